This is an optimization exercise on Yosys and OpenROAD, whose aim is small area, a short achievable clock period and few clock cycles, not a production implementation. In this exercise RTL edits were held to simulation tests only and were not proved equivalent to the original. The runs stand in the order in which they began. Some may have run side by side, so a run need not build on the results above it, and the first need not be the original design. The series may have gaps, and a smaller design here may also do less where the tests do not look. Power figures rest on the tool's default switching activity, not on a simulated workload.

<file path="flow/run.sh">
#!/bin/bash
# synth_recipe.tcl (not shown) runs the flow's synth.tcl, then flattens the netlist and writes it again
# the make line also repeats each setting of config.mk as NAME=value (left out here)
make -C /OpenROAD-flow-scripts/flow DESIGN_CONFIG=/design/flow/config.mk WORK_HOME=/design/flow/orfs CLKGATE_MAP_FILE= SYNTH_SCRIPT=/design/flow/synth_recipe.tcl finish
</file>
<file path="flow/config.mk">
export PLATFORM = sky130hd
export DESIGN_NAME = JAM
export DESIGN_NICKNAME = JAM
export VERILOG_FILES = /design/flow/design.v
export SDC_FILE = /design/flow/constraint.sdc
export NUM_CORES = 4
export LEC_CHECK = 0
export CAP_MARGIN = 20
export CORE_MARGIN = 2
export CORE_UTILIZATION = 40
export SLEW_MARGIN = 20
</file>
<file path="flow/constraint.sdc">
create_clock -name core_clock -period 4.0 [get_ports {CLK}]
set_input_delay 0.8000 -clock core_clock [delete_from_list [all_inputs] [get_ports {CLK}]]
set_output_delay 0.8000 -clock core_clock [all_outputs]
set_load 0.01 [all_outputs]
</file>
<file path="flow/design.v">
module JAM (
input CLK,
input RST,
output reg [2:0] W,
output reg [2:0] J,
input [6:0] Cost,
output reg [3:0] MatchCount,
output reg [9:0] MinCost,
output reg Valid );
localparam
	FIND_POINT = 0,
	FIND_MIN   = 1,
	SWAP_VAL   = 2,
	ROTATE	   = 3;
localparam
	READ_FIRST_DATA = 0,
	READ_OTHER_DATA = 1,
	SUM_END   		= 2,
	KEEP_VALUE	    = 3;
reg [1:0]cur_state;
reg [1:0]next_state;
integer i;
reg [2:0]array[0:7];
reg [2:0]n_point;
reg [2:0]point;
reg [3:0]min;
reg [2:0]min_addr;
reg [9:0]sum;
reg [3:0]cnt_read;
reg last;
wire end_flag;
assign end_flag = (array[0]==7 && array[1]==6 && array[2]==5 && array[3]==4 && array[4]==3 && array[5]==2 && array[6]==1 && array[7]==0);
always@(posedge CLK) begin
	if(RST)	cur_state <= 2'd0;
	else 	cur_state <= next_state;
end
always@(*) begin
	case(cur_state)
		0:
		begin
			if(end_flag && last)	
				next_state = 0;
			else 						
				next_state = 1;
		end
		1:
		begin
			if(n_point == 7 && cnt_read==8) next_state = 2;
			else 		   				    next_state = 1;
		end
		2 : next_state = 3;
		3 : next_state = 0;
	endcase
end
always@(posedge CLK) begin
	if(RST) begin
		for(i=0; i<=3'd7; i=i+1) array[i] <= i;
		n_point <= 3'd0;
		point <= 3'd0;
		min <= 4'd8;
		min_addr <= 3'd0;
		Valid <= 0;
		last <= 0;
 	end
	else begin
		case(cur_state)
			FIND_POINT:
			begin
				if(end_flag && last)
					Valid <= 1;
				else 
					Valid <= 0;
				if(end_flag)
					last <= 1;
				if(array[7]>array[6]) begin
					point <= 6;
					n_point <= 7;
				end
				else if(array[6]>array[5])begin
					point <= 5;
					n_point <= 6;
				end
				else if(array[5]>array[4])begin
					point <= 4;
					n_point <= 5;
				end
				else if(array[4]>array[3])begin
					point <= 3;
					n_point <= 4;
				end
				else if(array[3]>array[2])begin
					point <= 2;
					n_point <= 3;
				end
				else if(array[2]>array[1])begin
					point <= 1;
					n_point <= 2;
				end
				else if(array[1]>array[0]) begin
					point <= 0;
					n_point <= 1;
				end
				else begin
					point <= 0;
					n_point <= 0;
				end
			end
			FIND_MIN:
			begin
				if(n_point==7)
					n_point <= 7;
				else 
					n_point <= n_point + 1'b1;
				if(array[n_point] > array[point]) begin
					if(min > array[n_point]) begin
						min <= array[n_point];
						min_addr <= n_point;
					end
				end
			end
			SWAP_VAL:
			begin
				n_point <= 0;
				min <= 8;
				if(!last) begin
					array[min_addr] <= array[point];
					array[point] <= array[min_addr];
				end
			end
			ROTATE: 
			begin
				if(!last) case(point)
					0:	
					begin
						array[1] <= array[7];
						array[2] <= array[6];
						array[3] <= array[5];
						array[7] <= array[1];
						array[6] <= array[2];
						array[5] <= array[3];
					end
					1:
					begin
						array[2] <= array[7];
						array[3] <= array[6];
						array[4] <= array[5];
						array[7] <= array[2];
						array[6] <= array[3];
						array[5] <= array[4];
					end
					2:
					begin
						array[3] <= array[7];
						array[4] <= array[6];
						array[7] <= array[3];
						array[6] <= array[4];
					end
					3:
					begin
						array[4] <= array[7];
						array[5] <= array[6];
						array[7] <= array[4];
						array[6] <= array[5];
					end
					4:
					begin
						array[5] <= array[7];
						array[7] <= array[5];
					end
					5:
					begin
						array[6] <= array[7];
						array[7] <= array[6];
					end
				endcase
			end
		endcase
	end
end
always@(posedge CLK) begin
	if(RST) begin
		cnt_read <= 4'd1;
		sum <= 10'd0;
		MatchCount <= 4'd1;
		MinCost <= 10'd1023;
		W <= 3'd0;
		J <= 3'd0;
	end
	else begin
		case(cur_state)
			READ_FIRST_DATA:	
			begin	
				if(cnt_read==1) begin	
					W <= cnt_read;
					J <= array[cnt_read];
					cnt_read <= cnt_read + 1'b1;
				end
				else begin
					W <= 2;
					J <= array[2];
					cnt_read <= 3;
					sum <= Cost;
				end
			end
			READ_OTHER_DATA:	
			begin
				cnt_read <= cnt_read + 1'b1;
				if(cnt_read==2) begin	
					W <= 2;
					J <= array[2];
					sum <= Cost;
				end
				else begin
					sum <= sum + Cost;
					if(cnt_read<8) begin
						W <= cnt_read;
						J <= array[cnt_read];
					end
				end
			end
			SUM_END:
			begin
				W <= 0;
				if(point==0 && !last)
					J <= array[min_addr];
				else
					J <= array[0];
				cnt_read <= 1;
				sum <= sum + Cost;
			end
			KEEP_VALUE:
			begin
				W <= 1;
				if(point==0 && !last)
					J <= array[7];
				else
					J <= array[1];
				cnt_read <= 2;
				sum <= 0;
				if(sum < MinCost) begin
					MinCost <= sum;
					MatchCount <= 1;
				end
				else if(sum == MinCost) begin
					MatchCount <= MatchCount + 1'b1;
				end
			end
		endcase
	end
end
endmodule
</file>
==> results of run 1 <==
-- worst max path at each step --
stage	start	end	slack, ns	cells after the start
2_1_floorplan	flip-flop	min[0]$_SDFFE_PP0P_	1.58	10
3_3_place_gp	Cost[0]	sum[6]$_SDFFE_PP0P_	1.01	10
3_5_place_dp	Cost[0]	sum[8]$_SDFFE_PP0P_	1.0	10
4_1_cts	array[3][0]$_DFFE_PP_	min[2]$_SDFFE_PP0P_	1.10	9
5_1_grt	flip-flop	min[2]$_SDFFE_PP0P_	0.91	10
6_report	array[3][0]$_DFFE_PP_	min[2]$_SDFFE_PP0P_	1.02	9
-- power groups by stage --
stage          clock network (mW)  registers (mW)  logic [mW]
2_1_floorplan                   0           0.991       0.500
3_3_place_gp                    0            1.05       0.620
3_5_place_dp                    0            1.05       0.621
4_1_cts                     0.834            1.03       0.625
5_1_grt                     0.874            1.04       0.698
6_report                    0.814            1.03       0.634
-- tightest hold or removal path, delay by kind of cell (launching register included) --
family	cells	cell delay (ns)
flops	1	0.31
simple gates	1	0.05
compound gates	1	0.05
-- per-stage QoR --
step | cells | utilization, % | worst slack, ns | hold WS [ns] | power, mW
floorplan | 793 | - | 1.58 | 0.438 | 1.49
global placement | 1015 | 43.7 | 1.01 | 0.440 | 1.67
detailed placement | 1015 | 43.7 | 0.998 | 0.448 | 1.67
CTS | 1031 | 45.5 | 1.10 | 0.461 | 2.49
global route | 1031 | 45.5 | 0.911 | 0.505 | 2.62
finish | 1031 | 45.5 | 1.02 | 0.461 | 2.48
-- metal layers --
layer / vias up / part of all wire, % / global-route usage (%) / wire length, um
met2: 320 / 45 / 38.8 / 9620
met3: 75 / 8.4 / 4.80 / 1790
met5: - / 0 / 0 / 0
met1: 2969 / 43 / 32.0 / 9120
li1: 2994 / - / - / -
met4: 0 / 4.2 / 11.8 / 897
-- synthesized netlist by cell type (all sizes together) (20+ instances only) --
master / n
buf: 27
nor3: 20
nand3: 29
nor2: 42
a21oi: 54
ha: 56
o21ai: 53
dfxtp: 60
edfxtp: 24
mux4: 20
mux2i: 22
nand2: 92
inv: 65
-- kinds of logic after synthesis --
family	count (synthesis)	synth area share, %
buffers and inverters	111	7.08
AOI/OAI and AO/OA	231	22.3
and+or+nand+nor	257	20.0
adders and majority gates	57	10.6
muxes	45	10.7
DFF	84	28.3
xor gates and xnor gates	8	1.03
-- layout make-up --
cell class	count	area (um^2)
inverters	68	255
fillers	1657	9050
multi-input cells	598	4400
flip-flops and latches	84	1920
clock inverters	6	43.8
well taps	220	275
clock buffers	10	239
repair buffers	45	405
==> flow_metrics.tcl, run 1 <==
set metrics [dict create \
    status "complete, no violations" \
    cellLeakagePower_nw 2.89 \
    vias 6358 \
    fin_crit_ns 2.98 \
    grt_max_degree 28 \
    arrival_ns 3.21 \
    io_buffers 29 \
    drt_pass1_iterations 5 \
    min_path_cells 2 \
    post-route-period-util_pct 74.4 \
    cpMaxStageDelayCell "edfxtp_1" \
    synth_top_area_cell "dfxtp_1" \
    antenna_found_initial 0 \
    core_mm2 0.0166 \
    ir_drop_uv 220 \
    worstSetupEndpointType "flip-flop" \
    wl_um 21400 \
    grt_remaining_overflow 0 \
    clock_path_buffers 2 \
    grt_pass1_vias 6149 \
    seqPwrFrac_pct 41.7 \
    cp.required_ns 4.23 \
    cts_buffers 9 \
    clkPwrFrac_pct 32.8 \
    ant_nets 0 \
    cts_sinks 84 \
    initial_utilization_pct 41.0 \
    cpPeakStageDelay_ns 0.65 \
    r2r_start "array[3][0]$_DFFE_PP_" \
    min_to "W[1]$_SDFFE_PP0P_" \
    reg2regPathDepth 9 \
    layout-drive-gt1-share_pct 10.4 \
    path_class "flip-flop to flip-flop" \
    rows 47 \
    die_h_um 134 \
    cts_resized 0 \
    maxCapViolations 0 \
    final_common_cell "nand2_1" \
    holdBufCountCts 0 \
    ff2ff_setup_slack_ns 1.02 \
    dpl_cell_area_mm2 0.00725 \
    num_antenna_cells 0 \
    synth_ff_type "dfxtp_1" \
    p_int_mw 1.64 \
    post_cts_buffers 0 \
    finalNetCount 872 \
    reg2reg_to "min[2]$_SDFFE_PP0P_" \
    dieArea_mm2 0.0181 \
    dp_hpwl_um 15700 \
    syn_to_final_growth_pct 10.8 \
    grtUsageTotal_pct 24.5 \
    ys_seq_area_share_pct 28.3 \
    setup_viol 0 \
    max_slew_margin_pct 42.4 \
    wl_per_cell_um 20.8 \
    crit_buf_inv 0 \
    drt_iter0_drc 518 \
    synth_edf_count 24 \
    min_path_type "flip-flop to flip-flop" \
    drc 0 \
    htree_levels 3 \
    synthTopCellsByArea "dfxtp_1, edfxtp_1, ha_1, mux4_2, nand2_1" \
    final_cell_mix "nand2_1, inv_1, dfxtp_1, ha_1, a21oi_1" \
    tightest_slew_ns 0.862 \
    ys_ff_latch 84 \
    tns_ns 0 \
    cts_tree "done" \
    crit_chain "mux4_2 -> mux2_2 -> ha_1 -> nor2b_1 -> o21ai_0 -> nand2b_1 -> nand4_1 -> o2111ai_1 -> o31ai_1" \
    clkSlewWorstSetupHoldPaths_ns 0.07 \
    cts_root_buf "clkbuf_16" \
    drv_slew 0 \
    final-hold-violation-count 0 \
    syn_avg_cell_area_um2 8.58 \
    p_per_area_mw_per_mm2 329 \
    fmax_mhz 336 \
    hold_start "W[1]$_SDFFE_PP0P_" \
    syn-instance-count 793 \
    start_kind "flip-flop" \
    synth_cell_types 81 \
    power_frac_comb_pct 25.5 \
    ys_warn_count 1 \
    io_pins 30 \
    clk_latency_ns 0.35 \
    async_reset_ff_share_pct 0 \
    crit_fanout 10 \
    place_congestion 0.924 \
    final_area_mm2 0.00754 \
    grt_pass1_wl_um 34200 \
    critPathTopFamily "multiplexers" \
    clock_skew_ns 0.00997 \
    die_w_um 134 \
    synth_area_mm2 0.00680 \
    routed_via_density 6.17 \
    synthesis.nets 859 \
    switching_power_mw 0.843 \
    rsz0062_at_grt "no" \
    synth.top_cell.area_share_pct 17.7 \
    swShare_pct 33.9 \
]
Testbench counts, summed over its fixed seeds: cycles 8,712,264.
==> run 2: changes to the inputs <==
==> flow/design.v (replaced) <==
module JAM (
input CLK,
input RST,
output reg [2:0] W,
output reg [2:0] J,
input [6:0] Cost,
output [3:0] MatchCount,
output [9:0] MinCost,
output reg Valid );
localparam K_INIT  = 2'd0,
           K_U     = 2'd1,
           K_RELAX = 2'd2,
           K_TIGHT = 2'd3;
integer q;
function lt9(input [8:0] a, input [8:0] b);
	integer n, m;
	reg t;
	begin
		lt9 = 1'b0;
		for (n = 0; n < 9; n = n + 1) begin
			t = ~a[n] & b[n];
			for (m = n + 1; m < 9; m = m + 1) t = t & ~(a[m] ^ b[m]);
			lt9 = lt9 | t;
		end
	end
endfunction
function [8:0] add9(input [8:0] a, input [8:0] b);
	reg [8:0] g, p, gg, pp, g2, p2;
	integer n, d;
	begin
		g = a & b; p = a ^ b;
		gg = g; pp = p;
		for (d = 1; d < 9; d = d * 2) begin
			g2 = gg; p2 = pp;
			for (n = d; n < 9; n = n + 1) begin
				g2[n] = gg[n] | (pp[n] & gg[n - d]);
				p2[n] = pp[n] & pp[n - d];
			end
			gg = g2; pp = p2;
		end
		add9 = p ^ {gg[7:0], 1'b0};
	end
endfunction
reg s_init, s_wait, s_sel, s_relax, s_aug, s_tight, s_dfs;
reg [2:0] i;           
reg [2:0] r;           
reg [7:0] ac;          
reg       wt;          
reg       fin;         
reg       upd1;        
reg [7:0] dst  [0:7];  
reg [2:0] way  [0:7];  
reg [7:0] nv   [0:7];  
reg [2:0] mrow [0:7];  
reg [7:0] matched;
reg [7:0] vis;         
reg [7:0] dn;          
reg [2:0] js;          
reg [7:0] D;           
reg [8:0] DN;          
reg [8:0] K;           
reg [9:0] total;
reg [8:0] RM;          
reg [2:0] RJ;
reg [7:0] TM;          
reg       a_v, p1_v, p2_v;
reg [1:0] a_k, p1_k, p2_k;
reg [7:0] a_c, p1_c, p2_c;  
reg       a_f, p1_f, p2_f;  
reg       a_l, p1_l, p2_l;  
reg [7:0] NV1;         
reg [8:0] X;
reg [7:0] DD;
reg [2:0] k;
reg [7:0] skip;
reg [3:0] cnt;
assign MinCost = total;
assign MatchCount = cnt;
reg [2:0] acb;
always @(*) begin
	acb = 3'd0;
	for (q = 0; q < 8; q = q + 1) if (ac[q]) acb = acb | q[2:0];
end
wire [7:0] todo = ~vis & ~dn;
wire [7:0] nxo = todo & ~(todo - 8'd1);
reg [2:0] nx;
always @(*) begin
	nx = 3'd0;
	for (q = 0; q < 8; q = q + 1) if (nxo[q]) nx = nx | q[2:0];
end
wire nx_last = (todo & ~nxo) == 8'd0;
reg [7:0] rjo;
always @(*) begin
	for (q = 0; q < 8; q = q + 1) rjo[q] = (RJ == q);
	a_v = 1'b0; a_k = K_INIT; a_c = ac; a_f = ac[0]; a_l = ac[7];
	W = s_tight ? r : i; J = acb;
	if (s_init) a_v = 1'b1;
	if (s_sel) begin
		W = mrow[RJ]; J = RJ;
		a_v = matched[RJ]; a_k = K_U; a_c = rjo;
	end
	if (s_relax) begin
		W = r; J = nx;
		a_v = 1'b1; a_k = K_RELAX; a_c = nxo; a_f = (dn == 8'd0); a_l = nx_last;
	end
	if (s_tight) begin
		a_v = 1'b1; a_k = K_TIGHT;
	end
end
reg [7:0] nva;
always @(*) begin
	nva = 8'd0;
	for (q = 0; q < 8; q = q + 1) if (a_c[q]) nva = nva | nv[q];
end
reg [7:0] dd1;
always @(*) begin
	dd1 = 8'd0;
	for (q = 0; q < 8; q = q + 1) if (p1_c[q]) dd1 = dd1 | dst[q];
end
wire [7:0] nvs = nv[RJ];
wire upd = lt9(X, {1'b0, DD});
wire xlt = lt9(X, RM);
wire xeq = X == RM;
wire dlt = lt9({1'b0, DD}, RM);
wire rkeep = p2_k == K_RELAX && !upd;
wire [8:0] cand = rkeep ? {1'b0, DD} : X;
wire better = p2_f || (rkeep ? dlt : xlt);
wire wr2 = p2_v && (p2_k == K_INIT || (p2_k == K_RELAX && upd));
wire [7:0] trow = dst[k];
wire [7:0] cnd = trow & ~vis & ~skip;
wire [7:0] coh = cnd & ~(cnd - 8'd1);
reg [2:0] cj;
always @(*) begin
	cj = 3'd0;
	for (q = 0; q < 8; q = q + 1) if (coh[q]) cj = cj | q[2:0];
end
reg [7:0] la;
reg [7:0] fr;
always @(*) begin
	for (q = 0; q < 8; q = q + 1) la[q] = 1'b1;
	for (q = 1; q < 8; q = q + 1) begin
		fr = dst[q] & ~vis;
		if (q > k) la = la & {|(fr & 8'b01111111), |(fr & 8'b10111111), |(fr & 8'b11011111), |(fr & 8'b11101111),
		                      |(fr & 8'b11110111), |(fr & 8'b11111011), |(fr & 8'b11111101), |(fr & 8'b11111110)};
	end
end
wire la_ok = |(la & coh);
wire [2:0] km1 = k - 3'd1;
wire [2:0] rm1 = r - 3'd1;
wire [2:0] bsel = way[km1];
reg [7:0] bo, ble;
always @(*) begin
	for (q = 0; q < 8; q = q + 1) begin
		bo[q] = (bsel == q);
		ble[q] = (q <= bsel);
	end
end
wire [2:0] ar = way[js];
reg [2:0] aprev;
always @(*) begin
	aprev = 3'd0;
	for (q = 0; q < 8; q = q + 1) if (matched[q] && mrow[q] == ar) aprev = aprev | q[2:0];
end
always @(posedge CLK) begin
	p1_v <= a_v & ~RST; p1_k <= a_k; p1_c <= a_c; p1_f <= a_f; p1_l <= a_l;
	p2_v <= p1_v & ~RST; p2_k <= p1_k; p2_c <= p1_c; p2_f <= p1_f; p2_l <= p1_l;
	NV1 <= (s_init && i == 3'd0) ? 8'd0 : nva;
	X <= add9({2'b00, Cost}, {1'b0, NV1} + ((p1_k == K_RELAX) ? K : 9'd0));
	DD <= dd1;
	if (p1_v && p1_k == K_U) K <= DN - {2'b00, Cost};
	if (p2_v) begin
		if (p2_k == K_INIT || p2_k == K_RELAX) begin
			if (better) begin RM <= cand; RJ <= p2_c[1] | p2_c[3] | p2_c[5] | p2_c[7] ? {p2_c[4] | p2_c[5] | p2_c[6] | p2_c[7], p2_c[2] | p2_c[3] | p2_c[6] | p2_c[7], 1'b1}
			                                                                          : {p2_c[4] | p2_c[5] | p2_c[6] | p2_c[7], p2_c[2] | p2_c[3] | p2_c[6] | p2_c[7], 1'b0}; end
		end
		if (p2_k == K_TIGHT) begin
			if (p2_f || xlt) begin RM <= X; TM <= p2_c; end
			else if (xeq) TM <= TM | p2_c;
		end
	end
	for (q = 0; q < 8; q = q + 1)
		if (wr2 && p2_c[q]) begin
			dst[q] <= cand[7:0];
			way[q] <= (p2_k == K_INIT) ? i : r;
		end
	if (p2_v && p2_k == K_TIGHT && p2_l) dst[rm1] <= xlt ? p2_c : (xeq ? (TM | p2_c) : TM);
	if (RST) begin
		s_init <= 1'b1; s_wait <= 1'b0; s_sel <= 1'b0; s_relax <= 1'b0;
		s_aug <= 1'b0; s_tight <= 1'b0; s_dfs <= 1'b0;
		i <= 3'd0;
		ac <= 8'd1;
		matched <= 8'd0;
		fin <= 1'b0;
		total <= 10'd0;
		Valid <= 1'b0;
	end
	else begin
		if (s_init) begin
			if (i == 3'd0) for (q = 0; q < 8; q = q + 1) if (ac[q]) nv[q] <= 8'd0;
			vis <= 8'd0;
			ac <= {ac[6:0], ac[7]};
			if (ac[7]) begin s_init <= 1'b0; s_wait <= 1'b1; wt <= 1'b0; end
		end
		if (s_wait) begin
			wt <= 1'b1;
			if (wt) begin
				s_wait <= 1'b0;
				if (fin) begin
					k <= 3'd0;
					vis <= 8'd0;
					skip <= 8'd0;
					cnt <= 4'd0;
					s_dfs <= 1'b1;
				end
				else s_sel <= 1'b1;
			end
		end
		if (s_sel) begin
			js <= RJ;
			D <= RM[7:0];
			DN <= {1'b0, RM[7:0]} - {1'b0, nvs};
			dst[RJ] <= nvs - RM[7:0];
			r <= mrow[RJ];
			vis[RJ] <= 1'b1;
			dn <= 8'd0;
			s_sel <= 1'b0;
			if (matched[RJ]) s_relax <= 1'b1;
			else begin
				total <= total + {2'b00, RM[7:0]};
				upd1 <= 1'b1;
				s_aug <= 1'b1;
			end
		end
		if (s_relax) begin
			dn <= dn | nxo;
			if (nx_last) begin s_relax <= 1'b0; s_wait <= 1'b1; wt <= 1'b0; end
		end
		if (s_aug) begin
			upd1 <= 1'b0;
			if (upd1) for (q = 0; q < 8; q = q + 1) if (vis[q]) nv[q] <= dst[q] + D;
			mrow[js] <= ar;
			matched[js] <= 1'b1;
			if (ar == i) begin
				i <= i + 3'd1;
				ac <= 8'd1;
				r <= 3'd0;
				s_aug <= 1'b0;
				if (i == 3'd7) s_tight <= 1'b1; else s_init <= 1'b1;
			end
			else js <= aprev;
		end
		if (s_tight) begin
			ac <= {ac[6:0], ac[7]};
			if (ac[7]) begin
				r <= r + 3'd1;
				if (r == 3'd7) begin s_tight <= 1'b0; s_wait <= 1'b1; wt <= 1'b0; fin <= 1'b1; end
			end
		end
		if (s_dfs) begin
			if (cnd == 8'd0 || (la_ok && k == 3'd7)) begin
				if (cnd != 8'd0) cnt <= cnt + 4'd1;
				if (k == 3'd0) begin s_dfs <= 1'b0; Valid <= 1'b1; end
				else begin
					k <= km1;
					vis <= vis & ~bo;
					skip <= ble;
				end
			end
			else if (!la_ok) skip <= skip | coh;
			else begin
				way[k] <= cj;
				vis <= vis | coh;
				k <= k + 3'd1;
				skip <= 8'd0;
			end
		end
	end
end
endmodule
==> flow_metrics.tcl, run 2 <==
set metrics [dict create \
    clock_path_buffers 3 \
    wl_per_cell_um 27.1 \
    drt_pass1_iterations 8 \
    critPathTopFamily "compound AO/OA/AOI/OAI gates" \
    grtUsageTotal_pct 28.8 \
    syn_to_final_growth_pct 15.8 \
    initial_utilization_pct 40.3 \
    instances_no_fill 3402 \
    clkSlewWorstSetupHoldPaths_ns 0.06 \
    cts_buffers 43 \
    power_frac_comb_pct 14.1 \
    io_pins 30 \
    syn-instance-count 2445 \
    ys_warn_count 2 \
    grt_remaining_overflow 0 \
    core_mm2 0.0600 \
    crit_chain "inv_1 -> a22oi_1 -> nand3_1 -> a21oi_1 -> nor3_1 -> a211o_1 -> nor4_4 -> buf_4 -> nor3b_4 -> buf_4 -> and4_1 -> buf_4 -> mux2i_1" \
    tns_ns 0 \
    cp.required_ns 4.27 \
    ys_ff_latch 359 \
    status "complete, no violations" \
    async_reset_ff_share_pct 0 \
    drv_slew 0 \
    dieArea_mm2 0.0624 \
    die_w_um 250 \
    place_congestion 1.01 \
    synthTopCellsByArea "edfxtp_1, dfxtp_1, ha_1, mux2i_1, o21ai_0" \
    clock_skew_ns 0.0232 \
    crit_buf_inv 4 \
    final_cell_mix "edfxtp_1, buf_4, nor2_1, nand2_1, mux2i_1" \
    finalNetCount 2754 \
    layout-drive-gt1-share_pct 13.6 \
    arrival_ns 4.17 \
    synth_edf_count 261 \
    ant_nets 0 \
    swShare_pct 27.3 \
    synth_most_common_cell "edfxtp_1" \
    synth_ff_type "edfxtp_1" \
    synth_top_area_cell "edfxtp_1" \
    cts_tree "done" \
    dpl.cell_count 3304 \
    cpMaxStageDelayCell "edfxtp_1" \
    cts_sinks 359 \
    post-route-period-util_pct 97.4 \
    dp_hpwl_um 72000 \
    tightest_slew_ns 1.31 \
    cts_root_buf "clkbuf_16" \
    final-hold-violation-count 0 \
    p_per_area_mw_per_mm2 346 \
    crit_fanout 9 \
    final_common_cell "edfxtp_1" \
    synthesis.nets 2614 \
    routed_via_density 6.20 \
    seqPwrFrac_pct 44.0 \
    ys_seq_area_share_pct 40.5 \
    largestRegisters "dst: 64 flops, nv: 64 flops" \
    fin_crit_ns 3.90 \
    fin_ws_ns 0.103 \
    setup_viol 0 \
    drt_iter0_drc 2212 \
    p_int_mw 7.04 \
    ir_drop_uv 323 \
    htree_levels 2 \
    wl_um 92300 \
    synth_cell_types 89 \
    cpPeakStageDelay_ns 0.71 \
    cp_common_cell "buf_4" \
    place_ws_ns -0.101 \
    rows 90 \
    synth_area_mm2 0.0242 \
    syn_avg_cell_area_um2 9.89 \
    fmax_mhz 257 \
    maxCapViolations 0 \
    clkPwrFrac_pct 41.8 \
    vias 21090 \
    worstSetupEndpointType "flip-flop" \
    antenna_found_initial 1 \
    synthTopCellsByCount "edfxtp_1, nor2_1, nand2_1" \
    io_buffers 29 \
    start_kind "flip-flop" \
    clk_latency_ns 0.58 \
    max_slew_margin_pct 12.5 \
    grt_pass1_wl_um 134000 \
    cellLeakagePower_nw 11.1 \
    path_class "flip-flop to flip-flop" \
    drc 0 \
    synth.top_cell.area_share_pct 32.4 \
    min_path_type "flip-flop to flip-flop" \
    grt_max_degree 73 \
    grt_pass1_vias 20136 \
    die_h_um 250 \
    switching_power_mw 2.65 \
]
run 2: cell types whose count changed after synthesis, sizes merged, moves of 68 or more:
cell    before  now
edfxtp      24  261
mux2i       22  153
nor2        42  171
o21ai       53  153
nand3       29  125
ha          56  146
a21oi       54  139
a22oi        3   80
clkbuf      16   88
xnor2        3   71
run 2: power groups by stage:
stage,sequential [mW],clock (mW),combinational (mW)
global route,4.27,4.23,1.45
finish,4.27,4.05,1.37
floorplan,4.26,0,0.816
CTS,4.26,4.09,1.29
detailed placement,4.34,0,1.28
global placement,4.34,0,1.27
run 2: cells by family (layout without fill, tap and decap cells):
| family | after synthesis | after routing | share of synthesized area [%] |
|---|---|---|---|
| adders and majority gates | 162 | 162 | 8.80 |
| AOI/OAI and AO/OA | 641 | 641 | 17.7 |
| other | 0 | 1 | 0 |
| and+or+nand+nor | 709 | 709 | 14.8 |
| buffers and inverters | 256 | 430 | 4.20 |
| xor gates and xnor gates | 125 | 125 | 4.53 |
| muxes | 193 | 193 | 9.41 |
| DFF | 359 | 359 | 40.5 |
run 2: through the flow:
stage	power (mW)	hold slack [ns]	instance area, um^2	utilization (%)
6_report	9.69	0.330	28000	46.7
4_1_cts	9.64	0.334	27700	46.2
2_1_floorplan	5.08	0.310	24200	-
3_3_place_gp	5.61	0.321	26300	43.8
5_1_grt	9.96	0.341	28000	46.7
3_5_place_dp	5.62	0.319	26300	43.8
run 2: worst paths after layout:
check	startpoint	end	slack, ns	cells after the start
worst max-delay path	vis[6]$_DFFE_PN_	way[1][1]$_DFFE_PP_	0.10	13
worst min-delay path	p1_f$_DFF_P_	p2_f$_DFF_P_	0.33	0
worst max register to register	vis[6]$_DFFE_PN_	way[1][1]$_DFFE_PP_	0.10	13
worst min register to register	p1_f$_DFF_P_	p2_f$_DFF_P_	0.33	0
run 2: what timing repair did:
| item | 4_1_cts | 5_1_grt |
|---|---|---|
| hold buffers | 0 | 0 |
| pin swaps | 0 | 10 |
| endpoints found under the hold margin | 0 | 0 |
| gates cloned | 0 | 0 |
| setup endpoints to repair | 18 | 98 |
| buffers inserted | 2 | 16 |
| gates resized for setup | 5 | 28 |
run 2: area by class of cell:
type | count | area (um^2)
clock inverter | 18 | 174
tap | 782 | 978
timing repair buffer | 224 | 1790
multi-input combinational | 1830 | 13500
antenna | 1 | 2.50
clock buffer | 61 | 1270
inverter | 127 | 479
sequential | 359 | 9800
fill | 5648 | 32000
run 2: per-layer routing:
layer | share of wire, % | routed length, um | up-vias | track usage [%]
met4 | 5.7 | 5260 | 0 | 14.0
li1 | - | - | 9428 | -
met3 | 8.6 | 7950 | 256 | 4.79
met1 | 41 | 37800 | 10293 | 38.1
met2 | 45 | 41300 | 1113 | 45.7
met5 | 0 | 0 | - | 0
Testbench counts for the RTL of run 2, summed over its fixed seeds: cycles 6,257.
==> run 3: changes to the inputs <==
--- a/flow/config.mk
+++ b/flow/config.mk
@@ -8,4 +8,5 @@
 export CAP_MARGIN = 20
 export CORE_MARGIN = 2
 export CORE_UTILIZATION = 40
+export SETUP_SLACK_MARGIN = 0.8
 export SLEW_MARGIN = 20
==> flow_metrics.tcl, run 3 <==
set metrics [dict create \
    status "complete, no violations" \
    cellLeakagePower_nw 11.7 \
    holdWs_ns 0.330 \
    synth_cell_types 89 \
    post-route-period-util_pct 95.1 \
    min_path_type "flip-flop to flip-flop" \
    ys_ff_latch 359 \
    maxCapViolations 0 \
    cts_sinks 359 \
    cts_root_buf "clkbuf_16" \
    synth_top_area_cell "edfxtp_1" \
    instances_no_fill 3460 \
    grt_remaining_overflow 0 \
    final_common_cell "edfxtp_1" \
    drv_slew 0 \
    syn_avg_cell_area_um2 9.89 \
    fmax_mhz 263 \
    setup_viol 0 \
    htree_levels 2 \
    cts_tree "done" \
    io_buffers 29 \
    grtUsageTotal_pct 28.8 \
    rsz0062_at_grt "yes" \
    grt_max_degree 68 \
    wl_um 92600 \
    initial_utilization_pct 40.3 \
    io_pins 30 \
    finalNetCount 2810 \
    final_cell_mix "edfxtp_1, buf_4, nor2_1, mux2i_1, nand2_1" \
    cts_buffers 44 \
    synthTopCellsByCount "edfxtp_1, nor2_1, nand2_1" \
    ir_drop_uv 354 \
    start_kind "flip-flop" \
    drc 0 \
    final-hold-violation-count 0 \
    ys_seq_area_share_pct 40.5 \
    p_per_area_mw_per_mm2 343 \
    dieArea_mm2 0.0624 \
    total_power_mw 10.2 \
    grt_pass1_wl_um 135000 \
    crit_fanout 8 \
    layout-drive-gt1-share_pct 22.3 \
    cp.required_ns 4.32 \
    antenna_found_initial 3 \
    clk_latency_ns 0.61 \
    synth.top_cell.area_share_pct 32.4 \
    tightest_slew_ns 1.24 \
    dp_hpwl_um 69100 \
    clock_path_buffers 3 \
    core_mm2 0.0600 \
    worstSetupEndpointType "flip-flop" \
    fin_crit_ns 3.80 \
    fin_ws_ns 0.197 \
    place_congestion 1.01 \
    clock_skew_ns 0.0288 \
    largestRegisters "dst: 64 flops, nv: 64 flops" \
    die_w_um 250 \
    synthTopCellsByArea "edfxtp_1, dfxtp_1, ha_1, mux2i_1, o21ai_0" \
    rows 90 \
    drt_iter0_drc 2536 \
    die_h_um 250 \
    clkSlewWorstSetupHoldPaths_ns 0.06 \
    ant_nets 0 \
    wl_per_cell_um 26.8 \
    syn-instance-count 2445 \
    synth_ff_type "edfxtp_1" \
    synth_area_mm2 0.0242 \
    place_ws_ns -0.124 \
    syn_to_final_growth_pct 23.4 \
    vias 21465 \
    max_slew_margin_pct 17.0 \
    tns_ns 0 \
    path_class "flip-flop to flip-flop" \
    drt_pass1_iterations 8 \
    synth_edf_count 261 \
    synth_most_common_cell "edfxtp_1" \
    fin_util_pct 49.7 \
    synthesis.nets 2614 \
    dpl_cell_area_mm2 0.0263 \
    grt_pass1_vias 20788 \
    holdBufCountCts 0 \
    async_reset_ff_share_pct 0 \
    arrival_ns 4.12 \
    ys_warn_count 2 \
    routed_via_density 6.20 \
    final_area_mm2 0.0298 \
    dpl.cell_count 3277 \
]
run 3: cell counts after synthesis:
No cell type changed its count.
run 3: layer usage:
layer / part of all wire [%] / up-vias / global-route usage, %
met5: 0.025 / - / 0
met4: 5.9 / 4 / 13.9
met3: 9.1 / 287 / 5.76
met2: 45 / 1106 / 45.7
met1: 40 / 10504 / 37.5
li1: - / 9564 / -
run 3: kinds of logic after synthesis:
| family | synth area share (%) |
|---|---|
| xor gates and xnor gates | 4.53 |
| adders and majority gates | 8.80 |
| buffers and inverters | 4.20 |
| DFF | 40.5 |
| AOI/OAI and AO/OA | 17.7 |
| and+or+nand+nor | 14.8 |
| muxes | 9.41 |
run 3: timing repair:
item,4_1_cts,5_1_grt
buffers inserted,56,39
gates cloned,5,0
resized for setup,198,136
pin swaps,59,84
setup endpoints to repair,192,215
run 3: layout make-up:
| type | count | area [um^2] |
|---|---|---|
| diodes | 1 | 2.50 |
| clock buffers | 66 | 1340 |
| clock inverters | 16 | 223 |
| fillers | 5418 | 30200 |
| inverters | 127 | 503 |
| multi-input cells | 1832 | 14600 |
| flip-flops and latches | 359 | 9820 |
| well taps | 782 | 978 |
| repair buffers | 277 | 2360 |
run 3: where the power goes:
| part | switching (mW) | internal, mW |
|---|---|---|
| registers | 0.149 | 4.12 |
| logic | 0.953 | 0.698 |
| clock network | 1.72 | 2.60 |
run 3: path summary, 6_finish.rpt:
check                                startpoint             endpoint  slack, ns  cells after the start
worst max-delay path            RJ[1]$_DFFE_PP_  dst[4][6]$_DFFE_PP_       0.20                     18
worst min-delay path               p1_l$_DFF_P_         p2_l$_DFF_P_       0.33                      0
worst max register to register  RJ[1]$_DFFE_PP_  dst[4][6]$_DFFE_PP_       0.20                     18
worst min register to register     p1_l$_DFF_P_         p2_l$_DFF_P_       0.33                      0
run 3: critical path: stages, from the launching register on:
cell      delay (ns)
edfxtp_1        0.48
clkinv_4        0.09
ha_4            0.18
ha_4            0.17
a222oi_1        0.39
o21a_1          0.21
a21oi_2         0.05
o21a_1          0.21
inv_1           0.07
ha_2            0.19
inv_2           0.05
fa_2            0.34
a21o_1          0.17
a21oi_2         0.15
o21bai_1        0.11
a21oi_2         0.27
xnor2_4         0.19
nor2_1          0.12
a21oi_1         0.06
==> run 4: changes to the inputs <==
==> flow/design.v (replaced) <==
module JAM (
input CLK,
input RST,
output reg [2:0] W,
output reg [2:0] J,
input [6:0] Cost,
output [3:0] MatchCount,
output [9:0] MinCost,
output reg Valid );
localparam K_INIT  = 2'd0,
           K_U     = 2'd1,
           K_RELAX = 2'd2,
           K_TIGHT = 2'd3;
integer q;
function lt9(input [8:0] a, input [8:0] b);
	integer n, m;
	reg t;
	begin
		lt9 = 1'b0;
		for (n = 0; n < 9; n = n + 1) begin
			t = ~a[n] & b[n];
			for (m = n + 1; m < 9; m = m + 1) t = t & ~(a[m] ^ b[m]);
			lt9 = lt9 | t;
		end
	end
endfunction
function [8:0] add9(input [8:0] a, input [8:0] b);
	reg [8:0] g, p, gg, pp, g2, p2;
	integer n, d;
	begin
		g = a & b; p = a ^ b;
		gg = g; pp = p;
		for (d = 1; d < 9; d = d * 2) begin
			g2 = gg; p2 = pp;
			for (n = d; n < 9; n = n + 1) begin
				g2[n] = gg[n] | (pp[n] & gg[n - d]);
				p2[n] = pp[n] & pp[n - d];
			end
			gg = g2; pp = p2;
		end
		add9 = p ^ {gg[7:0], 1'b0};
	end
endfunction
function [8:0] add9c(input [8:0] a, input [8:0] b, input ci);
	reg [8:0] g, p, gg, pp, g2, p2;
	integer n, d;
	begin
		g = a & b; p = a ^ b;
		gg = g; gg[0] = g[0] | (p[0] & ci);
		pp = p;
		for (d = 1; d < 9; d = d * 2) begin
			g2 = gg; p2 = pp;
			for (n = d; n < 9; n = n + 1) begin
				g2[n] = gg[n] | (pp[n] & gg[n - d]);
				p2[n] = pp[n] & pp[n - d];
			end
			gg = g2; pp = p2;
		end
		add9c = p ^ {gg[7:0], ci};
	end
endfunction
function [7:0] low8(input [7:0] a);
	integer n;
	reg seen;
	begin
		seen = 1'b0;
		for (n = 0; n < 8; n = n + 1) begin
			low8[n] = a[n] & ~seen;
			seen = seen | a[n];
		end
	end
endfunction
function [2:0] enc8(input [7:0] a);
	enc8 = {a[4] | a[5] | a[6] | a[7], a[2] | a[3] | a[6] | a[7], a[1] | a[3] | a[5] | a[7]};
endfunction
reg s_init, s_wait, s_sel, s_relax, s_aug, s_tight, s_dfs;
reg [2:0] i;           
reg [2:0] r;           
reg [7:0] ac;          
reg       wt;          
reg       fin;         
reg       upd1;        
reg [7:0] dst  [0:7];  
reg [2:0] way  [0:7];  
reg [7:0] nv   [0:7];  
reg [2:0] mrow [0:7];  
reg [7:0] matched;
reg [7:0] vis;         
reg [7:0] cur;         
reg [7:0] rest;        
reg       rfirst;
reg [2:0] js;          
reg [7:0] D;           
reg [8:0] DN;          
reg [8:0] K;           
reg [9:0] total;
reg [8:0] RM;          
reg [2:0] RJ;
reg [7:0] TM;          
reg       a_v, p1_v, p2_v;
reg [1:0] a_k, p1_k, p2_k;
reg [7:0] a_c, p1_c, p2_c;  
reg       a_f, p1_f, p2_f;  
reg       a_l, p1_l, p2_l;  
reg [7:0] NV1;         
reg [7:0] NV2;
reg [7:0] RNV;         
reg [8:0] X;
reg [7:0] DD;
reg       UPD;         
reg [2:0] k;
reg [7:0] crow;        
reg [7:0] skip;
reg [3:0] cnt;
assign MinCost = total;
assign MatchCount = cnt;
wire [2:0] acb = enc8(ac);
wire [2:0] curb = enc8(cur);
reg [7:0] rjo;
always @(*) for (q = 0; q < 8; q = q + 1) rjo[q] = (RJ == q);
always @(*) begin
	a_v = 1'b0; a_k = K_INIT; a_c = ac; a_f = ac[0]; a_l = ac[7];
	W = s_tight ? r : i; J = acb;
	if (s_init) a_v = 1'b1;
	if (s_sel) begin
		W = mrow[RJ]; J = RJ;
		a_v = matched[RJ]; a_k = K_U; a_c = rjo;
	end
	if (s_relax) begin
		W = r; J = curb;
		a_v = 1'b1; a_k = K_RELAX; a_c = cur; a_f = rfirst; a_l = (rest == 8'd0);
	end
	if (s_tight) begin
		a_v = 1'b1; a_k = K_TIGHT;
	end
end
reg [7:0] nva;
always @(*) begin
	nva = 8'd0;
	for (q = 0; q < 8; q = q + 1) if (a_c[q]) nva = nva | nv[q];
end
reg [7:0] dd1;
always @(*) begin
	dd1 = 8'd0;
	for (q = 0; q < 8; q = q + 1) if (p1_c[q]) dd1 = dd1 | dst[q];
end
wire [7:0] nvs = RNV;
wire [8:0] o1 = {2'b00, Cost};
wire [8:0] o2 = {1'b0, NV1};
wire [8:0] o3 = (p1_k == K_RELAX) ? K : 9'd0;
wire [8:0] cs_s = o1 ^ o2 ^ o3;
wire [8:0] cs_c = {(o1[7:0] & o2[7:0]) | (o1[7:0] & o3[7:0]) | (o2[7:0] & o3[7:0]), 1'b0};
wire [8:0] x1 = add9(cs_s, cs_c);
wire xlt = lt9(X, RM);
wire xeq = X == RM;
wire dlt = lt9({1'b0, DD}, RM);
wire rkeep = p2_k == K_RELAX && !UPD;
wire [8:0] cand = rkeep ? {1'b0, DD} : X;
wire better = p2_f || (rkeep ? dlt : xlt);
wire wr2 = p2_v && (p2_k == K_INIT || (p2_k == K_RELAX && UPD));
wire [7:0] cnd = crow & ~vis & ~skip;
wire [7:0] coh = low8(cnd);
reg [7:0] koh, kge;
always @(*) for (q = 0; q < 8; q = q + 1) begin koh[q] = (k == q); kge[q] = (q >= k); end
reg dead;
always @(*) begin
	dead = 1'b0;
	for (q = 0; q < 8; q = q + 1) if (kge[q] && (dst[q] & ~vis) == 8'd0) dead = 1'b1;
end
wire [2:0] km1 = k - 3'd1;
wire [2:0] kp1 = k + 3'd1;
wire [2:0] rm1 = r - 3'd1;
wire [2:0] bsel = way[km1];
reg [7:0] bo, ble;
always @(*) begin
	for (q = 0; q < 8; q = q + 1) begin
		bo[q] = (bsel == q);
		ble[q] = (q <= bsel);
	end
end
wire [2:0] ar = way[js];
reg [2:0] aprev;
always @(*) begin
	aprev = 3'd0;
	for (q = 0; q < 8; q = q + 1) if (matched[q] && mrow[q] == ar) aprev = aprev | q[2:0];
end
wire [7:0] unv = ~(vis | rjo);
wire [8:0] dns = add9c({1'b0, RM[7:0]}, {1'b1, ~nvs}, 1'b1);
wire [8:0] snd = add9c({1'b0, nvs}, {1'b1, ~RM[7:0]}, 1'b1);
wire [7:0] unv1 = low8(unv);
wire [7:0] rest1 = low8(rest);
always @(posedge CLK) begin
	p1_v <= a_v & ~RST; p1_k <= a_k; p1_c <= a_c; p1_f <= a_f; p1_l <= a_l;
	p2_v <= p1_v & ~RST; p2_k <= p1_k; p2_c <= p1_c; p2_f <= p1_f; p2_l <= p1_l;
	NV1 <= (s_init && i == 3'd0) ? 8'd0 : nva;
	X <= x1;
	NV2 <= NV1;
	DD <= dd1;
	UPD <= lt9(x1, {1'b0, dd1});
	if (p1_v && p1_k == K_U) K <= add9c(DN, {2'b11, ~Cost}, 1'b1);
	if (p2_v) begin
		if (p2_k == K_INIT || p2_k == K_RELAX) begin
			if (better) begin RM <= cand; RJ <= enc8(p2_c); RNV <= NV2; end
		end
		if (p2_k == K_TIGHT) begin
			if (p2_f || xlt) begin RM <= X; TM <= p2_c; end
			else if (xeq) TM <= TM | p2_c;
		end
	end
	for (q = 0; q < 8; q = q + 1)
		if (wr2 && p2_c[q]) begin
			dst[q] <= X[7:0];
			way[q] <= (p2_k == K_INIT) ? i : r;
		end
	if (p2_v && p2_k == K_TIGHT && p2_l) dst[rm1] <= xlt ? p2_c : (xeq ? (TM | p2_c) : TM);
	if (RST) begin
		s_init <= 1'b1; s_wait <= 1'b0; s_sel <= 1'b0; s_relax <= 1'b0;
		s_aug <= 1'b0; s_tight <= 1'b0; s_dfs <= 1'b0;
		i <= 3'd0;
		ac <= 8'd1;
		matched <= 8'd0;
		fin <= 1'b0;
		total <= 10'd0;
		Valid <= 1'b0;
	end
	else begin
		if (s_init) begin
			if (i == 3'd0) for (q = 0; q < 8; q = q + 1) if (ac[q]) nv[q] <= 8'd0;
			vis <= 8'd0;
			ac <= {ac[6:0], ac[7]};
			if (ac[7]) begin s_init <= 1'b0; s_wait <= 1'b1; wt <= 1'b0; end
		end
		if (s_wait) begin
			wt <= 1'b1;
			if (wt) begin
				s_wait <= 1'b0;
				if (fin) begin
					k <= 3'd0;
					crow <= dst[0];
					vis <= 8'd0;
					skip <= 8'd0;
					cnt <= 4'd0;
					s_dfs <= 1'b1;
				end
				else s_sel <= 1'b1;
			end
		end
		if (s_sel) begin
			js <= RJ;
			D <= RM[7:0];
			DN <= dns;
			dst[RJ] <= snd[7:0];
			r <= mrow[RJ];
			vis[RJ] <= 1'b1;
			cur <= unv1;
			rest <= unv & ~unv1;
			rfirst <= 1'b1;
			s_sel <= 1'b0;
			if (matched[RJ]) s_relax <= 1'b1;
			else begin
				total <= total + {2'b00, RM[7:0]};
				upd1 <= 1'b1;
				s_aug <= 1'b1;
			end
		end
		if (s_relax) begin
			rfirst <= 1'b0;
			cur <= rest1;
			rest <= rest & ~rest1;
			if (rest == 8'd0) begin s_relax <= 1'b0; s_wait <= 1'b1; wt <= 1'b0; end
		end
		if (s_aug) begin
			upd1 <= 1'b0;
			if (upd1) for (q = 0; q < 8; q = q + 1) if (vis[q]) nv[q] <= add9({1'b0, dst[q]}, {1'b0, D});
			mrow[js] <= ar;
			matched[js] <= 1'b1;
			if (ar == i) begin
				i <= i + 3'd1;
				ac <= 8'd1;
				r <= 3'd0;
				s_aug <= 1'b0;
				if (i == 3'd7) s_tight <= 1'b1; else s_init <= 1'b1;
			end
			else js <= aprev;
		end
		if (s_tight) begin
			ac <= {ac[6:0], ac[7]};
			if (ac[7]) begin
				r <= r + 3'd1;
				if (r == 3'd7) begin s_tight <= 1'b0; s_wait <= 1'b1; wt <= 1'b0; fin <= 1'b1; end
			end
		end
		if (s_dfs) begin
			if (dead || cnd == 8'd0 || k == 3'd7) begin
				if (!dead && cnd != 8'd0) cnt <= cnt + 4'd1;
				if (k == 3'd0) begin s_dfs <= 1'b0; Valid <= 1'b1; end
				else begin
					k <= km1;
					crow <= dst[km1];
					vis <= vis & ~bo;
					skip <= ble;
				end
			end
			else begin
				way[k] <= enc8(coh);
				vis <= vis | coh;
				k <= kp1;
				crow <= dst[kp1];
				skip <= 8'd0;
			end
		end
	end
end
endmodule
--- a/flow/config.mk
+++ b/flow/config.mk
@@ -8,5 +8,4 @@
 export CAP_MARGIN = 20
 export CORE_MARGIN = 2
 export CORE_UTILIZATION = 40
-export SETUP_SLACK_MARGIN = 0.8
 export SLEW_MARGIN = 20
==> flow_metrics.tcl, run 4 <==
set metrics [dict create \
    cts_resized 0 \
    htree_levels 2 \
    async_reset_ff_share_pct 0 \
    ys_ff_latch 389 \
    endpoint "W[2]" \
    syn-instance-count 2237 \
    cts_sinks 389 \
    cts_root_buf "clkbuf_16" \
    holdBufCountCts 0 \
    ir_drop_uv 392 \
    worstSetupEndpointType "output pin" \
    clock_path_buffers 3 \
    synthTopCellsByArea "edfxtp_1, dfxtp_1, ha_1, mux4_2, nand2_1" \
    largestRegisters "dst: 64 flops, nv: 64 flops" \
    drv_slew 0 \
    fmax_mhz 274 \
    cts_tree "done" \
    post-route-period-util_pct 91.4 \
    grt_remaining_overflow 0 \
    fin_crit_ns 3.66 \
    synth_area_mm2 0.0238 \
    ys_seq_area_share_pct 44.7 \
    final_cell_mix "edfxtp_1, nand2_1, ha_1, inv_1, o21ai_0" \
    syn_avg_cell_area_um2 10.6 \
    ant_nets 0 \
    die_h_um 248 \
    setup_viol 0 \
    ff2ff_setup_slack_ns 0.45 \
    drt_iter0_drc 2677 \
    vias 19343 \
    synth_top_area_cell "edfxtp_1" \
    initial_utilization_pct 40.4 \
    antenna_found_initial 4 \
    drc 0 \
    dieArea_mm2 0.0614 \
    clkSlewWorstSetupHoldPaths_ns 0.06 \
    synth_ff_type "edfxtp_1" \
    maxCapViolations 0 \
    synth_edf_count 285 \
    finalNetCount 2459 \
    syn_to_final_growth_pct 12.0 \
    post_cts_buffers 0 \
    wl_um 83100 \
    p_per_area_mw_per_mm2 365 \
    arrival_ns 2.86 \
    rsz0062_at_grt "no" \
    grt_max_degree 71 \
    reg2regPathDepth 14 \
    grtUsageTotal_pct 27.1 \
    clock_skew_ns 0.0134 \
    routed_via_density 6.24 \
    total_power_mw 9.73 \
    r2r_start "p1_k[1]$_SDFF_PP1_" \
    crit_fanout 6 \
    fin_ws_ns 0.344 \
    instances_no_fill 3099 \
    place_congestion 1.03 \
    ys_warn_count 2 \
    dpl.cell_count 3015 \
    final-hold-violation-count 0 \
    clk_latency_ns 0.60 \
    io_buffers 29 \
    synthTopCellsByCount "edfxtp_1, nand2_1, ha_1" \
    path_class "flip-flop to output pin" \
    tightest_slew_ns 1.19 \
    min_path_type "flip-flop to flip-flop" \
    final_common_cell "edfxtp_1" \
    start_kind "flip-flop" \
    place_ws_ns -0.00309 \
    synth_cell_types 84 \
    synth.top_cell.area_share_pct 36.0 \
    cellLeakagePower_nw 10.5 \
    fin_util_pct 45.2 \
    cp.required_ns 3.20 \
    reg2reg_to "UPD$_DFF_P_" \
    core_mm2 0.0589 \
    cts_buffers 45 \
    tns_ns 0 \
    max_slew_margin_pct 20.1 \
    num_antenna_cells 0 \
    status "complete, no violations" \
    io_pins 30 \
    dp_hpwl_um 61800 \
    synth_most_common_cell "edfxtp_1" \
    die_w_um 248 \
    layout-drive-gt1-share_pct 11.1 \
    drt_pass1_iterations 12 \
    synthesis.nets 2407 \
    grt_pass1_vias 18509 \
    wl_per_cell_um 26.8 \
    rows 89 \
    grt_pass1_wl_um 123000 \
]
[run 4: layer usage]
metal | track usage (%) | up-vias | share of wire [%]
met5 | 0 | - | 0
met4 | 10.7 | 0 | 4.3
met3 | 5.61 | 200 | 10
met2 | 40.7 | 1121 | 43
met1 | 38.1 | 9450 | 42
li1 | - | 8572 | -
[run 4: metrics by stage]
stage | hold slack (ns) | cell area, um^2
final | 0.330 | 26600
after global routing | 0.346 | 26600
after CTS | 0.330 | 26600
after detailed placement | 0.315 | 25200
after global placement | 0.315 | 25200
after floorplan | 0.310 | 23800
[run 4: worst min path at each step]
stage,startpoint,to,depth (start not counted),slack [ns]
finish,p1_l$_DFF_P_,p2_l$_DFF_P_,0,0.33
global route,p1_l$_DFF_P_,p2_l$_DFF_P_,0,0.35
CTS,p1_l$_DFF_P_,p2_l$_DFF_P_,0,0.33
detailed placement,p1_l$_DFF_P_,p2_l$_DFF_P_,0,0.31
global placement,p1_l$_DFF_P_,p2_l$_DFF_P_,0,0.32
floorplan,p1_f$_DFF_P_,p2_f$_DFF_P_,0,0.31
[run 4: layout make-up]
cell class	instances	area (um^2)
inverters	141	534
well taps	773	967
flip-flops and latches	389	10600
repair buffers	100	816
multi-input cells	1612	12200
fillers	5427	32300
clock buffers	55	1190
clock inverters	29	249
[run 4: cells by family after synthesis]
group / synth area share (%)
AO/OA/AOI/OAI: 16.9
XOR/XNOR: 4.20
adder cells (fa/ha/maj): 9.10
buffers and inverters: 3.89
flip-flops: 44.7
multiplexers: 8.68
AND/OR/NAND/NOR: 12.5
[run 4: report_power, final]
| group | total (mW) | switching [mW] | leakage, nW | internal (mW) |
|---|---|---|---|---|
| Clock | 4.12 | 1.83 | 0.709 | 2.29 |
| Sequential | 4.62 | 0.165 | 3.53 | 4.45 |
| Combinational | 0.996 | 0.599 | 6.28 | 0.397 |
[run 4: worst max-delay path, cell delays in order (launching register included)]
cell	delay [ns]
dfxtp_1	0.58
mux4_2	0.58
mux2i_1	0.40
o221ai_1	0.19
clkdlybuf4s50_1	0.51
Testbench counts for the RTL of run 4, summed over its fixed seeds: cycles 6,321.
==> run 5: changes to the inputs <==
--- a/flow/design.v
+++ b/flow/design.v
@@ -105,6 +105,9 @@
 reg [7:0] NV1;         
 reg [7:0] NV2;
 reg [7:0] RNV;         
+reg [2:0] RW;          
+reg [2:0] MR2;         
+reg [8:0] KX;          
 reg [8:0] X;
 reg [7:0] DD;
 reg       UPD;         
@@ -123,7 +126,7 @@
 	W = s_tight ? r : i; J = acb;
 	if (s_init) a_v = 1'b1;
 	if (s_sel) begin
-		W = mrow[RJ]; J = RJ;
+		W = RW; J = RJ;
 		a_v = matched[RJ]; a_k = K_U; a_c = rjo;
 	end
 	if (s_relax) begin
@@ -145,12 +148,18 @@
 	for (q = 0; q < 8; q = q + 1) if (p1_c[q]) dd1 = dd1 | dst[q];
 end
 wire [7:0] nvs = RNV;
+reg [2:0] mr1;
+always @(*) begin
+	mr1 = 3'd0;
+	for (q = 0; q < 8; q = q + 1) if (p1_c[q]) mr1 = mr1 | mrow[q];
+end
 wire [8:0] o1 = {2'b00, Cost};
 wire [8:0] o2 = {1'b0, NV1};
-wire [8:0] o3 = (p1_k == K_RELAX) ? K : 9'd0;
+wire [8:0] o3 = KX;
 wire [8:0] cs_s = o1 ^ o2 ^ o3;
 wire [8:0] cs_c = {(o1[7:0] & o2[7:0]) | (o1[7:0] & o3[7:0]) | (o2[7:0] & o3[7:0]), 1'b0};
 wire [8:0] x1 = add9(cs_s, cs_c);
+wire [8:0] kn = add9c(DN, {2'b11, ~Cost}, 1'b1);
 wire xlt = lt9(X, RM);
 wire xeq = X == RM;
 wire dlt = lt9({1'b0, DD}, RM);
@@ -195,12 +204,14 @@
 	NV1 <= (s_init && i == 3'd0) ? 8'd0 : nva;
 	X <= x1;
 	NV2 <= NV1;
+	MR2 <= mr1;
 	DD <= dd1;
 	UPD <= lt9(x1, {1'b0, dd1});
-	if (p1_v && p1_k == K_U) K <= add9c(DN, {2'b11, ~Cost}, 1'b1);
+	if (p1_v && p1_k == K_U) K <= kn;
+	KX <= (a_k == K_RELAX) ? ((p1_v && p1_k == K_U) ? kn : K) : 9'd0;
 	if (p2_v) begin
 		if (p2_k == K_INIT || p2_k == K_RELAX) begin
-			if (better) begin RM <= cand; RJ <= enc8(p2_c); RNV <= NV2; end
+			if (better) begin RM <= cand; RJ <= enc8(p2_c); RNV <= NV2; RW <= MR2; end
 		end
 		if (p2_k == K_TIGHT) begin
 			if (p2_f || xlt) begin RM <= X; TM <= p2_c; end
@@ -250,7 +261,7 @@
 			D <= RM[7:0];
 			DN <= dns;
 			dst[RJ] <= snd[7:0];
-			r <= mrow[RJ];
+			r <= RW;
 			vis[RJ] <= 1'b1;
 			cur <= unv1;
 			rest <= unv & ~unv1;
==> flow_metrics.tcl, run 5 <==
set metrics [dict create \
    clkSlewWorstSetupHoldPaths_ns 0.06 \
    routed_via_density 6.20 \
    core_mm2 0.0592 \
    final_common_cell "edfxtp_1" \
    synth_edf_count 279 \
    synth_area_mm2 0.0240 \
    synth_cell_types 80 \
    io_pins 30 \
    cp.required_ns 3.20 \
    finalNetCount 2525 \
    cts_tree "done" \
    holdBufCountCts 0 \
    async_reset_ff_share_pct 0 \
    die_h_um 249 \
    num_antenna_cells 0 \
    status "complete, no violations" \
    maxCapViolations 0 \
    ir_drop_uv 293 \
    drc 0 \
    dieArea_mm2 0.0620 \
    rows 89 \
    grtUsageTotal_pct 26.6 \
    rsz0062_at_grt "no" \
    drt_pass1_iterations 6 \
    final_cell_mix "edfxtp_1, o21ai_0, nor2_1, nand2_1, ha_1" \
    min_path_cells 0 \
    grt_remaining_overflow 0 \
    synth_most_common_cell "edfxtp_1" \
    antenna_found_initial 2 \
    ys_ff_latch 401 \
    cellLeakagePower_nw 10.9 \
    worstSetupEndpointType "output pin" \
    final-hold-violation-count 0 \
    post_cts_buffers 0 \
    arrival_ns 2.94 \
    io_buffers 29 \
    drv_slew 0 \
    fin_crit_ns 3.74 \
    synthTopCellsByArea "edfxtp_1, dfxtp_1, ha_1, mux4_2, o21ai_0" \
    drt_iter0_drc 2472 \
    post-route-period-util_pct 93.5 \
    wl_per_cell_um 26.7 \
    cp-startpoint "s_sel$_SDFF_PP0_" \
    syn-instance-count 2293 \
    synthesis.nets 2463 \
    layout-drive-gt1-share_pct 10.5 \
    fmax_mhz 267 \
    vias 19646 \
    cts_root_buf "clkbuf_16" \
    cts_resized 0 \
    dpl_cell_area_mm2 0.0256 \
    place_congestion 0.982 \
    r2r_start "vis[1]$_DFFE_PN_" \
    ys_warn_count 2 \
    clk_latency_ns 0.62 \
    ant_nets 0 \
    dp_hpwl_um 62500 \
    clock_skew_ns 0.0337 \
    path_class "flip-flop to output pin" \
    min_path_type "flip-flop to flip-flop" \
    die_w_um 249 \
    clock_path_buffers 3 \
    start_kind "flip-flop" \
    max_slew_margin_pct 27.1 \
    syn_avg_cell_area_um2 10.5 \
    grt_max_degree 77 \
    p_per_area_mw_per_mm2 383 \
    ys_seq_area_share_pct 45.0 \
    synthTopCellsByCount "edfxtp_1, o21ai_0, nor2_1" \
    grt_pass1_vias 18873 \
    crit_fanout 16 \
    synth_ff_type "edfxtp_1" \
    synth_top_area_cell "edfxtp_1" \
    tns_ns 0 \
    tightest_slew_ns 1.09 \
    cts_sinks 401 \
    grt_pass1_wl_um 124000 \
    setup_viol 0 \
    synth.top_cell.area_share_pct 34.9 \
    largestRegisters "dst: 64 flops, nv: 64 flops" \
    final_area_mm2 0.0272 \
    hold_start "p1_l$_DFF_P_" \
    cts_buffers 47 \
    wl_um 84500 \
    htree_levels 2 \
    syn_to_final_growth_pct 13.3 \
    reg2regPathDepth 7 \
    initial_utilization_pct 40.6 \
]
-- run 5: cell types whose count changed after synthesis, moves of 12 or more --
cell / change
a211o_1: +64
nor2_1: +56
nor2b_1: +12
o21ai_0: +60
clkbuf_1: +27
a21oi_1: -22
a21o_1: +18
o221ai_1: -54
inv_1: -16
o21bai_1: -17
dfxtp_1: +18
nand2_1: -69
-- run 5: layout make-up --
class / instances / area (um^2)
tap: 773 / 967
clock inverter: 34 / 417
sequential: 401 / 10800
clock buffer: 54 / 1220
timing repair buffer: 119 / 973
fill: 5481 / 32000
multi-input combinational: 1667 / 12400
inverter: 119 / 449
-- run 5: logic make-up (layout without fill, tap and decap cells) --
family / after synthesis / in the layout / synth area share, %
simple gates: 612 / 612 / 12.2
fa+ha+maj: 161 / 161 / 9.01
mux: 120 / 120 / 7.62
xor+xnor: 117 / 117 / 4.27
flops: 401 / 401 / 45.0
buf+inv: 225 / 326 / 3.57
compound gates: 657 / 657 / 18.3
-- run 5: stage by stage --
step	setup slack [ns]	instances	power (mW)	hold slack, ns	utilization [%]
4_1_cts	0.268	3167	10.5	0.335	45.9
3_3_place_gp	0.135	3079	5.86	0.316	43.2
2_1_floorplan	0.394	2293	5.44	0.310	-
6_report	0.261	3167	10.4	0.336	45.9
5_1_grt	0.126	3167	10.7	0.340	45.9
3_5_place_dp	0.140	3079	5.88	0.322	43.2
-- run 5: routing by layer --
metal,track usage [%],vias to the layer above,part of all wire (%),wire length [um]
li1,-,8805,-,-
met1,36.5,9532,41,34800
met2,42.4,1114,45,38100
met3,4.58,195,9.8,8300
met4,9.86,0,3.9,3330
met5,0,-,0,0
-- run 5: path summary, 6_finish.rpt --
path,end,slack [ns]
worst min-delay path,p2_l$_DFF_P_,0.34
worst max-delay path,W[0],0.26
worst max register to register,way[7][2]$_DFFE_PP_,0.55
worst min register to register,p2_l$_DFF_P_,0.34
-- run 5: where the power goes --
part	total, mW	switching (mW)	internal, mW
Clock	4.61	1.88	2.73
Combinational	1.09	0.662	0.431
Sequential	4.73	0.152	4.58
-- run 5: critical path, stage by stage, from the launching register on --
cell,delay [ns]
dfxtp_1,0.75
clkinv_1,0.52
a21o_1,0.31
nand2_1,0.07
o21ai_0,0.15
clkdlybuf4s50_1,0.54
Testbench counts for the RTL of run 5, summed over its fixed seeds: cycles 6,321.
==> run 6: changes to the inputs <==
--- a/flow/config.mk
+++ b/flow/config.mk
@@ -7,5 +7,5 @@
 export LEC_CHECK = 0
 export CAP_MARGIN = 20
 export CORE_MARGIN = 2
-export CORE_UTILIZATION = 40
+export CORE_UTILIZATION = 65
 export SLEW_MARGIN = 20
==> flow_metrics.tcl, run 6 <==
set metrics [dict create \
    status "complete, no violations" \
    drt_iter0_drc 2963 \
    arrival_ns 3.79 \
    cts_tree "done" \
    synth_area_mm2 0.0240 \
    ys_ff_latch 401 \
    post_cts_buffers 0 \
    syn_to_final_growth_pct 10.5 \
    dieArea_mm2 0.0385 \
    syn-instance-count 2293 \
    vias 20276 \
    synth_most_common_cell "edfxtp_1" \
    synth_edf_count 279 \
    grt_remaining_overflow 0 \
    clock_skew_ns 0.0173 \
    async_reset_ff_share_pct 0 \
    maxCapViolations 0 \
    dpl.cell_count 2764 \
    synthAdderAreaFrac_pct 9.01 \
    synthMuxAreaShare_pct 7.62 \
    synthSimpleGateAreaFrac_pct 12.2 \
    ant_nets 0 \
    crit_fanout 10 \
    synth_compound_area_share_pct 18.3 \
    cts_sinks 401 \
    dp_hpwl_um 58800 \
    synthTopCellsByArea "edfxtp_1, dfxtp_1, ha_1, mux4_2, o21ai_0" \
    grt_pass1_vias 19078 \
    min_path_type "flip-flop to flip-flop" \
    die_h_um 196 \
    synth_ff_type "edfxtp_1" \
    drv_slew 0 \
    min_path_cells 0 \
    largestRegisters "dst: 64 flops, nv: 64 flops" \
    synth_top_area_cell "edfxtp_1" \
    htree_levels 2 \
    syn_avg_cell_area_um2 10.5 \
    instances_no_fill 2847 \
    cts_root_buf "clkbuf_16" \
    cp.required_ns 4.28 \
    finalNetCount 2511 \
    synth_top_family_by_area "compound AO/OA/AOI/OAI gates" \
    die_w_um 196 \
    synthesis.nets 2463 \
    p_per_area_mw_per_mm2 372 \
    ir_drop_uv 511 \
    synthTopCellsByCount "edfxtp_1, o21ai_0, nor2_1" \
    synthXorXnorAreaFrac_pct 4.27 \
    ys_warn_count 2 \
    synth.top_cell.area_share_pct 34.9 \
    final-hold-violation-count 0 \
    nFillCells 2547 \
    io_pins 30 \
    start_kind "flip-flop" \
    rows 70 \
    routed_via_density 7.12 \
    max_slew_margin_pct 29.4 \
    tns_ns 0 \
    wl_per_cell_um 28.0 \
    setup_viol 0 \
    clock_path_buffers 3 \
    tightest_slew_ns 1.06 \
    clk_latency_ns 0.59 \
    final_cell_mix "edfxtp_1, o21ai_0, nor2_1, nand2_1, ha_1" \
    synth_cell_types 80 \
    grtUsageTotal_pct 41.6 \
    drc 0 \
    fmax_mhz 285 \
    reg2regPathDepth 8 \
    clkSlewWorstSetupHoldPaths_ns 0.06 \
    post-route-period-util_pct 87.7 \
    ys_seq_area_share_pct 45.0 \
    antenna_found_initial 0 \
    worstSetupEndpointType "flip-flop" \
    core_mm2 0.0365 \
    grt_max_degree 78 \
    rsz0062_at_grt "no" \
    grt_pass1_wl_um 119000 \
    cts_buffers 43 \
    initial_utilization_pct 65.8 \
    fin_crit_ns 3.51 \
    cellLeakagePower_nw 10.7 \
    io_buffers 29 \
    layout-drive-gt1-share_pct 9.85 \
    holdBufCountCts 0 \
    place_congestion 1.03 \
    drt_pass1_iterations 9 \
    path_class "flip-flop to flip-flop" \
    cts_resized 0 \
    wl_um 79800 \
    final_common_cell "edfxtp_1" \
]
## run 6: cell counts after synthesis
Identical to the previous run, type by type.
## run 6: final timing paths
check / from / end / slack [ns]
min: p1_f$_DFF_P_ / p2_f$_DFF_P_ / 0.34
max reg2reg: vis[4]$_DFFE_PN_ / way[6][1]$_DFFE_PP_ / 0.49
min reg2reg: p1_f$_DFF_P_ / p2_f$_DFF_P_ / 0.34
max: vis[4]$_DFFE_PN_ / way[6][1]$_DFFE_PP_ / 0.49
## run 6: worst max-delay path: stages (launching register included)
cell,delay (ns)
edfxtp_1,0.62
or3b_1,0.50
nand2b_1,0.14
nor3_1,0.09
a211o_1,0.38
nor4_4,0.63
and3_1,0.31
nand3_1,0.28
nand2_1,0.24
## run 6: per-layer routing
layer	GRT usage, %	vias up	wire, um
met5	0	-	0
met3	11.1	242	10500
li1	-	8760	-
met1	57.8	9816	30700
met2	61.5	1458	34400
met4	18.9	0	4130
## run 6: kinds of logic after synthesis
kind of cell,after synthesis
and+or+nand+nor,612
AOI/OAI and AO/OA,657
xor gates and xnor gates,117
muxes,120
DFF,401
adders and majority gates,161
buffers and inverters,225
## run 6: where the power goes
group	internal, mW	switching, mW	total, mW
combinational	0.421	0.648	1.07
sequential	4.58	0.153	4.73
clock	2.34	1.73	4.06
## run 6: area by class of cell
type / count / area, um^2 / area share (%)
diodes: 3 / 7.51 / 0.0283
clock inverters: 21 / 184 / 0.693
flip-flops and latches: 401 / 10800 / 40.8
well taps: 468 / 586 / 2.21
repair buffers: 109 / 886 / 3.34
inverters: 119 / 449 / 1.69
multi-input cells: 1667 / 12400 / 46.6
clock buffers: 59 / 1250 / 4.71
## run 6: through the flow
stage                     utilization [%]  hold slack (ns)  instance area [um^2]  setup slack [ns]  power (mW)
after floorplan                         -            0.310                 24000             0.394        5.44
after global placement               68.7            0.321                 25100             0.159        5.81
after detailed placement             68.8            0.319                 25100            0.0526        5.84
after CTS                            72.7            0.340                 26500             0.590        9.83
after global routing                 72.7            0.345                 26500             0.357        10.1
final                                72.7            0.342                 26600             0.490        9.87
==> run 7: changes to the inputs <==
--- a/flow/design.v
+++ b/flow/design.v
@@ -121,21 +121,12 @@
 wire [2:0] curb = enc8(cur);
 reg [7:0] rjo;
 always @(*) for (q = 0; q < 8; q = q + 1) rjo[q] = (RJ == q);
+reg       A_v;
+reg [1:0] A_k;
+reg [7:0] A_c;
+reg       A_f, A_l;
 always @(*) begin
-	a_v = 1'b0; a_k = K_INIT; a_c = ac; a_f = ac[0]; a_l = ac[7];
-	W = s_tight ? r : i; J = acb;
-	if (s_init) a_v = 1'b1;
-	if (s_sel) begin
-		W = RW; J = RJ;
-		a_v = matched[RJ]; a_k = K_U; a_c = rjo;
-	end
-	if (s_relax) begin
-		W = r; J = curb;
-		a_v = 1'b1; a_k = K_RELAX; a_c = cur; a_f = rfirst; a_l = (rest == 8'd0);
-	end
-	if (s_tight) begin
-		a_v = 1'b1; a_k = K_TIGHT;
-	end
+	a_v = A_v; a_k = A_k; a_c = A_c; a_f = A_f; a_l = A_l;
 end
 reg [7:0] nva;
 always @(*) begin
@@ -194,6 +185,12 @@
 	for (q = 0; q < 8; q = q + 1) if (matched[q] && mrow[q] == ar) aprev = aprev | q[2:0];
 end
 wire [7:0] unv = ~(vis | rjo);
+wire bp = p2_v && (p2_k == K_INIT || p2_k == K_RELAX) && better;
+wire [2:0] RJn = bp ? enc8(p2_c) : RJ;
+wire [2:0] RWn = bp ? MR2 : RW;
+reg [7:0] rjno;
+always @(*) for (q = 0; q < 8; q = q + 1) rjno[q] = (RJn == q);
+wire [7:0] acr = {ac[6:0], ac[7]};
 wire [8:0] dns = add9c({1'b0, RM[7:0]}, {1'b1, ~nvs}, 1'b1);
 wire [8:0] snd = add9c({1'b0, nvs}, {1'b1, ~RM[7:0]}, 1'b1);
 wire [7:0] unv1 = low8(unv);
@@ -208,7 +205,7 @@
 	DD <= dd1;
 	UPD <= lt9(x1, {1'b0, dd1});
 	if (p1_v && p1_k == K_U) K <= kn;
-	KX <= (a_k == K_RELAX) ? ((p1_v && p1_k == K_U) ? kn : K) : 9'd0;
+	KX <= (A_k == K_RELAX) ? ((p1_v && p1_k == K_U) ? kn : K) : 9'd0;
 	if (p2_v) begin
 		if (p2_k == K_INIT || p2_k == K_RELAX) begin
 			if (better) begin RM <= cand; RJ <= enc8(p2_c); RNV <= NV2; RW <= MR2; end
@@ -224,7 +221,10 @@
 			way[q] <= (p2_k == K_INIT) ? i : r;
 		end
 	if (p2_v && p2_k == K_TIGHT && p2_l) dst[rm1] <= xlt ? p2_c : (xeq ? (TM | p2_c) : TM);
+	A_v <= 1'b0;
 	if (RST) begin
+		A_v <= 1'b1; A_k <= K_INIT; A_c <= 8'd1; A_f <= 1'b1; A_l <= 1'b0;
+		W <= 3'd0; J <= 3'd0;
 		s_init <= 1'b1; s_wait <= 1'b0; s_sel <= 1'b0; s_relax <= 1'b0;
 		s_aug <= 1'b0; s_tight <= 1'b0; s_dfs <= 1'b0;
 		i <= 3'd0;
@@ -238,8 +238,12 @@
 		if (s_init) begin
 			if (i == 3'd0) for (q = 0; q < 8; q = q + 1) if (ac[q]) nv[q] <= 8'd0;
 			vis <= 8'd0;
-			ac <= {ac[6:0], ac[7]};
+			ac <= acr;
 			if (ac[7]) begin s_init <= 1'b0; s_wait <= 1'b1; wt <= 1'b0; end
+			else begin
+				A_v <= 1'b1; A_k <= K_INIT; A_c <= acr; A_f <= 1'b0; A_l <= acr[7];
+				W <= i; J <= enc8(acr);
+			end
 		end
 		if (s_wait) begin
 			wt <= 1'b1;
@@ -253,7 +257,11 @@
 					cnt <= 4'd0;
 					s_dfs <= 1'b1;
 				end
-				else s_sel <= 1'b1;
+				else begin
+					s_sel <= 1'b1;
+					A_v <= |(matched & rjno); A_k <= K_U; A_c <= rjno; A_f <= 1'b0; A_l <= 1'b0;
+					W <= RWn; J <= RJn;
+				end
 			end
 		end
 		if (s_sel) begin
@@ -267,7 +275,11 @@
 			rest <= unv & ~unv1;
 			rfirst <= 1'b1;
 			s_sel <= 1'b0;
-			if (matched[RJ]) s_relax <= 1'b1;
+			if (matched[RJ]) begin
+				s_relax <= 1'b1;
+				A_v <= 1'b1; A_k <= K_RELAX; A_c <= unv1; A_f <= 1'b1; A_l <= (unv & ~unv1) == 8'd0;
+				W <= RW; J <= enc8(unv1);
+			end
 			else begin
 				total <= total + {2'b00, RM[7:0]};
 				upd1 <= 1'b1;
@@ -279,6 +291,10 @@
 			cur <= rest1;
 			rest <= rest & ~rest1;
 			if (rest == 8'd0) begin s_relax <= 1'b0; s_wait <= 1'b1; wt <= 1'b0; end
+			else begin
+				A_v <= 1'b1; A_k <= K_RELAX; A_c <= rest1; A_f <= 1'b0; A_l <= (rest & ~rest1) == 8'd0;
+				W <= r; J <= enc8(rest1);
+			end
 		end
 		if (s_aug) begin
 			upd1 <= 1'b0;
@@ -290,15 +306,20 @@
 				ac <= 8'd1;
 				r <= 3'd0;
 				s_aug <= 1'b0;
-				if (i == 3'd7) s_tight <= 1'b1; else s_init <= 1'b1;
+				A_v <= 1'b1; A_c <= 8'd1; A_f <= 1'b1; A_l <= 1'b0;
+				J <= 3'd0;
+				if (i == 3'd7) begin s_tight <= 1'b1; A_k <= K_TIGHT; W <= 3'd0; end
+				else begin s_init <= 1'b1; A_k <= K_INIT; W <= i + 3'd1; end
 			end
 			else js <= aprev;
 		end
 		if (s_tight) begin
-			ac <= {ac[6:0], ac[7]};
-			if (ac[7]) begin
-				r <= r + 3'd1;
-				if (r == 3'd7) begin s_tight <= 1'b0; s_wait <= 1'b1; wt <= 1'b0; fin <= 1'b1; end
+			ac <= acr;
+			if (ac[7]) r <= r + 3'd1;
+			if (ac[7] && r == 3'd7) begin s_tight <= 1'b0; s_wait <= 1'b1; wt <= 1'b0; fin <= 1'b1; end
+			else begin
+				A_v <= 1'b1; A_k <= K_TIGHT; A_c <= acr; A_f <= acr[0]; A_l <= acr[7];
+				W <= ac[7] ? r + 3'd1 : r; J <= enc8(acr);
 			end
 		end
 		if (s_dfs) begin
--- a/flow/config.mk
+++ b/flow/config.mk
@@ -7,5 +7,5 @@
 export LEC_CHECK = 0
 export CAP_MARGIN = 20
 export CORE_MARGIN = 2
-export CORE_UTILIZATION = 65
+export CORE_UTILIZATION = 40
 export SLEW_MARGIN = 20
==> flow_metrics.tcl, run 7 <==
set metrics [dict create \
    synthMuxAreaShare_pct 7.66 \
    routed_via_density 6.30 \
    clock_path_buffers 3 \
    ys_ff_latch 411 \
    power_frac_comb_pct 10.3 \
    ff2ff_setup_slack_ns 0.23 \
    synth_top_family_by_area "compound AO/OA/AOI/OAI gates" \
    synthSimpleGateAreaFrac_pct 12.5 \
    maxCapViolations 0 \
    place_congestion 1.00 \
    dpl_cell_area_mm2 0.0264 \
    met1_usage_pct 36.7 \
    rsz0062_at_grt "no" \
    synth_most_common_cell "edfxtp_1" \
    p_int_mw 8.08 \
    wl_um 91900 \
    cts_tree "done" \
    cts_root_buf "clkbuf_16" \
    synth_top_area_cell "edfxtp_1" \
    layout-drive-gt1-share_pct 9.59 \
    syn-instance-count 2463 \
    synth_ff_type "edfxtp_1" \
    cpPeakStageDelay_ns 0.65 \
    dp_hpwl_um 68000 \
    fin_crit_ns 3.77 \
    tightest_slew_ns 1.14 \
    clkPwrFrac_pct 45.3 \
    post-route-period-util_pct 94.3 \
    cp.required_ns 4.31 \
    fmax_mhz 265 \
    min_path_type "flip-flop to flip-flop" \
    cellLeakagePower_nw 10.9 \
    cts_buffers 47 \
    holdWs_ns 0.326 \
    async_reset_ff_share_pct 0 \
    reg2reg_to "dst[3][1]$_DFFE_PP_" \
    synthAdderAreaFrac_pct 8.74 \
    synth_cell_types 90 \
    syn_to_final_growth_pct 12.8 \
    io_pins 30 \
    dieArea_mm2 0.0645 \
    crit_buf_inv 2 \
    rows 91 \
    r2r_start "X[3]$_DFF_P_" \
    finalNetCount 2665 \
    synth_edf_count 270 \
    io_buffers 29 \
    cts_sinks 411 \
    final_area_mm2 0.0282 \
    clock_skew_ns 0.0458 \
    critPathTopFamily "compound AO/OA/AOI/OAI gates" \
    synth_compound_area_share_pct 19.0 \
    drt_pass1_iterations 7 \
    clk_latency_ns 0.63 \
    drt_iter0_drc 2878 \
    crit_chain "inv_1 -> ha_1 -> a211oi_1 -> o221ai_1 -> a21o_1 -> a21o_1 -> a21oi_2 -> o21ai_1 -> a22oi_1 -> buf_4 -> o221ai_1" \
    synthesis.nets 2633 \
    die_w_um 254 \
    synthTopCellsByCount "edfxtp_1, nand2_1, o21ai_0" \
    die_h_um 254 \
    final_cell_mix "edfxtp_1, nand2_1, o21ai_0, inv_1, a22oi_1" \
    cpMaxStageDelayCell "dfxtp_1" \
    synth.top_cell.area_share_pct 32.4 \
    start_kind "flip-flop" \
    synth_area_mm2 0.0250 \
    switching_power_mw 2.82 \
    p_per_area_mw_per_mm2 387 \
    drc 0 \
    ant_nets 0 \
    grt_remaining_overflow 0 \
    cp-startpoint "X[3]$_DFF_P_" \
    core_mm2 0.0617 \
    met3_usage_pct 5.78 \
    holdBufCountCts 0 \
    ys_warn_count 2 \
    cts_resized 0 \
    htree_levels 2 \
    post_cts_buffers 0 \
    grtUsageTotal_pct 28.3 \
    initial_utilization_pct 40.5 \
    drv_slew 0 \
    fin_util_pct 45.7 \
    swShare_pct 25.9 \
    crit_cells 11 \
    status "complete, no violations" \
    final-hold-violation-count 0 \
    synthXorXnorAreaFrac_pct 3.98 \
    largestRegisters "dst: 64 flops, nv: 64 flops" \
    ir_drop_uv 275 \
    path_class "flip-flop to flip-flop" \
    arrival_ns 4.08 \
    wl_per_cell_um 27.3 \
    crit_fanout 9 \
    synthTopCellsByArea "edfxtp_1, dfxtp_1, ha_1, a22oi_1, mux4_2" \
    num_antenna_cells 0 \
    grt_pass1_vias 20372 \
    grt-busiest-layer "met2" \
    grt_max_degree 115 \
    endpoint "dst[3][1]$_DFFE_PP_" \
    final_common_cell "edfxtp_1" \
    reg2regPathDepth 11 \
    nFillCells 5807 \
    syn_avg_cell_area_um2 10.1 \
    vias 21226 \
    use_met2_pct 45.2 \
    setup_viol 0 \
    max_slew_margin_pct 23.1 \
    worstSetupEndpointType "flip-flop" \
    clkSlewWorstSetupHoldPaths_ns 0.06 \
    grt_pass1_wl_um 135000 \
    antenna_found_initial 0 \
    seqPwrFrac_pct 44.5 \
    ys_seq_area_share_pct 43.7 \
]
==> run 7: cell count changes in the layout (fill, tap and decap cells not counted), moves of 30 or more <==
| cell | change |
|---|---|
| inv_1 | +42 |
| a21oi_1 | +32 |
| nand2_1 | +41 |
| a211o_1 | -66 |
| o21bai_1 | +30 |
| nor2_1 | -32 |
| a21o_1 | -31 |
| a22oi_1 | +60 |
==> run 7: worst min-delay path by stage <==
stage / endpoint / depth (start not counted) / from / slack [ns]
detailed placement: p2_f$_DFF_P_ / 0 / p1_f$_DFF_P_ / 0.31
global placement: p2_f$_DFF_P_ / 0 / p1_f$_DFF_P_ / 0.31
CTS: p2_l$_DFF_P_ / 0 / p1_l$_DFF_P_ / 0.33
finish: p2_l$_DFF_P_ / 0 / p1_l$_DFF_P_ / 0.33
floorplan: p2_f$_DFF_P_ / 0 / p1_f$_DFF_P_ / 0.31
global route: p2_l$_DFF_P_ / 0 / p1_l$_DFF_P_ / 0.35
==> run 7: metal layers <==
| metal | part of all wire [%] | vias to the layer above | wire, um |
|---|---|---|---|
| li1 | - | 9339 | - |
| met3 | 9.6 | 273 | 8860 |
| met4 | 5.3 | 0 | 4880 |
| met5 | 0 | - | 0 |
| met1 | 40 | 10406 | 36600 |
| met2 | 45 | 1208 | 41600 |
==> run 7: worst reg2reg max path: stages, from the launching register on <==
cell and delay, ns:
dfxtp_1 0.65, inv_1 0.16, ha_1 0.36, a211oi_1 0.24, o221ai_1 0.21, a21o_1 0.22
a21o_1 0.21, a21oi_2 0.42, o21ai_1 0.38, a22oi_1 0.27, buf_4 0.21, o221ai_1 0.15
==> run 7: logic make-up (layout without fill, tap and decap cells) <==
group	after synthesis	in the layout
simple gates	651	651
fa+ha+maj	163	163
compound gates	719	719
xor+xnor	112	112
flops	411	411
mux	129	129
buf+inv	278	349
==> run 7: final cells by class <==
class	instances	area, um^2	area share (%)
inverter	157	592	2.10
clock buffer	54	1280	4.53
tap	837	1050	3.71
sequential	411	10900	38.8
multi-input combinational	1774	13000	46.1
clock inverter	34	498	1.77
timing repair buffer	104	861	3.05
==> run 7: power groups by stage <==
| stage | Sequential, mW | Clock [mW] | Combinational [mW] |
|---|---|---|---|
| after global routing | 4.86 | 5.15 | 1.20 |
| after global placement | 4.93 | 0 | 1.07 |
| after floorplan | 4.83 | 0 | 0.769 |
| after CTS | 4.84 | 4.99 | 1.10 |
| after detailed placement | 4.93 | 0 | 1.09 |
| final | 4.85 | 4.93 | 1.12 |
==> run 7: per-stage QoR <==
step	setup slack, ns	total power, mW	TNS (ns)	std cells
2_1_floorplan	0.484	5.60	0	2463
5_1_grt	0.191	11.2	0	3371
4_1_cts	0.404	10.9	0	3371
3_5_place_dp	-0.0486	6.02	-0.0486	3283
6_report	0.229	10.9	0	3371
3_3_place_gp	-0.0258	6.00	-0.0258	3283
Testbench counts for the RTL of run 7, summed over its fixed seeds: cycles 6,321.
==> run 8: changes to the inputs <==
--- a/flow/config.mk
+++ b/flow/config.mk
@@ -7,5 +7,5 @@
 export LEC_CHECK = 0
 export CAP_MARGIN = 20
 export CORE_MARGIN = 2
-export CORE_UTILIZATION = 40
+export CORE_UTILIZATION = 65
 export SLEW_MARGIN = 20
==> flow_metrics.tcl, run 8 <==
set metrics [dict create \
    status "complete, no violations" \
    instances_no_fill 3049 \
    synth.top_cell.area_share_pct 32.4 \
    synth_compound_area_share_pct 19.0 \
    max_slew_margin_pct 21.4 \
    maxCapViolations 0 \
    routed_via_density 7.18 \
    synth_ff_type "edfxtp_1" \
    layout-drive-gt1-share_pct 9.22 \
    clock_path_buffers 3 \
    synth_most_common_cell "edfxtp_1" \
    grt_max_degree 66 \
    ant_nets 0 \
    critPathTopFamily "compound AO/OA/AOI/OAI gates" \
    core_mm2 0.0378 \
    final_cell_mix "edfxtp_1, nand2_1, o21ai_0, inv_1, a22oi_1" \
    tns_ns 0 \
    cellLeakagePower_nw 10.8 \
    worstSetupEndpointType "flip-flop" \
    post-route-period-util_pct 95.1 \
    crit_fanout 9 \
    place_ws_ns -0.169 \
    synthXorXnorAreaFrac_pct 3.98 \
    clk_latency_ns 0.59 \
    die_w_um 200 \
    num_antenna_cells 0 \
    grt_remaining_overflow 0 \
    dpl_cell_area_mm2 0.0261 \
    switching_power_mw 2.63 \
    power_frac_comb_pct 11.3 \
    arrival_ns 4.10 \
    holdWs_ns 0.326 \
    ir_drop_uv 371 \
    path_class "flip-flop to flip-flop" \
    clkSlewWorstSetupHoldPaths_ns 0.07 \
    wl_um 88900 \
    drv_slew 0 \
    die_h_um 200 \
    ys_ff_latch 411 \
    grtUsageTotal_pct 43.9 \
    final-hold-violation-count 0 \
    min_path_type "flip-flop to flip-flop" \
    synthAdderAreaFrac_pct 8.74 \
    final_area_mm2 0.0275 \
    tightest_slew_ns 1.15 \
    fin_crit_ns 3.81 \
    vias 21893 \
    grt_pass1_vias 20801 \
    cpMaxStageDelayCell "dfxtp_1" \
    syn-instance-count 2463 \
    synthesis.nets 2633 \
    start_kind "flip-flop" \
    clock_skew_ns 0.0211 \
    cts_buffers 45 \
    synthTopCellsByArea "edfxtp_1, dfxtp_1, ha_1, a22oi_1, mux4_2" \
    cts_sinks 411 \
    drt_iter0_drc 3316 \
    io_pins 30 \
    crit_buf_inv 2 \
    initial_utilization_pct 66.2 \
    synth_top_family_by_area "compound AO/OA/AOI/OAI gates" \
    total_power_mw 10.0 \
    finalNetCount 2673 \
    grt_pass1_wl_um 132000 \
    synth_cell_types 90 \
    synth_top_area_cell "edfxtp_1" \
    p_int_mw 7.37 \
    cts_tree "done" \
    ys_seq_area_share_pct 43.7 \
    fmax_mhz 263 \
    synth_area_mm2 0.0250 \
    dp_hpwl_um 66000 \
    rsz0062_at_grt "no" \
    ys_warn_count 2 \
    setup_viol 0 \
    fin_util_pct 72.8 \
    rows 71 \
    largestRegisters "dst: 64 flops, nv: 64 flops" \
    synthSimpleGateAreaFrac_pct 12.5 \
    dieArea_mm2 0.0400 \
    htree_levels 2 \
    swShare_pct 26.3 \
    synthTopCellsByCount "edfxtp_1, nand2_1, o21ai_0" \
    drc 0 \
    async_reset_ff_share_pct 0 \
    cpPeakStageDelay_ns 0.63 \
    drt_pass1_iterations 9 \
    antenna_found_initial 0 \
    dpl.cell_count 2967 \
    final_common_cell "edfxtp_1" \
    clkPwrFrac_pct 40.1 \
    fin_ws_ns 0.194 \
    cp_common_cell "a21o_1" \
    cts_root_buf "clkbuf_16" \
    syn_avg_cell_area_um2 10.1 \
    syn_to_final_growth_pct 9.88 \
    crit_chain "inv_1 -> ha_1 -> a211oi_1 -> o221ai_1 -> a21o_1 -> a21o_1 -> a21oi_2 -> o21ai_1 -> a22oi_1 -> buf_4 -> o21ai_0" \
    p_per_area_mw_per_mm2 364 \
    cp.required_ns 4.30 \
    synthMuxAreaShare_pct 7.66 \
    wl_per_cell_um 29.2 \
    place_congestion 1.07 \
    synth_edf_count 270 \
    io_buffers 29 \
    seqPwrFrac_pct 48.6 \
]
[run 8: path summary, 6_finish.rpt]
path                 from             endpoint  slack, ns  depth (start not counted)
min reg2reg  p1_f$_DFF_P_         p2_f$_DFF_P_       0.33                          0
max          X[3]$_DFF_P_  dst[5][3]$_DFFE_PP_       0.19                         11
max reg2reg  X[3]$_DFF_P_  dst[5][3]$_DFFE_PP_       0.19                         11
min          p1_f$_DFF_P_         p2_f$_DFF_P_       0.33                          0
[run 8: routing by layer]
| layer | track usage [%] | part of all wire [%] | up-vias |
|---|---|---|---|
| met3 | 10.1 | 12 | 396 |
| met5 | 1.67 | 0.075 | - |
| met1 | 57.3 | 36 | 10440 |
| met4 | 29.6 | 8.2 | 2 |
| met2 | 65.4 | 43 | 1704 |
| li1 | - | - | 9351 |
[run 8: what timing repair did]
action                                 CTS  global route
buffers inserted                         0             0
hold buffers                             0             0
resized for setup                        0             1
endpoints found under the hold margin    0             0
setup endpoints to repair                0            48
[run 8: cells by family after synthesis]
group	Yosys count
AOI/OAI and AO/OA	719
and+or+nand+nor	651
DFF	411
buffers and inverters	278
adders and majority gates	163
muxes	129
xor gates and xnor gates	112
[run 8: cell type report]
class | instances | area [um^2]
fill | 2704 | 10300
timing repair buffer | 114 | 936
clock inverter | 18 | 121
tap | 511 | 639
sequential | 411 | 10900
multi-input combinational | 1774 | 13000
clock buffer | 64 | 1260
inverter | 157 | 592
[run 8: power by group through the flow]
stage | Combinational (mW) | Sequential, mW | Clock (mW)
3_5_place_dp | 1.08 | 4.94 | 0
3_3_place_gp | 1.05 | 4.93 | 0
6_report | 1.13 | 4.86 | 4.01
5_1_grt | 1.20 | 4.86 | 4.15
4_1_cts | 1.09 | 4.85 | 4.00
2_1_floorplan | 0.769 | 4.83 | 0
==> run 9: changes to the inputs <==
--- a/flow/design.v
+++ b/flow/design.v
@@ -109,9 +109,13 @@
 reg [2:0] MR2;         
 reg [8:0] KX;          
 reg [8:0] X;
+reg       p3_l;        
+reg [2:0] TR;          
+reg       wt2;
 reg [7:0] DD;
 reg       UPD;         
-reg [2:0] k;
+reg [7:0] koh;         
+reg [7:0] top;         
 reg [7:0] crow;        
 reg [7:0] skip;
 reg [3:0] cnt;
@@ -121,12 +125,21 @@
 wire [2:0] curb = enc8(cur);
 reg [7:0] rjo;
 always @(*) for (q = 0; q < 8; q = q + 1) rjo[q] = (RJ == q);
-reg       A_v;
-reg [1:0] A_k;
-reg [7:0] A_c;
-reg       A_f, A_l;
 always @(*) begin
-	a_v = A_v; a_k = A_k; a_c = A_c; a_f = A_f; a_l = A_l;
+	a_v = 1'b0; a_k = K_INIT; a_c = ac; a_f = ac[0]; a_l = ac[7];
+	W = s_tight ? r : i; J = acb;
+	if (s_init) a_v = 1'b1;
+	if (s_sel) begin
+		W = RW; J = RJ;
+		a_v = matched[RJ]; a_k = K_U; a_c = rjo;
+	end
+	if (s_relax) begin
+		W = r; J = curb;
+		a_v = 1'b1; a_k = K_RELAX; a_c = cur; a_f = rfirst; a_l = (rest == 8'd0);
+	end
+	if (s_tight) begin
+		a_v = 1'b1; a_k = K_TIGHT;
+	end
 end
 reg [7:0] nva;
 always @(*) begin
@@ -160,24 +173,37 @@
 wire wr2 = p2_v && (p2_k == K_INIT || (p2_k == K_RELAX && UPD));
 wire [7:0] cnd = crow & ~vis & ~skip;
 wire [7:0] coh = low8(cnd);
-reg [7:0] koh, kge;
-always @(*) for (q = 0; q < 8; q = q + 1) begin koh[q] = (k == q); kge[q] = (q >= k); end
-reg dead;
+reg [7:0] kgt;
 always @(*) begin
-	dead = 1'b0;
-	for (q = 0; q < 8; q = q + 1) if (kge[q] && (dst[q] & ~vis) == 8'd0) dead = 1'b1;
+	kgt[0] = 1'b0;
+	for (q = 1; q < 8; q = q + 1) kgt[q] = kgt[q - 1] | koh[q - 1];
 end
-wire [2:0] km1 = k - 3'd1;
-wire [2:0] kp1 = k + 3'd1;
-wire [2:0] rm1 = r - 3'd1;
-wire [2:0] bsel = way[km1];
-reg [7:0] bo, ble;
+reg dead;              
+reg deadn;
 always @(*) begin
+	deadn = 1'b0;
+	for (q = 0; q < 8; q = q + 1) if (kgt[q] && (dst[q] & ~vis & ~coh) == 8'd0) deadn = 1'b1;
+end
+wire [7:0] km1 = {1'b0, koh[7:1]};
+wire [7:0] kp1 = {koh[6:0], 1'b0};
+wire [7:0] km2 = {2'b00, koh[7:2]};
+reg [7:0] rowm1, rowp1;
+reg [2:0] wayk2;
+always @(*) begin
+	rowm1 = 8'd0; rowp1 = 8'd0; wayk2 = 3'd0;
 	for (q = 0; q < 8; q = q + 1) begin
-		bo[q] = (bsel == q);
-		ble[q] = (q <= bsel);
+		if (km1[q]) rowm1 = rowm1 | dst[q];
+		if (kp1[q]) rowp1 = rowp1 | dst[q];
+		if (km2[q]) wayk2 = wayk2 | way[q];
 	end
 end
+wire [2:0] rm1 = r - 3'd1;
+reg [7:0] ble, topn;
+always @(*) begin
+	ble[7] = top[7];
+	for (q = 6; q >= 0; q = q - 1) ble[q] = ble[q + 1] | top[q];
+	for (q = 0; q < 8; q = q + 1) topn[q] = (wayk2 == q);
+end
 wire [2:0] ar = way[js];
 reg [2:0] aprev;
 always @(*) begin
@@ -185,12 +211,6 @@
 	for (q = 0; q < 8; q = q + 1) if (matched[q] && mrow[q] == ar) aprev = aprev | q[2:0];
 end
 wire [7:0] unv = ~(vis | rjo);
-wire bp = p2_v && (p2_k == K_INIT || p2_k == K_RELAX) && better;
-wire [2:0] RJn = bp ? enc8(p2_c) : RJ;
-wire [2:0] RWn = bp ? MR2 : RW;
-reg [7:0] rjno;
-always @(*) for (q = 0; q < 8; q = q + 1) rjno[q] = (RJn == q);
-wire [7:0] acr = {ac[6:0], ac[7]};
 wire [8:0] dns = add9c({1'b0, RM[7:0]}, {1'b1, ~nvs}, 1'b1);
 wire [8:0] snd = add9c({1'b0, nvs}, {1'b1, ~RM[7:0]}, 1'b1);
 wire [7:0] unv1 = low8(unv);
@@ -205,7 +225,7 @@
 	DD <= dd1;
 	UPD <= lt9(x1, {1'b0, dd1});
 	if (p1_v && p1_k == K_U) K <= kn;
-	KX <= (A_k == K_RELAX) ? ((p1_v && p1_k == K_U) ? kn : K) : 9'd0;
+	KX <= (a_k == K_RELAX) ? ((p1_v && p1_k == K_U) ? kn : K) : 9'd0;
 	if (p2_v) begin
 		if (p2_k == K_INIT || p2_k == K_RELAX) begin
 			if (better) begin RM <= cand; RJ <= enc8(p2_c); RNV <= NV2; RW <= MR2; end
@@ -220,17 +240,17 @@
 			dst[q] <= X[7:0];
 			way[q] <= (p2_k == K_INIT) ? i : r;
 		end
-	if (p2_v && p2_k == K_TIGHT && p2_l) dst[rm1] <= xlt ? p2_c : (xeq ? (TM | p2_c) : TM);
-	A_v <= 1'b0;
+	p3_l <= p2_v && p2_k == K_TIGHT && p2_l && !RST;
+	TR <= rm1;
+	if (p3_l) dst[TR] <= TM;
 	if (RST) begin
-		A_v <= 1'b1; A_k <= K_INIT; A_c <= 8'd1; A_f <= 1'b1; A_l <= 1'b0;
-		W <= 3'd0; J <= 3'd0;
 		s_init <= 1'b1; s_wait <= 1'b0; s_sel <= 1'b0; s_relax <= 1'b0;
 		s_aug <= 1'b0; s_tight <= 1'b0; s_dfs <= 1'b0;
 		i <= 3'd0;
 		ac <= 8'd1;
 		matched <= 8'd0;
 		fin <= 1'b0;
+		wt2 <= 1'b0;
 		total <= 10'd0;
 		Valid <= 1'b0;
 	end
@@ -238,30 +258,24 @@
 		if (s_init) begin
 			if (i == 3'd0) for (q = 0; q < 8; q = q + 1) if (ac[q]) nv[q] <= 8'd0;
 			vis <= 8'd0;
-			ac <= acr;
+			ac <= {ac[6:0], ac[7]};
 			if (ac[7]) begin s_init <= 1'b0; s_wait <= 1'b1; wt <= 1'b0; end
-			else begin
-				A_v <= 1'b1; A_k <= K_INIT; A_c <= acr; A_f <= 1'b0; A_l <= acr[7];
-				W <= i; J <= enc8(acr);
-			end
 		end
 		if (s_wait) begin
 			wt <= 1'b1;
-			if (wt) begin
+			if (wt && fin && !wt2) wt2 <= 1'b1;
+			else if (wt) begin
 				s_wait <= 1'b0;
 				if (fin) begin
-					k <= 3'd0;
+					koh <= 8'd1;
+					dead <= 1'b0;
 					crow <= dst[0];
 					vis <= 8'd0;
 					skip <= 8'd0;
 					cnt <= 4'd0;
 					s_dfs <= 1'b1;
 				end
-				else begin
-					s_sel <= 1'b1;
-					A_v <= |(matched & rjno); A_k <= K_U; A_c <= rjno; A_f <= 1'b0; A_l <= 1'b0;
-					W <= RWn; J <= RJn;
-				end
+				else s_sel <= 1'b1;
 			end
 		end
 		if (s_sel) begin
@@ -275,11 +289,7 @@
 			rest <= unv & ~unv1;
 			rfirst <= 1'b1;
 			s_sel <= 1'b0;
-			if (matched[RJ]) begin
-				s_relax <= 1'b1;
-				A_v <= 1'b1; A_k <= K_RELAX; A_c <= unv1; A_f <= 1'b1; A_l <= (unv & ~unv1) == 8'd0;
-				W <= RW; J <= enc8(unv1);
-			end
+			if (matched[RJ]) s_relax <= 1'b1;
 			else begin
 				total <= total + {2'b00, RM[7:0]};
 				upd1 <= 1'b1;
@@ -291,14 +301,10 @@
 			cur <= rest1;
 			rest <= rest & ~rest1;
 			if (rest == 8'd0) begin s_relax <= 1'b0; s_wait <= 1'b1; wt <= 1'b0; end
-			else begin
-				A_v <= 1'b1; A_k <= K_RELAX; A_c <= rest1; A_f <= 1'b0; A_l <= (rest & ~rest1) == 8'd0;
-				W <= r; J <= enc8(rest1);
-			end
 		end
 		if (s_aug) begin
 			upd1 <= 1'b0;
-			if (upd1) for (q = 0; q < 8; q = q + 1) if (vis[q]) nv[q] <= add9({1'b0, dst[q]}, {1'b0, D});
+			if (upd1) for (q = 0; q < 8; q = q + 1) if (vis[q]) nv[q] <= dst[q] + D;
 			mrow[js] <= ar;
 			matched[js] <= 1'b1;
 			if (ar == i) begin
@@ -306,38 +312,37 @@
 				ac <= 8'd1;
 				r <= 3'd0;
 				s_aug <= 1'b0;
-				A_v <= 1'b1; A_c <= 8'd1; A_f <= 1'b1; A_l <= 1'b0;
-				J <= 3'd0;
-				if (i == 3'd7) begin s_tight <= 1'b1; A_k <= K_TIGHT; W <= 3'd0; end
-				else begin s_init <= 1'b1; A_k <= K_INIT; W <= i + 3'd1; end
+				if (i == 3'd7) s_tight <= 1'b1; else s_init <= 1'b1;
 			end
 			else js <= aprev;
 		end
 		if (s_tight) begin
-			ac <= acr;
-			if (ac[7]) r <= r + 3'd1;
-			if (ac[7] && r == 3'd7) begin s_tight <= 1'b0; s_wait <= 1'b1; wt <= 1'b0; fin <= 1'b1; end
-			else begin
-				A_v <= 1'b1; A_k <= K_TIGHT; A_c <= acr; A_f <= acr[0]; A_l <= acr[7];
-				W <= ac[7] ? r + 3'd1 : r; J <= enc8(acr);
+			ac <= {ac[6:0], ac[7]};
+			if (ac[7]) begin
+				r <= r + 3'd1;
+				if (r == 3'd7) begin s_tight <= 1'b0; s_wait <= 1'b1; wt <= 1'b0; fin <= 1'b1; end
 			end
 		end
+		if (s_dfs) for (q = 0; q < 8; q = q + 1) if (koh[q]) way[q] <= enc8(coh);
 		if (s_dfs) begin
-			if (dead || cnd == 8'd0 || k == 3'd7) begin
+			dead <= 1'b0;
+			if (dead || cnd == 8'd0 || koh[7]) begin
 				if (!dead && cnd != 8'd0) cnt <= cnt + 4'd1;
-				if (k == 3'd0) begin s_dfs <= 1'b0; Valid <= 1'b1; end
+				if (koh[0]) begin s_dfs <= 1'b0; Valid <= 1'b1; end
 				else begin
-					k <= km1;
-					crow <= dst[km1];
-					vis <= vis & ~bo;
+					koh <= km1;
+					crow <= rowm1;
+					vis <= vis & ~top;
 					skip <= ble;
+					top <= topn;
 				end
 			end
 			else begin
-				way[k] <= enc8(coh);
 				vis <= vis | coh;
-				k <= kp1;
-				crow <= dst[kp1];
+				koh <= kp1;
+				top <= coh;
+				dead <= deadn;
+				crow <= rowp1;
 				skip <= 8'd0;
 			end
 		end
==> flow_metrics.tcl, run 9 <==
set metrics [dict create \
    synth_top_family_by_area "compound AO/OA/AOI/OAI gates" \
    min_path_type "flip-flop to flip-flop" \
    clkPwrFrac_pct 43.4 \
    syn_avg_cell_area_um2 9.83 \
    clk_latency_ns 0.60 \
    io_buffers 29 \
    synthTopCellsByArea "edfxtp_1, dfxtp_1, ha_1, o21ai_0, nand2_1" \
    fin_crit_ns 3.77 \
    synth.top_cell.area_share_pct 33.5 \
    synth_compound_area_share_pct 21.5 \
    final_area_mm2 0.0266 \
    instances_no_fill 2969 \
    fin_ws_ns 0.225 \
    cts_root_buf "clkbuf_16" \
    ff2ff_setup_slack_ns 0.35 \
    ir_drop_uv 435 \
    htree_levels 2 \
    min_to "p2_l$_DFF_P_" \
    min_path_cells 0 \
    arrival_ns 4.27 \
    ys_seq_area_share_pct 45.8 \
    vias 21089 \
    switching_power_mw 2.59 \
    synth_cell_types 81 \
    finalNetCount 2629 \
    grtUsageTotal_pct 42.6 \
    clock_path_buffers 3 \
    dieArea_mm2 0.0386 \
    ys_ff_latch 417 \
    start_kind "input pin" \
    fmax_mhz 265 \
    rows 70 \
    initial_utilization_pct 66.0 \
    p_per_area_mw_per_mm2 390 \
    core_mm2 0.0365 \
    cellLeakagePower_nw 10.4 \
    routed_via_density 7.10 \
    grt_pass1_vias 20210 \
    grt_max_degree 105 \
    post-route-period-util_pct 94.4 \
    power_frac_comb_pct 9.3 \
    synthXorXnorAreaFrac_pct 3.42 \
    dp_hpwl_um 59000 \
    final-hold-violation-count 0 \
    final_common_cell "edfxtp_1" \
    async_reset_ff_share_pct 0 \
    synth_area_mm2 0.0241 \
    swShare_pct 25.0 \
    dpl_cell_area_mm2 0.0250 \
    rsz0062_at_grt "no" \
    r2r_start "js[1]$_DFFE_PN_" \
    clkSlewWorstSetupHoldPaths_ns 0.06 \
    cts_buffers 44 \
    ant_nets 0 \
    synthSimpleGateAreaFrac_pct 13.1 \
    drc 0 \
    drv_slew 0 \
    wl_um 81900 \
    drt_iter0_drc 3266 \
    setup_viol 0 \
    wl_per_cell_um 27.6 \
    reg2regPathDepth 10 \
    cts_sinks 417 \
    crit_fanout 2 \
    cp.required_ns 4.49 \
    synthMuxAreaShare_pct 3.23 \
    max_slew_margin_pct 32.4 \
    layout-drive-gt1-share_pct 7.08 \
    die_w_um 197 \
    path_class "input pin to flip-flop" \
    grt_pass1_wl_um 123000 \
    synthesis.nets 2616 \
    hold_start "p1_l$_DFF_P_" \
    grt_remaining_overflow 0 \
    synth_ff_type "edfxtp_1" \
    syn-instance-count 2452 \
    num_antenna_cells 0 \
    io_pins 30 \
    reg2reg_to "js[2]$_DFFE_PN_" \
    seqPwrFrac_pct 47.3 \
    synthTopCellsByCount "edfxtp_1, nand2_1, o21ai_0" \
    worstSetupEndpointType "flip-flop" \
    clock_skew_ns 0.0254 \
    cts_tree "done" \
    p_int_mw 7.76 \
    cp-startpoint "Cost[0]" \
    place_congestion 1.03 \
    total_power_mw 10.4 \
    tightest_slew_ns 1.01 \
    antenna_found_initial 3 \
    synth_top_area_cell "edfxtp_1" \
    largestRegisters "dst: 64 flops, nv: 64 flops" \
    synthAdderAreaFrac_pct 8.67 \
    synth_most_common_cell "edfxtp_1" \
    holdWs_ns 0.332 \
    syn_to_final_growth_pct 10.2 \
    synth_edf_count 269 \
    ys_warn_count 3 \
    place_ws_ns -0.344 \
    maxCapViolations 0 \
    dpl.cell_count 2887 \
    drt_pass1_iterations 7 \
    final_cell_mix "edfxtp_1, nand2_1, o21ai_0, nor2_1, inv_1" \
    die_h_um 197 \
    status "complete, no violations" \
]
run 9: changes by cell type in the layout (fill, tap and decap cells not counted), moves of 14 or more:
cell / delta
a22oi_1: -45
nand2_1: +44
o221ai_1: -23
mux4_2: -42
mux2i_1: -36
nand3_1: -25
nor2b_1: -18
a222oi_1: +28
a21oi_1: +34
nor2_1: +21
mux2_2: +14
a31oi_1: -17
o21ai_0: +24
buf_4: -31
run 9: how the worst max path moves through the flow:
stage / end / cells after the start / slack, ns
6_report: UPD$_DFF_P_ / 18 / 0.23
3_3_place_gp: UPD$_DFF_P_ / 18 / -0.15
3_5_place_dp: UPD$_DFF_P_ / 18 / -0.34
4_1_cts: W[0] / 5 / 0.17
5_1_grt: UPD$_DFF_P_ / 18 / 0.009
2_1_floorplan: dst[1][0]$_DFFE_PP_ / 7 / 0.46
run 9: power by group through the flow:
stage | sequential (mW) | clock (mW) | combinational [mW]
finish | 4.90 | 4.49 | 0.958
global route | 4.91 | 4.64 | 1.03
CTS | 4.89 | 4.49 | 0.924
detailed placement | 4.98 | 0 | 0.911
global placement | 4.97 | 0 | 0.880
floorplan | 4.90 | 0 | 0.642
run 9: final cells by class:
cell class | count | area [um^2]
fill | 2656 | 9970
sequential | 417 | 11000
clock inverter | 24 | 339
clock buffer | 58 | 1250
multi-input combinational | 1759 | 12000
tap | 468 | 586
inverter | 160 | 608
timing repair buffer | 83 | 703
run 9: timing repair:
item                       in CTS  in global routing
resized for setup               0                  3
setup buffers                   0                  0
hold buffers                    0                  0
setup endpoints to repair       0                  2
run 9: logic make-up (layout without fill, tap and decap cells):
group           Yosys count  count (layout)
compound gates          774             774
xor+xnor                 94              94
fa+ha+maj               155             155
buf+inv                 276             325
flops                   417             417
mux                      65              65
simple gates            671             671
run 9: stage by stage:
step | setup TNS [ns] | util, %
5_1_grt | 0 | 72.7
3_3_place_gp | -0.150 | 68.3
4_1_cts | 0 | 72.7
3_5_place_dp | -0.344 | 68.3
2_1_floorplan | 0 | -
6_report | 0 | 72.7
run 9: metal layers:
layer	track usage [%]	part of all wire, %	vias up
met3	9.36	13	374
met5	0.383	0	-
met2	64.7	43	1587
met1	56.7	37	9908
li1	-	-	9220
met4	24.7	6.8	0
run 9: worst max-delay path, stage by stage:
cell and delay, ns:
clkdlybuf4s50_1 0.50, inv_1 0.07, fa_1 0.42, inv_1 0.08, ha_1 0.17, inv_1 0.07, fa_1 0.46, inv_1 0.07
a21oi_1 0.07, o21bai_1 0.21, a21oi_1 0.10, o21bai_1 0.18, xnor2_1 0.12, ha_1 0.23, a2111oi_1 0.35, o21ai_0 0.19
o21ai_0 0.12, nor2_1 0.05
Testbench counts for the RTL of run 9, summed over its fixed seeds: cycles 6,345.
==> run 10: changes to the inputs <==
--- a/flow/config.mk
+++ b/flow/config.mk
@@ -7,5 +7,5 @@
 export LEC_CHECK = 0
 export CAP_MARGIN = 20
 export CORE_MARGIN = 2
-export CORE_UTILIZATION = 65
+export CORE_UTILIZATION = 40
 export SLEW_MARGIN = 20
==> flow_metrics.tcl, run 10 <==
set metrics [dict create \
    status "complete, no violations" \
    finalNetCount 2651 \
    fmax_mhz 271 \
    io_pins 30 \
    vias 20618 \
    async_reset_ff_share_pct 0 \
    place_congestion 0.961 \
    routed_via_density 6.24 \
    start_kind "flip-flop" \
    crit_fanout 13 \
    drv_slew 0 \
    core_mm2 0.0592 \
    arrival_ns 2.89 \
    drt_pass1_iterations 10 \
    synthXorXnorAreaFrac_pct 3.42 \
    drt_iter0_drc 2856 \
    syn_to_final_growth_pct 12.9 \
    cts_resized 0 \
    dp_hpwl_um 62800 \
    synth_cell_types 81 \
    cts_sinks 417 \
    grt_max_degree 94 \
    nFillCells 5550 \
    ant_nets 0 \
    grt_pass1_wl_um 126000 \
    cts_root_buf "clkbuf_16" \
    total_power_mw 10.6 \
    ys_seq_area_share_pct 45.8 \
    post-route-period-util_pct 92.3 \
    cts_buffers 48 \
    reg2reg_to "js[2]$_DFFE_PN_" \
    rsz0062_at_grt "no" \
    cellLeakagePower_nw 10.5 \
    ys_warn_count 3 \
    final_common_cell "edfxtp_1" \
    grt_pass1_vias 19540 \
    min_path_cells 0 \
    setup_viol 0 \
    synthTopCellsByArea "edfxtp_1, dfxtp_1, ha_1, o21ai_0, nand2_1" \
    reg2regPathDepth 9 \
    synthSimpleGateAreaFrac_pct 13.1 \
    synth_top_family_by_area "compound AO/OA/AOI/OAI gates" \
    min_to "p2_f$_DFF_P_" \
    drc 0 \
    cts_tree "done" \
    synthTopCellsByCount "edfxtp_1, nand2_1, o21ai_0" \
    place_ws_ns -0.176 \
    die_w_um 249 \
    path_class "flip-flop to output pin" \
    tns_ns 0 \
    post_cts_buffers 0 \
    clkSlewWorstSetupHoldPaths_ns 0.06 \
    clock_skew_ns 0.0259 \
    synth_top_area_cell "edfxtp_1" \
    synthesis.nets 2616 \
    syn-instance-count 2452 \
    syn_avg_cell_area_um2 9.83 \
    clk_latency_ns 0.61 \
    synthMuxAreaShare_pct 3.23 \
    maxCapViolations 0 \
    die_h_um 249 \
    ys_ff_latch 417 \
    synth_area_mm2 0.0241 \
    synth_edf_count 269 \
    fin_ws_ns 0.310 \
    final_cell_mix "edfxtp_1, nand2_1, o21ai_0, nor2_1, inv_1" \
    cp.required_ns 3.20 \
    layout-drive-gt1-share_pct 7.87 \
    rows 89 \
    ff2ff_setup_slack_ns 0.37 \
    wl_um 84800 \
    antenna_found_initial 3 \
    hold_start "p1_f$_DFF_P_" \
    wl_per_cell_um 25.7 \
    grt_remaining_overflow 0 \
    initial_utilization_pct 40.7 \
    htree_levels 2 \
    p_per_area_mw_per_mm2 391 \
    worstSetupEndpointType "output pin" \
    tightest_slew_ns 1.06 \
    clock_path_buffers 3 \
    grtUsageTotal_pct 26.7 \
    dieArea_mm2 0.0622 \
    synthAdderAreaFrac_pct 8.67 \
    ir_drop_uv 387 \
    synth_most_common_cell "edfxtp_1" \
    fin_crit_ns 3.69 \
    min_path_type "flip-flop to flip-flop" \
    largestRegisters "dst: 64 flops, nv: 64 flops" \
    holdBufCountCts 0 \
    synth_compound_area_share_pct 21.5 \
    final-hold-violation-count 0 \
    io_buffers 29 \
    max_slew_margin_pct 28.6 \
    r2r_start "js[0]$_DFFE_PN_" \
    synth.top_cell.area_share_pct 33.5 \
    synth_ff_type "edfxtp_1" \
]
[run 10: logic make-up (layout without fill, tap and decap cells)]
family	after synthesis	in the layout
adders and majority gates	155	155
buffers and inverters	276	351
and+or+nand+nor	671	671
xor gates and xnor gates	94	94
DFF	417	417
muxes	65	65
AOI/OAI and AO/OA	774	774
other	0	2
[run 10: area by class of cell]
type	instances	area, um^2	share of cell area, %
sequential	417	11000	40.6
timing repair buffer	101	838	3.08
tap	773	967	3.56
multi-input combinational	1759	12000	44.2
inverter	160	604	2.22
clock inverter	35	440	1.62
antenna	2	5.00	0.0184
clock buffer	55	1270	4.67
[run 10: worst max path at each step]
| stage | from | end | slack, ns |
|---|---|---|---|
| finish | RJ[2]$_DFFE_PP_ | J[2] | 0.31 |
| detailed placement | Cost[1] | UPD$_DFF_P_ | -0.18 |
| CTS | RJ[2]$_DFFE_PP_ | J[2] | 0.35 |
| floorplan | RST | dst[1][0]$_DFFE_PP_ | 0.46 |
| global route | Cost[1] | UPD$_DFF_P_ | 0.09 |
| global placement | Cost[0] | UPD$_DFF_P_ | -0.19 |
[run 10: critical path: stages, from the launching register on]
cell and delay, ns:
edfxtp_1 0.76, inv_1 0.25, nand2_1 0.20, o21ai_0 0.14, o21ai_0 0.32, clkdlybuf4s50_1 0.61
[run 10: where the power goes]
part	total [mW]	switching (mW)	internal, mW	leakage (nW)
clock network	4.77	1.95	2.82	0.805
registers	4.90	0.161	4.74	3.74
logic	0.972	0.604	0.368	5.98
[run 10: through the flow]
stage	hold slack, ns	instances	util (%)	area (um^2)
after floorplan	0.310	2452	-	24100
after global placement	0.317	3210	43.0	25500
after detailed placement	0.312	3210	43.0	25500
after CTS	0.328	3300	45.9	27200
after global routing	0.334	3300	45.9	27200
final	0.329	3302	45.9	27200
[run 10: metal layers]
metal	global-route usage [%]	share of wire, %
met2	41.0	44
met3	5.09	9.3
met1	36.8	42
met5	0	0
met4	11.4	4.7
==> run 11: changes to the inputs <==
--- a/flow/design.v
+++ b/flow/design.v
@@ -113,7 +113,7 @@
 reg [2:0] TR;          
 reg       wt2;
 reg [7:0] DD;
-reg       UPD;         
+wire      UPD = lt9(X, {1'b0, DD});
 reg [7:0] koh;         
 reg [7:0] top;         
 reg [7:0] crow;        
@@ -125,21 +125,12 @@
 wire [2:0] curb = enc8(cur);
 reg [7:0] rjo;
 always @(*) for (q = 0; q < 8; q = q + 1) rjo[q] = (RJ == q);
+reg       A_v;
+reg [1:0] A_k;
+reg [7:0] A_c;
+reg       A_f, A_l;
 always @(*) begin
-	a_v = 1'b0; a_k = K_INIT; a_c = ac; a_f = ac[0]; a_l = ac[7];
-	W = s_tight ? r : i; J = acb;
-	if (s_init) a_v = 1'b1;
-	if (s_sel) begin
-		W = RW; J = RJ;
-		a_v = matched[RJ]; a_k = K_U; a_c = rjo;
-	end
-	if (s_relax) begin
-		W = r; J = curb;
-		a_v = 1'b1; a_k = K_RELAX; a_c = cur; a_f = rfirst; a_l = (rest == 8'd0);
-	end
-	if (s_tight) begin
-		a_v = 1'b1; a_k = K_TIGHT;
-	end
+	a_v = A_v; a_k = A_k; a_c = A_c; a_f = A_f; a_l = A_l;
 end
 reg [7:0] nva;
 always @(*) begin
@@ -211,6 +202,12 @@
 	for (q = 0; q < 8; q = q + 1) if (matched[q] && mrow[q] == ar) aprev = aprev | q[2:0];
 end
 wire [7:0] unv = ~(vis | rjo);
+wire bp = p2_v && (p2_k == K_INIT || p2_k == K_RELAX) && better;
+wire [2:0] RJn = bp ? enc8(p2_c) : RJ;
+wire [2:0] RWn = bp ? MR2 : RW;
+reg [7:0] rjno;
+always @(*) for (q = 0; q < 8; q = q + 1) rjno[q] = (RJn == q);
+wire [7:0] acr = {ac[6:0], ac[7]};
 wire [8:0] dns = add9c({1'b0, RM[7:0]}, {1'b1, ~nvs}, 1'b1);
 wire [8:0] snd = add9c({1'b0, nvs}, {1'b1, ~RM[7:0]}, 1'b1);
 wire [7:0] unv1 = low8(unv);
@@ -223,9 +220,8 @@
 	NV2 <= NV1;
 	MR2 <= mr1;
 	DD <= dd1;
-	UPD <= lt9(x1, {1'b0, dd1});
 	if (p1_v && p1_k == K_U) K <= kn;
-	KX <= (a_k == K_RELAX) ? ((p1_v && p1_k == K_U) ? kn : K) : 9'd0;
+	KX <= (A_k == K_RELAX) ? ((p1_v && p1_k == K_U) ? kn : K) : 9'd0;
 	if (p2_v) begin
 		if (p2_k == K_INIT || p2_k == K_RELAX) begin
 			if (better) begin RM <= cand; RJ <= enc8(p2_c); RNV <= NV2; RW <= MR2; end
@@ -243,7 +239,10 @@
 	p3_l <= p2_v && p2_k == K_TIGHT && p2_l && !RST;
 	TR <= rm1;
 	if (p3_l) dst[TR] <= TM;
+	A_v <= 1'b0;
 	if (RST) begin
+		A_v <= 1'b1; A_k <= K_INIT; A_c <= 8'd1; A_f <= 1'b1; A_l <= 1'b0;
+		W <= 3'd0; J <= 3'd0;
 		s_init <= 1'b1; s_wait <= 1'b0; s_sel <= 1'b0; s_relax <= 1'b0;
 		s_aug <= 1'b0; s_tight <= 1'b0; s_dfs <= 1'b0;
 		i <= 3'd0;
@@ -258,8 +257,12 @@
 		if (s_init) begin
 			if (i == 3'd0) for (q = 0; q < 8; q = q + 1) if (ac[q]) nv[q] <= 8'd0;
 			vis <= 8'd0;
-			ac <= {ac[6:0], ac[7]};
+			ac <= acr;
 			if (ac[7]) begin s_init <= 1'b0; s_wait <= 1'b1; wt <= 1'b0; end
+			else begin
+				A_v <= 1'b1; A_k <= K_INIT; A_c <= acr; A_f <= 1'b0; A_l <= acr[7];
+				W <= i; J <= enc8(acr);
+			end
 		end
 		if (s_wait) begin
 			wt <= 1'b1;
@@ -275,7 +278,11 @@
 					cnt <= 4'd0;
 					s_dfs <= 1'b1;
 				end
-				else s_sel <= 1'b1;
+				else begin
+					s_sel <= 1'b1;
+					A_v <= |(matched & rjno); A_k <= K_U; A_c <= rjno; A_f <= 1'b0; A_l <= 1'b0;
+					W <= RWn; J <= RJn;
+				end
 			end
 		end
 		if (s_sel) begin
@@ -289,7 +296,11 @@
 			rest <= unv & ~unv1;
 			rfirst <= 1'b1;
 			s_sel <= 1'b0;
-			if (matched[RJ]) s_relax <= 1'b1;
+			if (matched[RJ]) begin
+				s_relax <= 1'b1;
+				A_v <= 1'b1; A_k <= K_RELAX; A_c <= unv1; A_f <= 1'b1; A_l <= (unv & ~unv1) == 8'd0;
+				W <= RW; J <= enc8(unv1);
+			end
 			else begin
 				total <= total + {2'b00, RM[7:0]};
 				upd1 <= 1'b1;
@@ -301,6 +312,10 @@
 			cur <= rest1;
 			rest <= rest & ~rest1;
 			if (rest == 8'd0) begin s_relax <= 1'b0; s_wait <= 1'b1; wt <= 1'b0; end
+			else begin
+				A_v <= 1'b1; A_k <= K_RELAX; A_c <= rest1; A_f <= 1'b0; A_l <= (rest & ~rest1) == 8'd0;
+				W <= r; J <= enc8(rest1);
+			end
 		end
 		if (s_aug) begin
 			upd1 <= 1'b0;
@@ -312,15 +327,20 @@
 				ac <= 8'd1;
 				r <= 3'd0;
 				s_aug <= 1'b0;
-				if (i == 3'd7) s_tight <= 1'b1; else s_init <= 1'b1;
+				A_v <= 1'b1; A_c <= 8'd1; A_f <= 1'b1; A_l <= 1'b0;
+				J <= 3'd0;
+				if (i == 3'd7) begin s_tight <= 1'b1; A_k <= K_TIGHT; W <= 3'd0; end
+				else begin s_init <= 1'b1; A_k <= K_INIT; W <= i + 3'd1; end
 			end
 			else js <= aprev;
 		end
 		if (s_tight) begin
-			ac <= {ac[6:0], ac[7]};
-			if (ac[7]) begin
-				r <= r + 3'd1;
-				if (r == 3'd7) begin s_tight <= 1'b0; s_wait <= 1'b1; wt <= 1'b0; fin <= 1'b1; end
+			ac <= acr;
+			if (ac[7]) r <= r + 3'd1;
+			if (ac[7] && r == 3'd7) begin s_tight <= 1'b0; s_wait <= 1'b1; wt <= 1'b0; fin <= 1'b1; end
+			else begin
+				A_v <= 1'b1; A_k <= K_TIGHT; A_c <= acr; A_f <= acr[0]; A_l <= acr[7];
+				W <= ac[7] ? r + 3'd1 : r; J <= enc8(acr);
 			end
 		end
 		if (s_dfs) for (q = 0; q < 8; q = q + 1) if (koh[q]) way[q] <= enc8(coh);
==> flow_metrics.tcl, run 11 <==
set metrics [dict create \
    dp_hpwl_um 68000 \
    wl_per_cell_um 25.8 \
    htree_levels 2 \
    die_w_um 254 \
    synth_ff_type "edfxtp_1" \
    post-route-period-util_pct 85.3 \
    rsz0062_at_grt "no" \
    syn_to_final_growth_pct 12.1 \
    grt_remaining_overflow 0 \
    start_kind "flip-flop" \
    post_cts_buffers 0 \
    antenna_found_initial 1 \
    min_path_type "flip-flop to flip-flop" \
    synthTopCellsByArea "edfxtp_1, dfxtp_1, ha_1, o21ai_0, nand2_1" \
    fin_crit_ns 3.41 \
    use_met2_pct 44.1 \
    drc 0 \
    synthesis.nets 2806 \
    synthMuxAreaShare_pct 3.14 \
    drt_iter0_drc 2491 \
    drt_pass1_iterations 8 \
    routed_via_density 6.14 \
    holdBufCountCts 0 \
    setup_viol 0 \
    path_class "flip-flop to flip-flop" \
    grtUsageTotal_pct 28.2 \
    synth_top_area_cell "edfxtp_1" \
    syn_avg_cell_area_um2 9.43 \
    cts_buffers 49 \
    crit_chain "inv_1 -> ha_1 -> a211oi_1 -> o211ai_1 -> o21ai_1 -> mux2i_1 -> buf_4 -> o21bai_2 -> o21ai_1 -> nand2_1 -> o21ai_0" \
    cp_common_cell "o21ai_1" \
    finalNetCount 2819 \
    ant_nets 0 \
    io_pins 30 \
    synthSimpleGateAreaFrac_pct 14.7 \
    wl_um 91000 \
    synth_top_family_by_area "compound AO/OA/AOI/OAI gates" \
    rows 91 \
    cpPeakStageDelay_ns 0.56 \
    grt_pass1_wl_um 135000 \
    hold_start "p1_f$_DFF_P_" \
    drv_slew 0 \
    io_buffers 29 \
    clock_skew_ns 0.0236 \
    layout-drive-gt1-share_pct 7.72 \
    die_h_um 254 \
    max_slew_margin_pct 34.0 \
    async_reset_ff_share_pct 0 \
    r2r_start "X[4]$_DFF_P_" \
    core_mm2 0.0616 \
    tns_ns 0 \
    cp.required_ns 4.33 \
    synthXorXnorAreaFrac_pct 3.97 \
    cts_tree "done" \
    final_common_cell "nand2_1" \
    dpl.cell_count 3440 \
    synth_edf_count 260 \
    clock_path_buffers 3 \
    clkSlewWorstSetupHoldPaths_ns 0.06 \
    vias 21702 \
    synth_compound_area_share_pct 20.5 \
    cts_root_buf "clkbuf_16" \
    met3_usage_pct 4.67 \
    cts_sinks 426 \
    largestRegisters "dst: 64 flops, nv: 64 flops" \
    syn-instance-count 2641 \
    maxCapViolations 0 \
    grt-busiest-layer "met2" \
    synthAdderAreaFrac_pct 8.48 \
    synth_area_mm2 0.0249 \
    cellLeakagePower_nw 10.7 \
    fmax_mhz 293 \
    crit_fanout 19 \
    crit_buf_inv 2 \
    status "complete, no violations" \
    ys_seq_area_share_pct 44.7 \
    ys_ff_latch 426 \
    ys_warn_count 3 \
    synth_most_common_cell "nand2_1" \
    grt_pass1_vias 20560 \
    critPathTopFamily "compound AO/OA/AOI/OAI gates" \
    synthTopCellsByCount "nand2_1, edfxtp_1, o21ai_0" \
    cts_resized 0 \
    final-hold-violation-count 0 \
    grt_max_degree 101 \
    worstSetupEndpointType "flip-flop" \
    met1_usage_pct 38.4 \
    p_per_area_mw_per_mm2 389 \
    cpMaxStageDelayCell "o21bai_2" \
    final_cell_mix "nand2_1, edfxtp_1, o21ai_0, a21oi_1, nor2_1" \
    cp-startpoint "X[4]$_DFF_P_" \
    tightest_slew_ns 0.986 \
    ir_drop_uv 323 \
    initial_utilization_pct 40.4 \
    place_congestion 1.01 \
    synth.top_cell.area_share_pct 31.4 \
    dieArea_mm2 0.0643 \
    instances_no_fill 3533 \
    synth_cell_types 86 \
    arrival_ns 3.75 \
    clk_latency_ns 0.62 \
]
run 11: final cells by class:
cell class	instances	area [um^2]
clock buffer	62	1370
tap	837	1050
multi-input combinational	1931	12700
timing repair buffer	98	816
fill	5894	33700
sequential	426	11100
antenna	1	2.50
inverter	148	558
clock inverter	30	344
run 11: worst reg2reg max path: stages (launching register included):
cell and delay, ns:
dfxtp_1 0.46, inv_1 0.16, ha_1 0.35, a211oi_1 0.27
o211ai_1 0.13, o21ai_1 0.28, mux2i_1 0.17, buf_4 0.17
o21bai_2 0.56, o21ai_1 0.36, nand2_1 0.14, o21ai_0 0.09
run 11: where the power goes:
part | switching (mW) | total, mW | internal (mW) | leakage (nW)
logic | 0.635 | 1.01 | 0.376 | 6.03
registers | 0.186 | 5.02 | 4.83 | 3.82
clock network | 2.00 | 4.83 | 2.83 | 0.846
total | 2.82 | 10.9 | 8.04 | 10.7
run 11: stage by stage:
step	cell area [um^2]	setup slack, ns	total power, mW	hold WS, ns	util [%]
2_1_floorplan	24900	0.677	5.69	0.310	-
3_3_place_gp	26200	0.600	6.08	0.315	42.6
3_5_place_dp	26200	0.632	6.09	0.325	42.6
4_1_cts	27900	0.646	10.9	0.343	45.3
5_1_grt	27900	0.332	11.2	0.353	45.3
6_report	27900	0.588	10.9	0.345	45.3
run 11: logic make-up (layout without fill, tap and decap cells):
| family | after synthesis | count (layout) |
|---|---|---|
| compound gates | 801 | 801 |
| simple gates | 788 | 788 |
| flops | 426 | 426 |
| buf+inv | 284 | 338 |
| fa+ha+maj | 157 | 157 |
| xor+xnor | 113 | 113 |
| mux | 72 | 72 |
| other cells | 0 | 1 |
run 11: metal layers:
metal  wire length, um  vias up
met5                17        -
met1             39100    10492
met2             40400     1174
met4              4260        2
li1                  -     9776
met3              7250      258
run 11: path summary, 6_finish.rpt:
check / to / slack [ns] / cells after the start
setup / recovery: RM[4]$_DFFE_PP_ / 0.59 / 11
hold reg to reg: p2_f$_DFF_P_ / 0.34 / 0
hold / removal: p2_f$_DFF_P_ / 0.34 / 0
setup reg to reg: RM[4]$_DFFE_PP_ / 0.59 / 11
Testbench counts for the RTL of run 11, summed over its fixed seeds: cycles 6,345.
==> run 12: changes to the inputs <==
--- a/flow/config.mk
+++ b/flow/config.mk
@@ -7,5 +7,5 @@
 export LEC_CHECK = 0
 export CAP_MARGIN = 20
 export CORE_MARGIN = 2
-export CORE_UTILIZATION = 40
+export CORE_UTILIZATION = 60
 export SLEW_MARGIN = 20
==> flow_metrics.tcl, run 12 <==
set metrics [dict create \
    io_buffers 29 \
    synthesis.nets 2806 \
    layout-drive-gt1-share_pct 6.88 \
    p_int_mw 7.67 \
    final_cell_mix "nand2_1, edfxtp_1, o21ai_0, a21oi_1, nor2_1" \
    largestRegisters "dst: 64 flops, nv: 64 flops" \
    fin_crit_ns 3.68 \
    place_congestion 1.02 \
    final_area_mm2 0.0272 \
    die_h_um 208 \
    p_per_area_mw_per_mm2 379 \
    synth.top_cell.area_share_pct 31.4 \
    drt_iter0_drc 2914 \
    syn-instance-count 2641 \
    synth_ff_type "edfxtp_1" \
    dp_hpwl_um 63300 \
    swShare_pct 25.8 \
    syn_to_final_growth_pct 9.41 \
    htree_levels 2 \
    post-route-period-util_pct 92.0 \
    synth_top_area_cell "edfxtp_1" \
    fmax_mhz 272 \
    cts_tree "done" \
    fin_ws_ns 0.321 \
    synthTopCellsByCount "nand2_1, edfxtp_1, o21ai_0" \
    routed_via_density 6.76 \
    grt_pass1_wl_um 127000 \
    cp.required_ns 4.33 \
    total_power_mw 10.3 \
    io_pins 30 \
    crit_fanout 19 \
    cts_root_buf "clkbuf_16" \
    grt_max_degree 101 \
    setup_viol 0 \
    clock_skew_ns 0.0170 \
    grtUsageTotal_pct 38.8 \
    synthTopCellsByArea "edfxtp_1, dfxtp_1, ha_1, o21ai_0, nand2_1" \
    seqPwrFrac_pct 48.7 \
    ys_warn_count 3 \
    fin_util_pct 66.6 \
    ir_drop_uv 432 \
    dpl_cell_area_mm2 0.0257 \
    place_ws_ns 0.484 \
    rsz0062_at_grt "no" \
    grt_pass1_vias 20661 \
    status "complete, no violations" \
    power_frac_comb_pct 9.4 \
    synth_most_common_cell "nand2_1" \
    clock_path_buffers 3 \
    wl_per_cell_um 26.6 \
    drt_pass1_iterations 8 \
    final-hold-violation-count 0 \
    clk_latency_ns 0.60 \
    antenna_found_initial 1 \
    ant_nets 0 \
    cellLeakagePower_nw 10.5 \
    grt_remaining_overflow 0 \
    tightest_slew_ns 1.06 \
    ys_ff_latch 426 \
    drc 0 \
    tns_ns 0 \
    synth_edf_count 260 \
    cts_resized 0 \
    arrival_ns 4.01 \
    path_class "flip-flop to flip-flop" \
    die_w_um 208 \
    min_path_type "flip-flop to flip-flop" \
    clkPwrFrac_pct 41.9 \
    vias 21688 \
    drv_slew 0 \
    ys_seq_area_share_pct 44.7 \
    wl_um 85400 \
    maxCapViolations 0 \
    synth_area_mm2 0.0249 \
    synth_cell_types 86 \
    clkSlewWorstSetupHoldPaths_ns 0.06 \
    rows 74 \
    max_slew_margin_pct 27.6 \
    start_kind "flip-flop" \
    post_cts_buffers 0 \
    holdBufCountCts 0 \
    async_reset_ff_share_pct 0 \
    initial_utilization_pct 60.8 \
    dieArea_mm2 0.0431 \
    worstSetupEndpointType "flip-flop" \
    cts_buffers 46 \
    syn_avg_cell_area_um2 9.43 \
    finalNetCount 2802 \
    switching_power_mw 2.67 \
    cts_sinks 426 \
    core_mm2 0.0409 \
    final_common_cell "nand2_1" \
]
[run 12: cell counts after synthesis]
Identical to the previous run, type by type.
[run 12: worst max-delay path: stages (launching register included)]
cell and delay (ns):
dfxtp_1 0.43, inv_1 0.15, ha_1 0.34, a211oi_1 0.32, o211ai_1 0.17, o21ai_1 0.45, mux2i_1 0.49, o21bai_2 0.32
o21ai_1 0.55, a22oi_1 0.17
[run 12: power groups by stage]
stage / Combinational, mW / Clock, mW / Sequential (mW)
2_1_floorplan: 0.685 / 0 / 5.00
3_3_place_gp: 0.917 / 0 / 5.11
3_5_place_dp: 0.941 / 0 / 5.11
4_1_cts: 0.946 / 4.34 / 5.02
5_1_grt: 1.05 / 4.49 / 5.04
6_report: 0.970 / 4.33 / 5.03
[run 12: final timing paths]
check                           cells after the start  slack, ns         endpoint          from
worst max-delay path                                9       0.32  RM[2]$_DFFE_PP_  X[4]$_DFF_P_
worst min-delay path                                0       0.33     p2_l$_DFF_P_  p1_l$_DFF_P_
worst max register to register                      9       0.32  RM[2]$_DFFE_PP_  X[4]$_DFF_P_
worst min register to register                      0       0.33     p2_l$_DFF_P_  p1_l$_DFF_P_
[run 12: cell families after synthesis]
logic type	after synthesis	synth area share [%]
compound gates	801	20.5
xor+xnor	113	3.97
fa+ha+maj	157	8.48
buf+inv	284	4.51
flops	426	44.7
mux	72	3.14
simple gates	788	14.7
[run 12: final cells by class]
class / instances / area [um^2]
multi-input combinational: 1931 / 12700
tap: 532 / 666
clock buffer: 66 / 1370
antenna: 2 / 5.00
timing repair buffer: 84 / 711
inverter: 148 / 558
clock inverter: 20 / 158
sequential: 426 / 11100
fill: 3275 / 13700
[run 12: through the flow]
stage               hold WS (ns)  instances
floorplan                  0.310       2641
global placement           0.313       3121
detailed placement         0.318       3121
CTS                        0.332       3207
global route               0.340       3207
finish                     0.329       3209
[run 12: routing by layer]
| metal | global-route usage, % | routed length (um) | vias up |
|---|---|---|---|
| li1 | - | - | 9734 |
| met1 | 51.2 | 33700 | 10392 |
| met2 | 62.0 | 38700 | 1273 |
| met3 | 6.84 | 8330 | 289 |
| met4 | 19.2 | 4680 | 0 |
| met5 | 0 | 0 | - |

==> separate check: timing with driven ports <==
How much do the figures lean on ideal ports? The routed layouts below were timed once more, with nothing changed but the port constraints. Step 1: set_driving_cell puts a clkbuf_16 on CLK and a buf_2 on each other input, an assumption about the parent block. Step 2 moves the port delays by t, midway between the first and last clock arrival at a register: inputs arrive t later, outputs are due t later. That takes back most of the time a late clock gives input paths. a / b / c = ideal ports / drivers / drivers and shift; a / b = the first two.
run | t, ns | setup WS [ns] | worst slew at a driven data input, ns
run 1 | 0.386 | 1.024 / 1.024 / 0.947 | 0.03
run 2 | 0.631 | 0.103 / 0.086 / 0.103 | 0.06
run 3 | 0.657 | 0.197 / 0.197 / 0.197 | 0.03
run 4 | 0.653 | 0.344 / 0.281 / -0.037 | 0.03
run 5 | 0.660 | 0.261 / 0.201 / 0.111 | 0.04
run 6 | 0.635 | 0.490 / 0.490 / -0.075 | 0.04
run 7 | 0.666 | 0.229 / 0.229 / -0.134 | 0.03
run 8 | 0.641 | 0.194 / 0.194 / -0.293 | 0.05
run 9 | 0.649 | 0.225 / 0.261 / -0.388 | 0.04
run 10 | 0.663 | 0.310 / 0.248 / -0.272 | 0.03
run 11 | 0.673 | 0.588 / 0.588 / 0.588 | 0.03
run 12 | 0.653 | 0.321 / 0.321 / 0.321 | 0.04
With both steps, setup timing fails in 6 of these runs, where it was met with ideal ports. For run 9, which loses most, drivers alone change the setup slack by +0.036 ns; drivers and shift together by -0.613 ns.
